This is an optimization exercise on Yosys and OpenROAD, whose aim is small area, a short achievable clock period and few clock cycles, not a production implementation.
Only simulation tests tie the RTL to the original design; equivalence was not proved.
The runs stand in the order in which they began. Some may have run side by side, so a run need not build on the results above it, and the first need not be the original design.
Not every run is shown, and edits may drop behaviour that the tests do not exercise.

### config.mk
export PLATFORM = sky130hd
export DESIGN_NAME = ConvCalculator
export DESIGN_NICKNAME = ConvCalculator
export VERILOG_FILES = /design/flow/design.v
export SDC_FILE = /design/flow/constraint.sdc
export NUM_CORES = 4
export LEC_CHECK = 0
export CAP_MARGIN = 20
export CORE_MARGIN = 2
export CORE_UTILIZATION = 45
export PLACE_DENSITY = 0.6
export SLEW_MARGIN = 20
### constraint.sdc
create_clock -name core_clock -period 24.0 [get_ports {clk}]
set_input_delay 4.8000 -clock core_clock [delete_from_list [all_inputs] [get_ports {clk}]]
set_output_delay 4.8000 -clock core_clock [all_outputs]
set_load 0.01 [all_outputs]
### design.v
module ConvCalculator(
    input clk,
    input rst,
    input [31:0] data_in,
    input in_valid,
    output in_ready,
    input [7:0] input_size,
    input [7:0] filter_size,
    output reg [31:0] data_out,
    output reg out_valid,
    output reg done,
    output [7:0] output_size
);
function [31:0] fp_add_func;
    input [31:0] a;     
    input [31:0] b;     
    reg sign_a, sign_b;
    reg [7:0] exponent_a, exponent_b;
    reg [23:0] mantissa_a, mantissa_b;
    reg [23:0] aligned_mantissa_a, aligned_mantissa_b;
    reg [7:0] exponent_diff;
    reg [7:0] exponent_result;
    reg sign_result;
    reg [24:0] mantissa_sum;
    reg [23:0] mantissa_final;
    reg [7:0] exponent_adjusted;
    reg [6:0] norm_fac;
    reg a_is_zero, b_is_zero;
    reg a_is_inf, b_is_inf;
    reg a_is_nan, b_is_nan;
    integer i;
    begin
        sign_a = a[31];
        sign_b = b[31];
        exponent_a = a[30:23];
        exponent_b = b[30:23];
        mantissa_a = (exponent_a == 0) ? {1'b0, a[22:0]} : {1'b1, a[22:0]};  
        mantissa_b = (exponent_b == 0) ? {1'b0, b[22:0]} : {1'b1, b[22:0]};  
        a_is_zero = (exponent_a == 8'd0 && a[22:0] == 23'd0);
        b_is_zero = (exponent_b == 8'd0 && b[22:0] == 23'd0);
        a_is_inf = (exponent_a == 8'd255 && a[22:0] == 23'd0);
        b_is_inf = (exponent_b == 8'd255 && b[22:0] == 23'd0);
        a_is_nan = (exponent_a == 8'd255 && a[22:0] != 23'd0);
        b_is_nan = (exponent_b == 8'd255 && b[22:0] != 23'd0);
        exponent_diff = (exponent_a > exponent_b) ? (exponent_a - exponent_b) : (exponent_b - exponent_a);
        aligned_mantissa_a = (exponent_a > exponent_b) ? mantissa_a : (mantissa_a >> exponent_diff);
        aligned_mantissa_b = (exponent_b > exponent_a) ? mantissa_b : (mantissa_b >> exponent_diff);
        exponent_result = (exponent_a > exponent_b) ? exponent_a : exponent_b;
        mantissa_sum = (sign_a == sign_b) ? ({1'b0, aligned_mantissa_a} + {1'b0, aligned_mantissa_b}) :
                                             (aligned_mantissa_a >= aligned_mantissa_b) ? ({1'b0, aligned_mantissa_a} - {1'b0, aligned_mantissa_b}) :
                                                                                             ({1'b0, aligned_mantissa_b} - {1'b0, aligned_mantissa_a});
        sign_result = (aligned_mantissa_a >= aligned_mantissa_b) ? sign_a : sign_b;
        mantissa_final = mantissa_sum[24] ? mantissa_sum[24:1] : mantissa_sum[23:0];
        exponent_adjusted = mantissa_sum[24] ? exponent_result + 1 : exponent_result;
        norm_fac = mantissa_final[23] ? 0 : (mantissa_final[22] ? 1 : (mantissa_final[21] ? 2 : (mantissa_final[20] ? 3 : 
        (mantissa_final[19] ? 4 : (mantissa_final[18] ? 5 : (mantissa_final[17] ? 6 : (mantissa_final[16] ? 7 : 
        (mantissa_final[15] ? 8 : (mantissa_final[14] ? 9 : (mantissa_final[13] ? 10 : (mantissa_final[12] ? 11 : 
        mantissa_final[11] ? 12 : (mantissa_final[10] ? 13 : (mantissa_final[9] ? 14 : (mantissa_final[8] ? 15 : 
        mantissa_final[7] ? 16 : (mantissa_final[6] ? 17 : (mantissa_final[5] ? 18 : (mantissa_final[4] ? 19 : 
        mantissa_final[3] ? 20 : (mantissa_final[2] ? 21 : (mantissa_final[1] ? 22 : (mantissa_final[0] ? 23 : 24))))))))))))))))))));
        mantissa_final = mantissa_final << norm_fac;
        exponent_adjusted = exponent_adjusted - norm_fac;
        fp_add_func = a_is_nan ? a :
                       b_is_nan ? b :
                       (a_is_inf & b_is_inf & (sign_a != sign_b)) ? 32'hFFC00000 :  
                       a_is_inf ? a :
                       b_is_inf ? b :
                       a_is_zero ? b :
                       b_is_zero ? a :
                       {sign_result, exponent_adjusted[7:0], mantissa_final[22:0]};
    end
endfunction
function [31:0] fp_mul_func;
    input [31:0] a;     
    input [31:0] b;     
    reg sign_a;
    reg sign_b;
    reg [7:0] exponent_a;
    reg [7:0] exponent_b;
    reg [23:0] mantissa_a;
    reg [23:0] mantissa_b;
    reg sign_result;
    reg [8:0] exponent_result;
    reg [47:0] mantissa_result;
    reg [22:0] mantissa_final;
    reg [7:0] exponent_final;
    reg overflow;
    reg a_is_zero, b_is_zero;
    reg a_is_inf, b_is_inf;
    reg a_is_nan, b_is_nan;
    begin
        sign_a = a[31];
        sign_b = b[31];
        exponent_a = a[30:23];
        exponent_b = b[30:23];
        mantissa_a = {1'b1, a[22:0]};  
        mantissa_b = {1'b1, b[22:0]};  
        a_is_zero = (exponent_a == 8'd0 && a[22:0] == 23'd0);
        b_is_zero = (exponent_b == 8'd0 && b[22:0] == 23'd0);
        a_is_inf = (exponent_a == 8'd255 && a[22:0] == 23'd0);
        b_is_inf = (exponent_b == 8'd255 && b[22:0] == 23'd0);
        a_is_nan = (exponent_a == 8'd255 && a[22:0] != 23'd0);
        b_is_nan = (exponent_b == 8'd255 && b[22:0] != 23'd0);
        sign_result = sign_a ^ sign_b;
        exponent_result = exponent_a + exponent_b - 8'd127;
        mantissa_result = mantissa_a * mantissa_b;
        mantissa_final = mantissa_result[47] ? mantissa_result[46:24] : mantissa_result[45:23];
        exponent_final = mantissa_result[47] ? exponent_result + 1 : exponent_result;
        overflow = (exponent_final > 8'd254);
        fp_mul_func = a_is_nan ? a :
                       b_is_nan ? b :
                       (a_is_inf & b_is_zero) | (b_is_inf & a_is_zero) ? 32'hFFC00000 :  
                       a_is_inf | b_is_inf ? {sign_result, 8'hFF, 23'd0} :
                       a_is_zero | b_is_zero ? {sign_result, 31'd0} :
                       overflow ? {sign_result, 8'hFF, 23'd0} :  
                       {sign_result, exponent_final[7:0], mantissa_final[22:0]};
    end
endfunction
    reg [31:0] input_matrix [0:63];    
    reg [31:0] filter_matrix [0:15];   
    reg [3:0] in_size;                 
    reg [2:0] f_size;
    reg [2:0] row_count;
    reg [2:0] col_count;
    reg [1:0] filter_row;
    reg [1:0] filter_col;
    reg [31:0] sum;
    reg [1:0] state;
    parameter READ_INPUT = 0,
              READ_FILTER = 1,
              CONVOLVE = 2;
    assign output_size = input_size - filter_size + 1;
    assign in_ready = (state != CONVOLVE);
    wire first_word = (row_count == 0) && (col_count == 0);
    wire [3:0] cur_in_size = first_word ? input_size[3:0] : in_size;
    wire [2:0] cur_f_size = first_word ? filter_size[2:0] : f_size;
    wire [2:0] in_row = row_count + {1'b0, filter_row};
    wire [2:0] in_col = col_count + {1'b0, filter_col};
    wire [31:0] product = fp_mul_func(input_matrix[{in_row, in_col}], filter_matrix[{filter_row, filter_col}]);
    wire [31:0] new_sum = fp_add_func(sum, product);
    wire last_tap = (filter_row == f_size - 1) && (filter_col == f_size - 1);
    wire [2:0] out_last = in_size - f_size;
    always @(posedge clk or posedge rst) begin
        if (rst) begin
            state <= READ_INPUT;
            in_size <= 0;
            f_size <= 0;
            row_count <= 0;
            col_count <= 0;
            filter_row <= 0;
            filter_col <= 0;
            sum <= 0;
            data_out <= 0;
            out_valid <= 0;
            done <= 0;
        end else begin
            out_valid <= 0;
            done <= 0;
            case (state)
                READ_INPUT: begin
                    if (in_valid) begin
                        input_matrix[{row_count, col_count}] <= data_in;
                        if (first_word) begin
                            in_size <= input_size[3:0];
                            f_size <= filter_size[2:0];
                        end
                        if (col_count == cur_in_size - 1) begin
                            col_count <= 0;
                            if (row_count == cur_in_size - 1) begin
                                row_count <= 0;
                                state <= READ_FILTER;
                            end else
                                row_count <= row_count + 1;
                        end else
                            col_count <= col_count + 1;
                    end
                end
                READ_FILTER: begin
                    if (in_valid) begin
                        filter_matrix[{filter_row, filter_col}] <= data_in;
                        if (filter_col == f_size - 1) begin
                            filter_col <= 0;
                            if (filter_row == f_size - 1) begin
                                filter_row <= 0;
                                sum <= 0;
                                state <= CONVOLVE;
                            end else
                                filter_row <= filter_row + 1;
                        end else
                            filter_col <= filter_col + 1;
                    end
                end
                CONVOLVE: begin
                    if (last_tap) begin
                        data_out <= new_sum;
                        out_valid <= 1;
                        sum <= 0;
                        filter_row <= 0;
                        filter_col <= 0;
                        if (col_count == out_last) begin
                            col_count <= 0;
                            if (row_count == out_last) begin
                                row_count <= 0;
                                done <= 1;
                                state <= READ_INPUT;
                            end else
                                row_count <= row_count + 1;
                        end else
                            col_count <= col_count + 1;
                    end else begin
                        sum <= new_sum;
                        if (filter_col == f_size - 1) begin
                            filter_col <= 0;
                            filter_row <= filter_row + 1;
                        end else
                            filter_col <= filter_col + 1;
                    end
                end
                default: state <= READ_INPUT;
            endcase
        end
    end
endmodule
### run.sh
#!/bin/bash
# synth_recipe.tcl (not shown) runs the flow's synth.tcl, then flattens the netlist and writes it again
# the make line also repeats each setting of config.mk as NAME=value (left out here)
make -C /OpenROAD-flow-scripts/flow DESIGN_CONFIG=/design/flow/config.mk WORK_HOME=/design/flow/orfs CLKGATE_MAP_FILE= SYNTH_SCRIPT=/design/flow/synth_recipe.tcl finish
==> summary.md, run 1 <==
| Metric | Value |
|---|---|
| Row count | 200 |
| Worst Path Class, Setup | reg -> reg |
| Number of storage elements in the synthesis netlist | 2645 |
| Clock sink count | 2645 |
| Post-synthesis area per instance | 12.9 um^2 |
| Minimum setup slack among reg-to-reg paths | 910 ps |
| Worst path slowest cell | sky130_fd_sc_hd__fa_4 |
| Count of flip-flops with a built-in enable after synthesis | 2560 |
| DRC | 0 |
| Run status | timing/DRC/antenna clean |
| Global-route wire length before repair | 841 mm |
| Clk pin slew, worst setup/hold paths | 60 ps |
| Vias in the first global route | 100k |
| Effective utilization at floorplan | 0.453 |
| Seq/Total Area, Yosys | 0.588 |
| Final critical-path setup slack | 913 ps |
| Buffer levels on the longest clock path | 4 |
| Drt first-iter violations | 20.7k |
| Placeable core region | 297000 um^2 |
| Arr. time, crit path | 23900 ps |
| Clock tree from TritonCTS | yes |
| Synth-to-layout area growth | 16.6% |
| Number of input and output port buffers inserted | 93 |
| Worst-case headroom to the max-slew limit | 0.0898 |
| Number of max-cap violations | 0 |
| Htree depth | 5 |
| Final worst-path cycle share | 0.962 |
| Warnings from Yosys | 3 |
| Net count after synthesis | 11.3k |
| Post-layout util | 0.528 |
| Post-Layout Inst Area | 157000 um^2 |
| Commonest non-fill, non-tap cell in the layout | sky130_fd_sc_hd__edfxtp_1 |
| Biggest fanout along the worst timing path | 27 |
| Kind of launch point of the worst setup path | register |
| Capturing element type of the critical path | register |
| Number of distinct library cells after synthesis | 118 |
| Data required time at the worst endpoint | 24810 ps |
| Cts bufs inserted | 286 |
| Hold crit path type | reg -> reg |
| Worst setup slack after placement | 122 ps |
| Sum Neg Setup Slack | 0 ps |
| Number of antenna violations at the first check in global routing | 45 |
| Die ar. | 303000 um^2 |
| Most used cells in the layout excluding fill and tap cells | 2560 x sky130_fd_sc_hd__edfxtp_1, 1013 x sky130_fd_sc_hd__buf_4, 949 x sky130_fd_sc_hd__nand2_1 |
| Cell at the root of the clock tree | sky130_fd_sc_hd__clkbuf_16 |
| Pins Over Slew Limit | 0 |
| Endpoints failing hold | 0 |
| Layout cell share with drive strength beyond 1 | 0.175 |
| Fraction of registers with async set or reset after synthesis | 0.0321 |
| ANT nets after route | 0 |
| Overall die height | 551 um |
| Netlist area before placement | 134000 um^2 |
| Remaining Overflow, GRT | 0 |
| Number of endpoints failing setup at the final stage | 0 |
| Maximum number of pins on one net before global-route repair | 81 |
| Time the worst path needs with I/O delays and setup | 23090 ps |
| Ys flop type | sky130_fd_sc_hd__edfxtp_1 |
| Total track usage | 0.404 |
| Via-per-instance ratio | 6.92 |
| Cell count after synthesis | 10.4k |
| Via count | 106k |
| Most common cell type on the critical path | sky130_fd_sc_hd__buf_4 |
| Boundary pin count | 94 |
| Post-detailed-routing wire length | 626 mm |
| Total placed instance area | 146000 um^2 |
| Clock skew | 73.4 ps |
| Pre-Repair DR Iteration Count | 7 |
| Post-DR wirelength/cell | 40.7 um |
| Maximum achievable frequency | 0.0433 GHz |
| Layout net count | 12.0k |
| Overall die width | 551 um |
| Largest incremental delay on the critical path | 1040 ps |
| Worst-Margin Slew | 1370 ps |
| DP HPWL | 397 mm |
| Final weighted congestion of routability-driven global placement | 0.983 |
| Clock network latency to the later pin of the worst-skew pair | 960 ps |
[kinds of logic after synthesis]
kind of cell | Yosys count | synth area share
flops | 2645 | 0.588
xor+xnor | 95 | 0.00658
mux | 482 | 0.0407
fa+ha+maj | 803 | 0.102
buf+inv | 1446 | 0.0458
compound gates | 2339 | 0.126
simple gates | 2590 | 0.0914
[stage by stage]
stage	hold WS [ps]	cells
2_1_floorplan	479	10400
3_3_place_gp	466	14800
3_5_place_dp	469	14800
4_1_cts	482	15300
5_1_grt	514	15400
6_report	479	15400
[registers in the layout (all words and copies together), names as in the netlist]
| register | cells |
|---|---|
| done | 1 |
| out_valid | 1 |
| input_matrix | 2048 |
| filter_row | 2 |
| filter_col | 2 |
| in_size | 4 |
| f_size | 3 |
| state | 2 |
| data_out | 32 |
| row_count | 3 |
| filter_matrix | 512 |
| col_count | 3 |
| sum | 32 |
[cell usage after synthesis, types with 243 or more instances]
master / count / share of area
sky130_fd_sc_hd__clkbuf_1: 341 / 0.0095
sky130_fd_sc_hd__mux2i_1: 324 / 0.024
sky130_fd_sc_hd__inv_1: 746 / 0.021
sky130_fd_sc_hd__a21oi_1: 476 / 0.018
sky130_fd_sc_hd__nand3_1: 331 / 0.012
sky130_fd_sc_hd__o21ai_0: 243 / 0.0090
sky130_fd_sc_hd__nand2_1: 961 / 0.027
sky130_fd_sc_hd__fa_1: 492 / 0.073
sky130_fd_sc_hd__edfxtp_1: 2560 / 0.57
sky130_fd_sc_hd__ha_1: 311 / 0.029
sky130_fd_sc_hd__nor2_1: 520 / 0.015
sky130_fd_sc_hd__a22oi_1: 285 / 0.016
[path summary, 6_finish.rpt]
path	start	end	depth (start not counted)
hold / removal	data_out[5]	data_out[5]	2
setup / recovery	col_count[0]	sum[29]	103
min in group asynchronous	rst	in_size[2]	2
hold reg to reg	data_out[5]	data_out[5]	2
max in group asynchronous	rst	f_size[2]	3
setup reg to reg	col_count[0]	sum[29]	103
[per-layer routing]
layer / up-vias / GRT usage / routed length [um] / part of all wire
met2: 9918 / 0.569 / 254000 / 0.41
li1: 40900 / - / - / -
met5: - / 0.00516 / 572 / 0.00091
met3: 2635 / 0.160 / 100000 / 0.16
met1: 53000 / 0.515 / 218000 / 0.35
met4: 54 / 0.261 / 52600 / 0.084
[worst max-delay path: cells and delay by family (launching register included)]
kind	cells	cell delay, ps
buf+inv	23	3530
simple gates	17	3920
mux	4	810
compound gates	43	7530
xor+xnor	1	120
fa+ha+maj	15	6490
flops	1	440
[cell type report]
| type | count | area [um^2] |
|---|---|---|
| diodes | 27 | 67.6 |
| clock buffers | 346 | 7460 |
| clock inverters | 165 | 1550 |
| fillers | 24900 | 140000 |
| inverters | 760 | 2880 |
| multi-input cells | 6311 | 50800 |
| flip-flops and latches | 2645 | 79000 |
| well taps | 3939 | 4930 |
| repair buffers | 1187 | 10100 |
[timing repair]
item                                    in CTS  in global routing
cloned                                       0                  5
gates resized for setup                      0                 97
buffers inserted                             3                 71
hold buffers                                 0                  0
endpoints found under the setup margin       2                 60
pin swaps                                    1                 22
Testbench counts, summed over its fixed seeds: cycles 16,510.
Power of run 1 is not shown: default switching activity piles up to over one toggle a cycle in this logic, so the estimate is an artifact.
==> run 2, diff against run 1 <==
--- a/design.v
+++ b/design.v
@@ -116,108 +116,267 @@
                        {sign_result, exponent_final[7:0], mantissa_final[22:0]};
     end
 endfunction
+    localparam K = 4;              
     reg [31:0] input_matrix [0:63];    
     reg [31:0] filter_matrix [0:15];   
-    reg [3:0] in_size;                 
-    reg [2:0] f_size;
-    reg [2:0] row_count;
-    reg [2:0] col_count;
-    reg [1:0] filter_row;
-    reg [1:0] filter_col;
-    reg [31:0] sum;
-    reg [1:0] state;
-    parameter READ_INPUT = 0,
-              READ_FILTER = 1,
-              CONVOLVE = 2;
     assign output_size = input_size - filter_size + 1;
-    assign in_ready = (state != CONVOLVE);
-    wire first_word = (row_count == 0) && (col_count == 0);
-    wire [3:0] cur_in_size = first_word ? input_size[3:0] : in_size;
-    wire [2:0] cur_f_size = first_word ? filter_size[2:0] : f_size;
-    wire [2:0] in_row = row_count + {1'b0, filter_row};
-    wire [2:0] in_col = col_count + {1'b0, filter_col};
-    wire [31:0] product = fp_mul_func(input_matrix[{in_row, in_col}], filter_matrix[{filter_row, filter_col}]);
-    wire [31:0] new_sum = fp_add_func(sum, product);
-    wire last_tap = (filter_row == f_size - 1) && (filter_col == f_size - 1);
-    wire [2:0] out_last = in_size - f_size;
+    reg        ld_filt;                
+    reg        handed;                 
+    reg [2:0]  wrow, wcol;
+    reg [3:0]  ld_n;
+    reg [2:0]  ld_f;
+    reg [1:0]  frow, fcol;
+    reg [4:0]  fcnt;                   
+    reg [3:0]  e_n;
+    reg [3:0]  e_w;                    
+    reg [4:0]  e_f2;                   
+    reg        busy0;                  
+    reg [4:0]  tcount;
+    reg [1:0]  tm, tn;
+    reg [2:0]  wr, wc;                 
+    reg        w_end;                  
+    reg [4:0]  dcnt;                   
+    reg [2:0]  r_cur, r_prev;
+    reg [1:0] e_f_m1_r;
+    wire [2:0] e_f_m1 = {1'b0, e_f_m1_r};
+    wire [K-1:0] act, first, last;
+    wire [1:0]   l_tm [0:K-1];
+    wire [1:0]   l_tn [0:K-1];
+    wire [31:0]  l_fw [0:K-1];
+    wire [K-1:0] st = act & first;
+    wire         adv = |st;
+    wire [2:0] w_last = e_w[2:0] - 3'd1;
+    wire walker_last = (wr == w_last) && (wc == w_last);
+    wire lane_quiet;
+    wire st_quiet;
+    wire idle_ok = !busy0 && w_end && st_quiet;
+    wire all_free = !busy0 && w_end && lane_quiet;
+    wire first_word = !ld_filt && (wrow == 0) && (wcol == 0);
+    wire [3:0] cur_n = first_word ? input_size[3:0] : ld_n;
+    wire row_ok = (wrow < r_prev) || ({1'b0, wrow} >= e_n) || all_free;
+    wire take = ld_filt && !handed && idle_ok;
+    assign in_ready = ld_filt ? (handed || idle_ok) : row_ok;
+    wire acc_in = in_valid && !ld_filt && row_ok;
+    wire acc_f = in_valid && ld_filt && (handed || idle_ok);
+    wire start = !busy0 && !w_end && (dcnt < e_f2) && (fcnt != 0);
+    wire tap_ok = busy0 && (tcount < fcnt);
+    wire issue0 = start || tap_ok;
+    wire last0 = start ? (e_f2 == 5'd1) : (tcount == e_f2 - 5'd1);
+    wire bubble = busy0 && !tap_ok;
+    assign act[0] = issue0;
+    assign first[0] = start;
+    assign last[0] = last0;
+    assign l_tm[0] = tm;
+    assign l_tn[0] = tn;
+    assign l_fw[0] = filter_matrix[{tm, tn}];
     always @(posedge clk or posedge rst) begin
         if (rst) begin
-            state <= READ_INPUT;
-            in_size <= 0;
-            f_size <= 0;
-            row_count <= 0;
-            col_count <= 0;
-            filter_row <= 0;
-            filter_col <= 0;
-            sum <= 0;
-            data_out <= 0;
-            out_valid <= 0;
-            done <= 0;
+            ld_filt <= 0;
+            handed <= 0;
+            wrow <= 0;
+            wcol <= 0;
+            ld_n <= 0;
+            ld_f <= 0;
+            frow <= 0;
+            fcol <= 0;
+            fcnt <= 0;
+            e_n <= 0;
+            e_w <= 0;
+            e_f2 <= 0;
+            busy0 <= 0;
+            tcount <= 0;
+            tm <= 0;
+            tn <= 0;
+            wr <= 0;
+            wc <= 0;
+            w_end <= 1;
+            dcnt <= 0;
+            r_cur <= 0;
+            r_prev <= 0;
         end else begin
+            if (acc_in) begin
+                input_matrix[{wrow, wcol}] <= data_in;
+                if (first_word) begin
+                    ld_n <= input_size[3:0];
+                    ld_f <= filter_size[2:0];
+                end
+                if ({1'b0, wcol} == cur_n - 4'd1) begin
+                    wcol <= 0;
+                    if ({1'b0, wrow} == cur_n - 4'd1) begin
+                        wrow <= 0;
+                        ld_filt <= 1;
+                    end else
+                        wrow <= wrow + 1;
+                end else
+                    wcol <= wcol + 1;
+            end
+            if (take) begin
+                handed <= 1;
+                e_n <= ld_n;
+                e_w <= ld_n - {1'b0, ld_f} + 4'd1;
+                e_f2 <= ld_f * ld_f;
+                wr <= 0;
+                wc <= 0;
+                w_end <= 0;
+                r_cur <= 0;
+                r_prev <= 0;
+                fcnt <= acc_f ? 5'd1 : 5'd0;
+            end else if (acc_f)
+                fcnt <= fcnt + 1;
+            if (acc_f) begin
+                filter_matrix[{frow, fcol}] <= data_in;
+                if ({1'b0, fcol} == ld_f - 3'd1) begin
+                    fcol <= 0;
+                    if ({1'b0, frow} == ld_f - 3'd1) begin
+                        frow <= 0;
+                        ld_filt <= 0;
+                        handed <= 0;
+                    end else
+                        frow <= frow + 1;
+                end else
+                    fcol <= fcol + 1;
+            end
+            if (!take) begin
+                if (adv && !w_end) begin
+                    if (wc == w_last) begin
+                        wc <= 0;
+                        if (wr == w_last)
+                            w_end <= 1;
+                        else
+                            wr <= wr + 1;
+                    end else
+                        wc <= wc + 1;
+                end
+                if (start) begin
+                    r_prev <= r_cur;
+                    r_cur <= wr;
+                end
+            end
+            if (start)
+                dcnt <= e_f2 + K - 2;
+            else if (dcnt != 0 && !bubble)
+                dcnt <= dcnt - 1;
+            if (issue0) begin
+                if (last0) begin
+                    busy0 <= 0;
+                    tcount <= 0;
+                    tm <= 0;
+                    tn <= 0;
+                end else begin
+                    busy0 <= 1;
+                    tcount <= tcount + 1;
+                    if ({1'b0, tn} == e_f_m1) begin
+                        tn <= 0;
+                        tm <= tm + 1;
+                    end else
+                        tn <= tn + 1;
+                end
+            end
+        end
+    end
+    always @(posedge clk or posedge rst)
+        if (rst)
+            e_f_m1_r <= 0;
+        else if (take)
+            e_f_m1_r <= ld_f[1:0] - 2'd1;
+    genvar k;
+    generate
+        for (k = 1; k < K; k = k + 1) begin : chain
+            reg a_r, f_r, l_r;
+            reg [1:0] m_r, n_r;
+            reg [31:0] fw_r;
+            always @(posedge clk or posedge rst)
+                if (rst) begin
+                    a_r <= 0;
+                    f_r <= 0;
+                    l_r <= 0;
+                end else begin
+                    a_r <= act[k-1];
+                    f_r <= first[k-1];
+                    l_r <= last[k-1];
+                end
+            always @(posedge clk) begin
+                m_r <= l_tm[k-1];
+                n_r <= l_tn[k-1];
+                fw_r <= l_fw[k-1];
+            end
+            assign act[k] = a_r;
+            assign first[k] = f_r;
+            assign last[k] = l_r;
+            assign l_tm[k] = m_r;
+            assign l_tn[k] = n_r;
+            assign l_fw[k] = fw_r;
+        end
+    endgenerate
+    wire [K-1:0] emit;
+    wire [K-1:0] emit_last;
+    wire [31:0] acc_o [0:K-1];
+    wire [K-1:0] busy_rd;
+    generate
+        for (k = 0; k < K; k = k + 1) begin : lane
+            reg [2:0] br, bc;
+            reg v, jl;
+            reg [31:0] p;
+            reg a1, f1, l1, v1, jl1;
+            reg [31:0] acc;
+            wire [2:0] rb = st[k] ? wr : br;
+            wire [2:0] cb = st[k] ? wc : bc;
+            wire [2:0] rr = rb + {1'b0, l_tm[k]};
+            wire [2:0] cc = cb + {1'b0, l_tn[k]};
+            wire [31:0] x = input_matrix[{rr, cc}];
+            wire [31:0] prod = fp_mul_func(x, l_fw[k]);
+            always @(posedge clk) begin
+                if (st[k]) begin
+                    br <= wr;
+                    bc <= wc;
+                    v <= !w_end;
+                    jl <= walker_last && !w_end;
+                end
+                if (act[k]) begin
+                    p <= prod;
+                    f1 <= first[k];
+                    l1 <= last[k];
+                    v1 <= st[k] ? !w_end : v;
+                    jl1 <= st[k] ? (walker_last && !w_end) : jl;
+                end
+                if (a1)
+                    acc <= f1 ? p : fp_add_func(acc, p);
+            end
+            always @(posedge clk or posedge rst)
+                if (rst)
+                    a1 <= 0;
+                else
+                    a1 <= act[k];
+            assign emit[k] = a1 && l1 && v1;
+            assign emit_last[k] = a1 && l1 && v1 && jl1;
+            assign acc_o[k] = acc;
+        end
+    endgenerate
+    generate
+        if (K > 1) begin : quiet_g
+            assign lane_quiet = !(|act[K-1:1]);
+            assign st_quiet = !(|st[K-1:1]);
+        end else begin : quiet_s
+            assign lane_quiet = 1'b1;
+            assign st_quiet = 1'b1;
+        end
+    endgenerate
+    reg [K-1:0] osel;
+    always @(posedge clk or posedge rst)
+        if (rst) begin
             out_valid <= 0;
             done <= 0;
-            case (state)
-                READ_INPUT: begin
-                    if (in_valid) begin
-                        input_matrix[{row_count, col_count}] <= data_in;
-                        if (first_word) begin
-                            in_size <= input_size[3:0];
-                            f_size <= filter_size[2:0];
-                        end
-                        if (col_count == cur_in_size - 1) begin
-                            col_count <= 0;
-                            if (row_count == cur_in_size - 1) begin
-                                row_count <= 0;
-                                state <= READ_FILTER;
-                            end else
-                                row_count <= row_count + 1;
-                        end else
-                            col_count <= col_count + 1;
-                    end
-                end
-                READ_FILTER: begin
-                    if (in_valid) begin
-                        filter_matrix[{filter_row, filter_col}] <= data_in;
-                        if (filter_col == f_size - 1) begin
-                            filter_col <= 0;
-                            if (filter_row == f_size - 1) begin
-                                filter_row <= 0;
-                                sum <= 0;
-                                state <= CONVOLVE;
-                            end else
-                                filter_row <= filter_row + 1;
-                        end else
-                            filter_col <= filter_col + 1;
-                    end
-                end
-                CONVOLVE: begin
-                    if (last_tap) begin
-                        data_out <= new_sum;
-                        out_valid <= 1;
-                        sum <= 0;
-                        filter_row <= 0;
-                        filter_col <= 0;
-                        if (col_count == out_last) begin
-                            col_count <= 0;
-                            if (row_count == out_last) begin
-                                row_count <= 0;
-                                done <= 1;
-                                state <= READ_INPUT;
-                            end else
-                                row_count <= row_count + 1;
-                        end else
-                            col_count <= col_count + 1;
-                    end else begin
-                        sum <= new_sum;
-                        if (filter_col == f_size - 1) begin
-                            filter_col <= 0;
-                            filter_row <= filter_row + 1;
-                        end else
-                            filter_col <= filter_col + 1;
-                    end
-                end
-                default: state <= READ_INPUT;
-            endcase
+            osel <= 0;
+        end else begin
+            out_valid <= |emit;
+            done <= |emit_last;
+            osel <= emit;
         end
+    integer j;
+    always @(*) begin
+        data_out = 32'd0;
+        for (j = 0; j < K; j = j + 1)
+            if (osel[j])
+                data_out = data_out | acc_o[j];
     end
 endmodule
==> summary.md, run 2 <==
| Metric | Value |
|---|---|
| Count of flip-flops with a built-in enable after synthesis | 2832 |
| Cells taking the most area after synthesis | sky130_fd_sc_hd__edfxtp_1 31%, sky130_fd_sc_hd__fa_1 14%, sky130_fd_sc_hd__a22oi_1 7.1% |
| Post-synth top area share | 0.314 |
| Clock sink count | 3053 |
| DP HPWL | 1590 mm |
| Final weighted congestion of routability-driven global placement | 1.36 |
| Stage where the flow stopped | 5_1_grt |
| Run status | aborted with a tool error |
| Number of storage elements in the synthesis netlist | 3053 |
| Ys flop type | sky130_fd_sc_hd__edfxtp_1 |
| Post-CTS setup buffers | 0 |
| PostCTS Resize Cnt | 0 |
| Cts bufs inserted | 358 |
| Boundary pin count | 94 |
| Post-synthesis area per instance | 9.61 um^2 |
| Most common cell in the netlist | sky130_fd_sc_hd__nand2_1 |
| Number of input and output port buffers inserted | 93 |
| Cts hold-fix bufs | 0 |
| First Err | [ERROR GRT-0116] Global routing finished with congestion. Check the congestion regions in the DRC Viewer. |
| Overall die height | 780 um |
| Effective utilization at floorplan | 0.452 |
| Netlist area before placement | 271000 um^2 |
| Placed Cells | 35.9k |
| Cell taking the most area after synthesis | sky130_fd_sc_hd__edfxtp_1 |
| Warnings from Yosys | 3 |
| Row count | 284 |
| Top cells by count, synth | 3324 x sky130_fd_sc_hd__nand2_1, 2932 x sky130_fd_sc_hd__inv_1, 2832 x sky130_fd_sc_hd__edfxtp_1 |
| Cell count after synthesis | 28.2k |
| Fraction of registers with async set or reset after synthesis | 0.0265 |
| Net count after synthesis | 31.4k |
| Remaining Overflow, GRT | 2403 |
| Seq/Total Area, Yosys | 0.332 |
| Htree depth | 5 |
| Total track usage | 0.846 |
| Cell at the root of the clock tree | sky130_fd_sc_hd__clkbuf_16 |
| Vias in the first global route | 331k |
| Number of distinct library cells after synthesis | 144 |
| Buffer levels on the longest clock path | 4 |
| Maximum number of pins on one net before global-route repair | 81 |
| Global-route wire length before repair | 3540 mm |
| Overall die width | 780 um |
## run 2: changes by cell type after synthesis, moves of 363 or more
cell                       delta
sky130_fd_sc_hd__a21oi_1    +468
sky130_fd_sc_hd__a22o_1     +364
sky130_fd_sc_hd__a22oi_1   +2259
sky130_fd_sc_hd__and3_1     +363
sky130_fd_sc_hd__clkbuf_1  +1091
sky130_fd_sc_hd__fa_1      +1469
sky130_fd_sc_hd__ha_1       +871
sky130_fd_sc_hd__inv_1     +2186
sky130_fd_sc_hd__nand2_1   +2363
sky130_fd_sc_hd__nand3_1    +481
sky130_fd_sc_hd__nand4_1    +638
sky130_fd_sc_hd__nor2_1     +660
sky130_fd_sc_hd__nor3_1     +501
sky130_fd_sc_hd__o21ai_0    +434
## run 2: how the worst max path moves through the flow
stage                    endpoint  slack (ps)
global placement    lane[0].p[21]        5890
detailed placement  lane[0].p[21]        6170
CTS                 lane[0].p[21]        6090
floorplan           lane[0].p[20]       10330
## run 2: logic make-up after synthesis
| logic type | after synthesis | synth area share |
|---|---|---|
| flops | 3053 | 0.332 |
| mux | 766 | 0.0322 |
| xor+xnor | 335 | 0.0109 |
| compound gates | 7467 | 0.203 |
| fa+ha+maj | 3143 | 0.200 |
| buf+inv | 4871 | 0.0696 |
| simple gates | 8549 | 0.152 |
## run 2: stage by stage
stage / worst slack (ps) / utilization / area (um^2) / hold slack, ps
after floorplan: 10330 / - / 271000 / 329
after global placement: 5890 / 0.485 / 291000 / 341
after detailed placement: 6170 / 0.486 / 291000 / 342
after CTS: 6090 / 0.507 / 303000 / 343
## run 2: per-layer routing
metal,track usage,overflow
met1,0.860,353
met2,0.936,846
met3,0.776,421
met4,0.785,733
met5,0.618,50
Testbench counts for the RTL of run 2, summed over its fixed seeds: cycles 6,133.
==> run 3, diff against run 2 <==
--- a/design.v
+++ b/design.v
@@ -116,7 +116,7 @@
                        {sign_result, exponent_final[7:0], mantissa_final[22:0]};
     end
 endfunction
-    localparam K = 4;              
+    localparam K = 4;
     reg [31:0] input_matrix [0:63];    
     reg [31:0] filter_matrix [0:15];   
     assign output_size = input_size - filter_size + 1;
@@ -127,48 +127,67 @@
     reg [2:0]  ld_f;
     reg [1:0]  frow, fcol;
     reg [4:0]  fcnt;                   
+    reg [2:0]  ld_base;                
     reg [3:0]  e_n;
     reg [3:0]  e_w;                    
     reg [4:0]  e_f2;                   
+    reg [1:0]  e_fm1;                  
+    reg [2:0]  e_base;                 
     reg        busy0;                  
     reg [4:0]  tcount;
     reg [1:0]  tm, tn;
     reg [2:0]  wr, wc;                 
     reg        w_end;                  
     reg [4:0]  dcnt;                   
-    reg [2:0]  r_cur, r_prev;
-    reg [1:0] e_f_m1_r;
-    wire [2:0] e_f_m1 = {1'b0, e_f_m1_r};
-    wire [K-1:0] act, first, last;
-    wire [1:0]   l_tm [0:K-1];
-    wire [1:0]   l_tn [0:K-1];
-    wire [31:0]  l_fw [0:K-1];
-    wire [K-1:0] st = act & first;
-    wire         adv = |st;
-    wire [2:0] w_last = e_w[2:0] - 3'd1;
-    wire walker_last = (wr == w_last) && (wc == w_last);
-    wire lane_quiet;
-    wire st_quiet;
-    wire idle_ok = !busy0 && w_end && st_quiet;
-    wire all_free = !busy0 && w_end && lane_quiet;
+    reg        linger;
+    reg [2:0]  r_min_r;
+    reg        all_free_r;
+    reg [2:0]   g_r0;
+    reg [2:0]   g_c [0:K-1];
+    reg [K-1:0] g_hi;                  
+    reg [K-1:0] g_v;                   
+    reg [K-1:0] g_jl;                  
+    wire idle_ok = !busy0 && w_end;
+    wire all_free = idle_ok;
+    wire [2:0] r_min = busy0 ? g_r0 : wr;
     wire first_word = !ld_filt && (wrow == 0) && (wcol == 0);
     wire [3:0] cur_n = first_word ? input_size[3:0] : ld_n;
-    wire row_ok = (wrow < r_prev) || ({1'b0, wrow} >= e_n) || all_free;
+    wire row_ok = (({1'b0, wrow} + e_n < {1'b1, r_min_r}) || all_free_r) && !linger;
     wire take = ld_filt && !handed && idle_ok;
     assign in_ready = ld_filt ? (handed || idle_ok) : row_ok;
     wire acc_in = in_valid && !ld_filt && row_ok;
     wire acc_f = in_valid && ld_filt && (handed || idle_ok);
+    wire [2:0] ld_prow = ld_base + wrow;
+    wire [2:0] w_last = e_w[2:0] - 3'd1;
+    wire [2:0] pr [0:K];
+    wire [2:0] pc [0:K];
+    wire [K:0] pe;
+    assign pr[0] = wr;
+    assign pc[0] = wc;
+    assign pe[0] = w_end;
+    genvar k;
+    generate
+        for (k = 0; k < K; k = k + 1) begin : pos
+            wire lc = (pc[k] == w_last);
+            wire lr = (pr[k] == w_last);
+            assign pc[k+1] = lc ? 3'd0 : pc[k] + 3'd1;
+            assign pr[k+1] = lc ? pr[k] + 3'd1 : pr[k];
+            assign pe[k+1] = pe[k] || (lc && lr);
+        end
+    endgenerate
+    wire [K-1:0] n_hi, n_v, n_jl;
+    generate
+        for (k = 0; k < K; k = k + 1) begin : nxt
+            assign n_hi[k] = (pr[k] != wr);
+            assign n_v[k] = !pe[k];
+            assign n_jl[k] = !pe[k] && (pr[k] == w_last) && (pc[k] == w_last);
+        end
+    endgenerate
     wire start = !busy0 && !w_end && (dcnt < e_f2) && (fcnt != 0);
     wire tap_ok = busy0 && (tcount < fcnt);
-    wire issue0 = start || tap_ok;
-    wire last0 = start ? (e_f2 == 5'd1) : (tcount == e_f2 - 5'd1);
+    wire issue = start || tap_ok;
+    wire last = start ? (e_f2 == 5'd1) : (tcount == e_f2 - 5'd1);
     wire bubble = busy0 && !tap_ok;
-    assign act[0] = issue0;
-    assign first[0] = start;
-    assign last[0] = last0;
-    assign l_tm[0] = tm;
-    assign l_tn[0] = tn;
-    assign l_fw[0] = filter_matrix[{tm, tn}];
     always @(posedge clk or posedge rst) begin
         if (rst) begin
             ld_filt <= 0;
@@ -180,9 +199,12 @@
             frow <= 0;
             fcol <= 0;
             fcnt <= 0;
+            ld_base <= 0;
             e_n <= 0;
             e_w <= 0;
             e_f2 <= 0;
+            e_fm1 <= 0;
+            e_base <= 0;
             busy0 <= 0;
             tcount <= 0;
             tm <= 0;
@@ -191,11 +213,15 @@
             wc <= 0;
             w_end <= 1;
             dcnt <= 0;
-            r_cur <= 0;
-            r_prev <= 0;
+            linger <= 0;
+            r_min_r <= 0;
+            all_free_r <= 1;
         end else begin
+            r_min_r <= r_min;
+            all_free_r <= all_free;
+            linger <= take;
             if (acc_in) begin
-                input_matrix[{wrow, wcol}] <= data_in;
+                input_matrix[{ld_prow, wcol}] <= data_in;
                 if (first_word) begin
                     ld_n <= input_size[3:0];
                     ld_f <= filter_size[2:0];
@@ -215,11 +241,8 @@
                 e_n <= ld_n;
                 e_w <= ld_n - {1'b0, ld_f} + 4'd1;
                 e_f2 <= ld_f * ld_f;
-                wr <= 0;
-                wc <= 0;
-                w_end <= 0;
-                r_cur <= 0;
-                r_prev <= 0;
+                e_fm1 <= ld_f[1:0] - 2'd1;
+                e_base <= ld_base;
                 fcnt <= acc_f ? 5'd1 : 5'd0;
             end else if (acc_f)
                 fcnt <= fcnt + 1;
@@ -231,33 +254,27 @@
                         frow <= 0;
                         ld_filt <= 0;
                         handed <= 0;
+                        ld_base <= ld_base + ld_n[2:0];
                     end else
                         frow <= frow + 1;
                 end else
                     fcol <= fcol + 1;
             end
-            if (!take) begin
-                if (adv && !w_end) begin
-                    if (wc == w_last) begin
-                        wc <= 0;
-                        if (wr == w_last)
-                            w_end <= 1;
-                        else
-                            wr <= wr + 1;
-                    end else
-                        wc <= wc + 1;
-                end
-                if (start) begin
-                    r_prev <= r_cur;
-                    r_cur <= wr;
-                end
+            if (take) begin
+                wr <= 0;
+                wc <= 0;
+                w_end <= 0;
+            end else if (start) begin
+                wr <= pr[K];
+                wc <= pc[K];
+                w_end <= pe[K];
             end
             if (start)
                 dcnt <= e_f2 + K - 2;
             else if (dcnt != 0 && !bubble)
                 dcnt <= dcnt - 1;
-            if (issue0) begin
-                if (last0) begin
+            if (issue) begin
+                if (last) begin
                     busy0 <= 0;
                     tcount <= 0;
                     tm <= 0;
@@ -265,7 +282,7 @@
                 end else begin
                     busy0 <= 1;
                     tcount <= tcount + 1;
-                    if ({1'b0, tn} == e_f_m1) begin
+                    if (tn == e_fm1) begin
                         tn <= 0;
                         tm <= tm + 1;
                     end else
@@ -274,109 +291,1247 @@
             end
         end
     end
-    always @(posedge clk or posedge rst)
-        if (rst)
-            e_f_m1_r <= 0;
-        else if (take)
-            e_f_m1_r <= ld_f[1:0] - 2'd1;
-    genvar k;
+    wire [2:0] row0 = busy0 ? g_r0 : wr;
+    wire [2:0] prow0 = e_base + row0 + {1'b0, tm};
+    wire [2:0] prow1 = prow0 + 3'd1;
+    wire [31:0] port0 [0:7];
+    wire [31:0] port1 [0:7];
     generate
-        for (k = 1; k < K; k = k + 1) begin : chain
-            reg a_r, f_r, l_r;
-            reg [1:0] m_r, n_r;
-            reg [31:0] fw_r;
-            always @(posedge clk or posedge rst)
-                if (rst) begin
-                    a_r <= 0;
-                    f_r <= 0;
-                    l_r <= 0;
-                end else begin
-                    a_r <= act[k-1];
-                    f_r <= first[k-1];
-                    l_r <= last[k-1];
-                end
-            always @(posedge clk) begin
-                m_r <= l_tm[k-1];
-                n_r <= l_tn[k-1];
-                fw_r <= l_fw[k-1];
-            end
-            assign act[k] = a_r;
-            assign first[k] = f_r;
-            assign last[k] = l_r;
-            assign l_tm[k] = m_r;
-            assign l_tn[k] = n_r;
-            assign l_fw[k] = fw_r;
+        for (k = 0; k < 8; k = k + 1) begin : ports
+            assign port0[k] = input_matrix[{prow0, k[2:0]}];
+            assign port1[k] = input_matrix[{prow1, k[2:0]}];
         end
     endgenerate
-    wire [K-1:0] emit;
-    wire [K-1:0] emit_last;
-    wire [31:0] acc_o [0:K-1];
-    wire [K-1:0] busy_rd;
+    reg [31:0] fw;                     
+    reg a1, l1, f1, a2, l2, f2;
+    reg [K-1:0] v1, jl1, v2, jl2;
+    always @(posedge clk) begin
+        if (start) begin
+            g_r0 <= wr;
+            g_hi <= n_hi;
+            g_v <= n_v;
+            g_jl <= n_jl;
+        end
+        fw <= filter_matrix[{tm, tn}];
+        f1 <= start;
+        l1 <= last;
+        v1 <= busy0 ? g_v : n_v;
+        jl1 <= busy0 ? g_jl : n_jl;
+        f2 <= f1;
+        l2 <= l1;
+        v2 <= v1;
+        jl2 <= jl1;
+    end
+    always @(posedge clk or posedge rst)
+        if (rst) begin
+            a1 <= 0;
+            a2 <= 0;
+        end else begin
+            a1 <= issue;
+            a2 <= a1;
+        end
+    wire [31:0] res_o [0:K-1];
     generate
         for (k = 0; k < K; k = k + 1) begin : lane
-            reg [2:0] br, bc;
-            reg v, jl;
-            reg [31:0] p;
-            reg a1, f1, l1, v1, jl1;
-            reg [31:0] acc;
-            wire [2:0] rb = st[k] ? wr : br;
-            wire [2:0] cb = st[k] ? wc : bc;
-            wire [2:0] rr = rb + {1'b0, l_tm[k]};
-            wire [2:0] cc = cb + {1'b0, l_tn[k]};
-            wire [31:0] x = input_matrix[{rr, cc}];
-            wire [31:0] prod = fp_mul_func(x, l_fw[k]);
+            reg [31:0] x, p, acc, res;
+            wire [2:0] cb = busy0 ? g_c[k] : pc[k];
+            wire hi = busy0 ? g_hi[k] : n_hi[k];
+            wire [2:0] col = cb + {1'b0, tn};
+            wire [31:0] prod, sum;
+            cc_fmul u_mul(.a(x), .b(fw), .y(prod));
+            cc_fadd u_add(.a(acc), .b(p), .y(sum));
+            wire [31:0] nacc = f2 ? p : sum;
             always @(posedge clk) begin
-                if (st[k]) begin
-                    br <= wr;
-                    bc <= wc;
-                    v <= !w_end;
-                    jl <= walker_last && !w_end;
-                end
-                if (act[k]) begin
-                    p <= prod;
-                    f1 <= first[k];
-                    l1 <= last[k];
-                    v1 <= st[k] ? !w_end : v;
-                    jl1 <= st[k] ? (walker_last && !w_end) : jl;
+                if (start)
+                    g_c[k] <= pc[k];
+                x <= hi ? port1[col] : port0[col];
+                p <= prod;
+                if (a2) begin
+                    if (l2)
+                        res <= nacc;
+                    else
+                        acc <= nacc;
                 end
-                if (a1)
-                    acc <= f1 ? p : fp_add_func(acc, p);
             end
-            always @(posedge clk or posedge rst)
-                if (rst)
-                    a1 <= 0;
-                else
-                    a1 <= act[k];
-            assign emit[k] = a1 && l1 && v1;
-            assign emit_last[k] = a1 && l1 && v1 && jl1;
-            assign acc_o[k] = acc;
-        end
-    endgenerate
-    generate
-        if (K > 1) begin : quiet_g
-            assign lane_quiet = !(|act[K-1:1]);
-            assign st_quiet = !(|st[K-1:1]);
-        end else begin : quiet_s
-            assign lane_quiet = 1'b1;
-            assign st_quiet = 1'b1;
+            assign res_o[k] = res;
         end
     endgenerate
+    reg [K-1:0] pend, pjl;
     reg [K-1:0] osel;
+    wire [K-1:0] src_v = (a2 && l2) ? v2 : pend;
+    wire [K-1:0] src_jl = (a2 && l2) ? jl2 : pjl;
+    wire [K-1:0] pick = src_v & (~src_v + 1'b1);
     always @(posedge clk or posedge rst)
         if (rst) begin
             out_valid <= 0;
             done <= 0;
             osel <= 0;
+            pend <= 0;
+            pjl <= 0;
         end else begin
-            out_valid <= |emit;
-            done <= |emit_last;
-            osel <= emit;
+            out_valid <= |src_v;
+            done <= |(pick & src_jl);
+            osel <= pick;
+            pend <= src_v & ~pick;
+            pjl <= src_jl;
         end
     integer j;
     always @(*) begin
         data_out = 32'd0;
         for (j = 0; j < K; j = j + 1)
             if (osel[j])
-                data_out = data_out | acc_o[j];
+                data_out = data_out | res_o[j];
     end
 endmodule
+module cc_fmul(input [31:0] a, input [31:0] b, output [31:0] y);
+    wire [7:0] ea = a[30:23];
+    wire [7:0] eb = b[30:23];
+    wire a_fz = (a[22:0] == 23'd0);
+    wire b_fz = (b[22:0] == 23'd0);
+    wire a_zero = (ea == 8'd0) && a_fz;
+    wire b_zero = (eb == 8'd0) && b_fz;
+    wire a_e1 = (ea == 8'd255);
+    wire b_e1 = (eb == 8'd255);
+    wire a_inf = a_e1 && a_fz;
+    wire b_inf = b_e1 && b_fz;
+    wire a_nan = a_e1 && !a_fz;
+    wire b_nan = b_e1 && !b_fz;
+    wire sr = a[31] ^ b[31];
+    wire [47:0] m;
+    cc_mul24 u_mul(.a({1'b1, a[22:0]}), .b({1'b1, b[22:0]}), .p(m));
+    wire [7:0] e0 = ea + eb + 8'd129;         
+    wire [7:0] e1 = ea + eb + 8'd130;         
+    wire [7:0] ef = m[47] ? e1 : e0;
+    wire [22:0] mf = m[47] ? m[46:24] : m[45:23];
+    wire ovf = m[47] ? (e1 == 8'd255) : (e0 == 8'd255);
+    assign y = a_nan ? a :
+               b_nan ? b :
+               ((a_inf & b_zero) | (b_inf & a_zero)) ? 32'hFFC00000 :
+               (a_inf | b_inf) ? {sr, 8'hFF, 23'd0} :
+               (a_zero | b_zero) ? {sr, 31'd0} :
+               ovf ? {sr, 8'hFF, 23'd0} :
+               {sr, ef, mf};
+endmodule
+module cc_fadd(input [31:0] a, input [31:0] b, output [31:0] y);
+    wire [7:0] ea = a[30:23];
+    wire [7:0] eb = b[30:23];
+    wire a_fz = (a[22:0] == 23'd0);
+    wire b_fz = (b[22:0] == 23'd0);
+    wire a_ez = (ea == 8'd0);
+    wire b_ez = (eb == 8'd0);
+    wire a_zero = a_ez && a_fz;
+    wire b_zero = b_ez && b_fz;
+    wire a_e1 = (ea == 8'd255);
+    wire b_e1 = (eb == 8'd255);
+    wire a_inf = a_e1 && a_fz;
+    wire b_inf = b_e1 && b_fz;
+    wire a_nan = a_e1 && !a_fz;
+    wire b_nan = b_e1 && !b_fz;
+    wire [23:0] ma = {!a_ez, a[22:0]};
+    wire [23:0] mb = {!b_ez, b[22:0]};
+    wire [7:0] dab, dba;
+    wire a_ge_e;                            
+    wire unused_c0;
+    cc_ks #(8) u_dab(.a(ea), .b(~eb), .ci(1'b1), .s(dab), .co(a_ge_e));
+    cc_ks #(8) u_dba(.a(eb), .b(~ea), .ci(1'b1), .s(dba), .co(unused_c0));
+    wire [7:0] sh = a_ge_e ? dab : dba;
+    wire [23:0] mu = a_ge_e ? ma : mb;      
+    wire [23:0] ms = a_ge_e ? mb : ma;      
+    wire [7:0] eu = a_ge_e ? ea : eb;
+    wire [23:0] al = (sh[7:5] != 3'd0) ? 24'd0 : (ms >> sh[4:0]);
+    wire [24:0] s_add;
+    wire [23:0] s_d1, s_d2;
+    wire d1_nb, unused_c1;
+    cc_ks #(24) u_add(.a(mu), .b(al), .ci(1'b0), .s(s_add[23:0]), .co(s_add[24]));
+    cc_ks #(24) u_d1(.a(mu), .b(~al), .ci(1'b1), .s(s_d1), .co(d1_nb));
+    cc_ks #(24) u_d2(.a(al), .b(~mu), .ci(1'b1), .s(s_d2), .co(unused_c1));
+    wire d1_neg = !d1_nb;
+    wire a_big = a_ge_e && !d1_neg;
+    wire sr = a_big ? a[31] : b[31];
+    wire same = (a[31] == b[31]);
+    wire [24:0] sum = same ? s_add : {1'b0, d1_neg ? s_d2 : s_d1};
+    wire [23:0] mf = sum[24] ? sum[24:1] : sum[23:0];
+    wire [4:0] nf;
+    cc_lzc24 u_lzc(.x(mf), .n(nf));
+    wire [23:0] mn = mf << nf;
+    wire [4:0] lo;
+    wire lo_nb, unused_c2;
+    cc_ks #(5) u_lo(.a(eu[4:0]), .b(~nf), .ci(1'b1), .s(lo), .co(lo_nb));
+    wire [2:0] hi = lo_nb ? eu[7:5] : eu[7:5] - 3'd1;
+    wire [7:0] eu1;
+    cc_ks #(8) u_eu1(.a(eu), .b(8'd0), .ci(1'b1), .s(eu1), .co(unused_c2));
+    wire [7:0] en = sum[24] ? eu1 : {hi, lo};
+    assign y = a_nan ? a :
+               b_nan ? b :
+               (a_inf & b_inf & (a[31] != b[31])) ? 32'hFFC00000 :
+               a_inf ? a :
+               b_inf ? b :
+               a_zero ? b :
+               b_zero ? a :
+               {sr, en, mn[22:0]};
+endmodule
+module cc_lzc24(input [23:0] x, output [4:0] n);
+    wire [3:0] g [0:5];
+    wire [5:0] nz;
+    wire [1:0] c [0:5];
+    genvar i;
+    generate
+        for (i = 0; i < 6; i = i + 1) begin : grp
+            assign g[i] = x[23 - 4 * i -: 4];
+            assign nz[i] = |g[i];
+            assign c[i] = g[i][3] ? 2'd0 : g[i][2] ? 2'd1 : g[i][1] ? 2'd2 : 2'd3;
+        end
+    endgenerate
+    assign n = nz[0] ? {3'd0, c[0]} :
+               nz[1] ? {3'd1, c[1]} :
+               nz[2] ? {3'd2, c[2]} :
+               nz[3] ? {3'd3, c[3]} :
+               nz[4] ? {3'd4, c[4]} :
+               nz[5] ? {3'd5, c[5]} : 5'd24;
+endmodule
+module cc_ks #(parameter W = 8) (input [W-1:0] a, input [W-1:0] b, input ci, output [W-1:0] s, output co);
+    localparam L = (W + 1 > 32) ? 6 : (W + 1 > 16) ? 5 : (W + 1 > 8) ? 4 : (W + 1 > 4) ? 3 : (W + 1 > 2) ? 2 : 1;
+    wire [W:0] g [0:L];
+    wire [W:0] p [0:L];
+    assign g[0] = {a & b, ci};
+    assign p[0] = {a ^ b, 1'b0};
+    genvar i, j;
+    generate
+        for (i = 0; i < L; i = i + 1) begin : lvl
+            for (j = 0; j <= W; j = j + 1) begin : bitj
+                if (j >= (1 << i)) begin : m
+                    assign g[i+1][j] = g[i][j] | (p[i][j] & g[i][j - (1 << i)]);
+                    assign p[i+1][j] = p[i][j] & p[i][j - (1 << i)];
+                end else begin : c
+                    assign g[i+1][j] = g[i][j];
+                    assign p[i+1][j] = p[i][j];
+                end
+            end
+        end
+    endgenerate
+    assign s = p[0][W:1] ^ g[L][W-1:0];
+    assign co = g[L][W];
+endmodule
+module cc_mul24(input [23:0] a, input [23:0] b, output [47:0] p);
+    wire [23:0] pp [0:23];
+    genvar gi;
+    generate for (gi = 0; gi < 24; gi = gi + 1) begin : g_pp
+        assign pp[gi] = a & {24{b[gi]}};
+    end endgenerate
+    wire t1 = pp[0][19] ^ pp[1][18];
+    wire t2 = pp[0][19] & pp[1][18];
+    wire t3 = pp[0][20] ^ pp[1][19] ^ pp[2][18];
+    wire t4 = (pp[0][20] & pp[1][19]) | (pp[0][20] & pp[2][18]) | (pp[1][19] & pp[2][18]);
+    wire t5 = pp[3][17] ^ pp[4][16];
+    wire t6 = pp[3][17] & pp[4][16];
+    wire t7 = pp[0][21] ^ pp[1][20] ^ pp[2][19];
+    wire t8 = (pp[0][21] & pp[1][20]) | (pp[0][21] & pp[2][19]) | (pp[1][20] & pp[2][19]);
+    wire t9 = pp[3][18] ^ pp[4][17] ^ pp[5][16];
+    wire t10 = (pp[3][18] & pp[4][17]) | (pp[3][18] & pp[5][16]) | (pp[4][17] & pp[5][16]);
+    wire t11 = pp[6][15] ^ pp[7][14];
+    wire t12 = pp[6][15] & pp[7][14];
+    wire t13 = pp[0][22] ^ pp[1][21] ^ pp[2][20];
+    wire t14 = (pp[0][22] & pp[1][21]) | (pp[0][22] & pp[2][20]) | (pp[1][21] & pp[2][20]);
+    wire t15 = pp[3][19] ^ pp[4][18] ^ pp[5][17];
+    wire t16 = (pp[3][19] & pp[4][18]) | (pp[3][19] & pp[5][17]) | (pp[4][18] & pp[5][17]);
+    wire t17 = pp[6][16] ^ pp[7][15] ^ pp[8][14];
+    wire t18 = (pp[6][16] & pp[7][15]) | (pp[6][16] & pp[8][14]) | (pp[7][15] & pp[8][14]);
+    wire t19 = pp[9][13] ^ pp[10][12];
+    wire t20 = pp[9][13] & pp[10][12];
+    wire t21 = pp[0][23] ^ pp[1][22] ^ pp[2][21];
+    wire t22 = (pp[0][23] & pp[1][22]) | (pp[0][23] & pp[2][21]) | (pp[1][22] & pp[2][21]);
+    wire t23 = pp[3][20] ^ pp[4][19] ^ pp[5][18];
+    wire t24 = (pp[3][20] & pp[4][19]) | (pp[3][20] & pp[5][18]) | (pp[4][19] & pp[5][18]);
+    wire t25 = pp[6][17] ^ pp[7][16] ^ pp[8][15];
+    wire t26 = (pp[6][17] & pp[7][16]) | (pp[6][17] & pp[8][15]) | (pp[7][16] & pp[8][15]);
+    wire t27 = pp[9][14] ^ pp[10][13] ^ pp[11][12];
+    wire t28 = (pp[9][14] & pp[10][13]) | (pp[9][14] & pp[11][12]) | (pp[10][13] & pp[11][12]);
+    wire t29 = pp[12][11] ^ pp[13][10];
+    wire t30 = pp[12][11] & pp[13][10];
+    wire t31 = pp[1][23] ^ pp[2][22] ^ pp[3][21];
+    wire t32 = (pp[1][23] & pp[2][22]) | (pp[1][23] & pp[3][21]) | (pp[2][22] & pp[3][21]);
+    wire t33 = pp[4][20] ^ pp[5][19] ^ pp[6][18];
+    wire t34 = (pp[4][20] & pp[5][19]) | (pp[4][20] & pp[6][18]) | (pp[5][19] & pp[6][18]);
+    wire t35 = pp[7][17] ^ pp[8][16] ^ pp[9][15];
+    wire t36 = (pp[7][17] & pp[8][16]) | (pp[7][17] & pp[9][15]) | (pp[8][16] & pp[9][15]);
+    wire t37 = pp[10][14] ^ pp[11][13] ^ pp[12][12];
+    wire t38 = (pp[10][14] & pp[11][13]) | (pp[10][14] & pp[12][12]) | (pp[11][13] & pp[12][12]);
+    wire t39 = pp[13][11] ^ pp[14][10];
+    wire t40 = pp[13][11] & pp[14][10];
+    wire t41 = pp[2][23] ^ pp[3][22] ^ pp[4][21];
+    wire t42 = (pp[2][23] & pp[3][22]) | (pp[2][23] & pp[4][21]) | (pp[3][22] & pp[4][21]);
+    wire t43 = pp[5][20] ^ pp[6][19] ^ pp[7][18];
+    wire t44 = (pp[5][20] & pp[6][19]) | (pp[5][20] & pp[7][18]) | (pp[6][19] & pp[7][18]);
+    wire t45 = pp[8][17] ^ pp[9][16] ^ pp[10][15];
+    wire t46 = (pp[8][17] & pp[9][16]) | (pp[8][17] & pp[10][15]) | (pp[9][16] & pp[10][15]);
+    wire t47 = pp[11][14] ^ pp[12][13] ^ pp[13][12];
+    wire t48 = (pp[11][14] & pp[12][13]) | (pp[11][14] & pp[13][12]) | (pp[12][13] & pp[13][12]);
+    wire t49 = pp[3][23] ^ pp[4][22] ^ pp[5][21];
+    wire t50 = (pp[3][23] & pp[4][22]) | (pp[3][23] & pp[5][21]) | (pp[4][22] & pp[5][21]);
+    wire t51 = pp[6][20] ^ pp[7][19] ^ pp[8][18];
+    wire t52 = (pp[6][20] & pp[7][19]) | (pp[6][20] & pp[8][18]) | (pp[7][19] & pp[8][18]);
+    wire t53 = pp[9][17] ^ pp[10][16] ^ pp[11][15];
+    wire t54 = (pp[9][17] & pp[10][16]) | (pp[9][17] & pp[11][15]) | (pp[10][16] & pp[11][15]);
+    wire t55 = pp[4][23] ^ pp[5][22] ^ pp[6][21];
+    wire t56 = (pp[4][23] & pp[5][22]) | (pp[4][23] & pp[6][21]) | (pp[5][22] & pp[6][21]);
+    wire t57 = pp[7][20] ^ pp[8][19] ^ pp[9][18];
+    wire t58 = (pp[7][20] & pp[8][19]) | (pp[7][20] & pp[9][18]) | (pp[8][19] & pp[9][18]);
+    wire t59 = pp[5][23] ^ pp[6][22] ^ pp[7][21];
+    wire t60 = (pp[5][23] & pp[6][22]) | (pp[5][23] & pp[7][21]) | (pp[6][22] & pp[7][21]);
+    wire t61 = pp[0][13] ^ pp[1][12];
+    wire t62 = pp[0][13] & pp[1][12];
+    wire t63 = pp[0][14] ^ pp[1][13] ^ pp[2][12];
+    wire t64 = (pp[0][14] & pp[1][13]) | (pp[0][14] & pp[2][12]) | (pp[1][13] & pp[2][12]);
+    wire t65 = pp[3][11] ^ pp[4][10];
+    wire t66 = pp[3][11] & pp[4][10];
+    wire t67 = pp[0][15] ^ pp[1][14] ^ pp[2][13];
+    wire t68 = (pp[0][15] & pp[1][14]) | (pp[0][15] & pp[2][13]) | (pp[1][14] & pp[2][13]);
+    wire t69 = pp[3][12] ^ pp[4][11] ^ pp[5][10];
+    wire t70 = (pp[3][12] & pp[4][11]) | (pp[3][12] & pp[5][10]) | (pp[4][11] & pp[5][10]);
+    wire t71 = pp[6][9] ^ pp[7][8];
+    wire t72 = pp[6][9] & pp[7][8];
+    wire t73 = pp[0][16] ^ pp[1][15] ^ pp[2][14];
+    wire t74 = (pp[0][16] & pp[1][15]) | (pp[0][16] & pp[2][14]) | (pp[1][15] & pp[2][14]);
+    wire t75 = pp[3][13] ^ pp[4][12] ^ pp[5][11];
+    wire t76 = (pp[3][13] & pp[4][12]) | (pp[3][13] & pp[5][11]) | (pp[4][12] & pp[5][11]);
+    wire t77 = pp[6][10] ^ pp[7][9] ^ pp[8][8];
+    wire t78 = (pp[6][10] & pp[7][9]) | (pp[6][10] & pp[8][8]) | (pp[7][9] & pp[8][8]);
+    wire t79 = pp[9][7] ^ pp[10][6];
+    wire t80 = pp[9][7] & pp[10][6];
+    wire t81 = pp[0][17] ^ pp[1][16] ^ pp[2][15];
+    wire t82 = (pp[0][17] & pp[1][16]) | (pp[0][17] & pp[2][15]) | (pp[1][16] & pp[2][15]);
+    wire t83 = pp[3][14] ^ pp[4][13] ^ pp[5][12];
+    wire t84 = (pp[3][14] & pp[4][13]) | (pp[3][14] & pp[5][12]) | (pp[4][13] & pp[5][12]);
+    wire t85 = pp[6][11] ^ pp[7][10] ^ pp[8][9];
+    wire t86 = (pp[6][11] & pp[7][10]) | (pp[6][11] & pp[8][9]) | (pp[7][10] & pp[8][9]);
+    wire t87 = pp[9][8] ^ pp[10][7] ^ pp[11][6];
+    wire t88 = (pp[9][8] & pp[10][7]) | (pp[9][8] & pp[11][6]) | (pp[10][7] & pp[11][6]);
+    wire t89 = pp[12][5] ^ pp[13][4];
+    wire t90 = pp[12][5] & pp[13][4];
+    wire t91 = pp[0][18] ^ pp[1][17] ^ pp[2][16];
+    wire t92 = (pp[0][18] & pp[1][17]) | (pp[0][18] & pp[2][16]) | (pp[1][17] & pp[2][16]);
+    wire t93 = pp[3][15] ^ pp[4][14] ^ pp[5][13];
+    wire t94 = (pp[3][15] & pp[4][14]) | (pp[3][15] & pp[5][13]) | (pp[4][14] & pp[5][13]);
+    wire t95 = pp[6][12] ^ pp[7][11] ^ pp[8][10];
+    wire t96 = (pp[6][12] & pp[7][11]) | (pp[6][12] & pp[8][10]) | (pp[7][11] & pp[8][10]);
+    wire t97 = pp[9][9] ^ pp[10][8] ^ pp[11][7];
+    wire t98 = (pp[9][9] & pp[10][8]) | (pp[9][9] & pp[11][7]) | (pp[10][8] & pp[11][7]);
+    wire t99 = pp[12][6] ^ pp[13][5] ^ pp[14][4];
+    wire t100 = (pp[12][6] & pp[13][5]) | (pp[12][6] & pp[14][4]) | (pp[13][5] & pp[14][4]);
+    wire t101 = pp[15][3] ^ pp[16][2];
+    wire t102 = pp[15][3] & pp[16][2];
+    wire t103 = pp[2][17] ^ pp[3][16] ^ pp[4][15];
+    wire t104 = (pp[2][17] & pp[3][16]) | (pp[2][17] & pp[4][15]) | (pp[3][16] & pp[4][15]);
+    wire t105 = pp[5][14] ^ pp[6][13] ^ pp[7][12];
+    wire t106 = (pp[5][14] & pp[6][13]) | (pp[5][14] & pp[7][12]) | (pp[6][13] & pp[7][12]);
+    wire t107 = pp[8][11] ^ pp[9][10] ^ pp[10][9];
+    wire t108 = (pp[8][11] & pp[9][10]) | (pp[8][11] & pp[10][9]) | (pp[9][10] & pp[10][9]);
+    wire t109 = pp[11][8] ^ pp[12][7] ^ pp[13][6];
+    wire t110 = (pp[11][8] & pp[12][7]) | (pp[11][8] & pp[13][6]) | (pp[12][7] & pp[13][6]);
+    wire t111 = pp[14][5] ^ pp[15][4] ^ pp[16][3];
+    wire t112 = (pp[14][5] & pp[15][4]) | (pp[14][5] & pp[16][3]) | (pp[15][4] & pp[16][3]);
+    wire t113 = pp[17][2] ^ pp[18][1] ^ pp[19][0];
+    wire t114 = (pp[17][2] & pp[18][1]) | (pp[17][2] & pp[19][0]) | (pp[18][1] & pp[19][0]);
+    wire t115 = pp[5][15] ^ pp[6][14] ^ pp[7][13];
+    wire t116 = (pp[5][15] & pp[6][14]) | (pp[5][15] & pp[7][13]) | (pp[6][14] & pp[7][13]);
+    wire t117 = pp[8][12] ^ pp[9][11] ^ pp[10][10];
+    wire t118 = (pp[8][12] & pp[9][11]) | (pp[8][12] & pp[10][10]) | (pp[9][11] & pp[10][10]);
+    wire t119 = pp[11][9] ^ pp[12][8] ^ pp[13][7];
+    wire t120 = (pp[11][9] & pp[12][8]) | (pp[11][9] & pp[13][7]) | (pp[12][8] & pp[13][7]);
+    wire t121 = pp[14][6] ^ pp[15][5] ^ pp[16][4];
+    wire t122 = (pp[14][6] & pp[15][5]) | (pp[14][6] & pp[16][4]) | (pp[15][5] & pp[16][4]);
+    wire t123 = pp[17][3] ^ pp[18][2] ^ pp[19][1];
+    wire t124 = (pp[17][3] & pp[18][2]) | (pp[17][3] & pp[19][1]) | (pp[18][2] & pp[19][1]);
+    wire t125 = pp[20][0] ^ t2 ^ t3;
+    wire t126 = (pp[20][0] & t2) | (pp[20][0] & t3) | (t2 & t3);
+    wire t127 = pp[8][13] ^ pp[9][12] ^ pp[10][11];
+    wire t128 = (pp[8][13] & pp[9][12]) | (pp[8][13] & pp[10][11]) | (pp[9][12] & pp[10][11]);
+    wire t129 = pp[11][10] ^ pp[12][9] ^ pp[13][8];
+    wire t130 = (pp[11][10] & pp[12][9]) | (pp[11][10] & pp[13][8]) | (pp[12][9] & pp[13][8]);
+    wire t131 = pp[14][7] ^ pp[15][6] ^ pp[16][5];
+    wire t132 = (pp[14][7] & pp[15][6]) | (pp[14][7] & pp[16][5]) | (pp[15][6] & pp[16][5]);
+    wire t133 = pp[17][4] ^ pp[18][3] ^ pp[19][2];
+    wire t134 = (pp[17][4] & pp[18][3]) | (pp[17][4] & pp[19][2]) | (pp[18][3] & pp[19][2]);
+    wire t135 = pp[20][1] ^ pp[21][0] ^ t4;
+    wire t136 = (pp[20][1] & pp[21][0]) | (pp[20][1] & t4) | (pp[21][0] & t4);
+    wire t137 = t6 ^ t7 ^ t9;
+    wire t138 = (t6 & t7) | (t6 & t9) | (t7 & t9);
+    wire t139 = pp[11][11] ^ pp[12][10] ^ pp[13][9];
+    wire t140 = (pp[11][11] & pp[12][10]) | (pp[11][11] & pp[13][9]) | (pp[12][10] & pp[13][9]);
+    wire t141 = pp[14][8] ^ pp[15][7] ^ pp[16][6];
+    wire t142 = (pp[14][8] & pp[15][7]) | (pp[14][8] & pp[16][6]) | (pp[15][7] & pp[16][6]);
+    wire t143 = pp[17][5] ^ pp[18][4] ^ pp[19][3];
+    wire t144 = (pp[17][5] & pp[18][4]) | (pp[17][5] & pp[19][3]) | (pp[18][4] & pp[19][3]);
+    wire t145 = pp[20][2] ^ pp[21][1] ^ pp[22][0];
+    wire t146 = (pp[20][2] & pp[21][1]) | (pp[20][2] & pp[22][0]) | (pp[21][1] & pp[22][0]);
+    wire t147 = t8 ^ t10 ^ t12;
+    wire t148 = (t8 & t10) | (t8 & t12) | (t10 & t12);
+    wire t149 = t13 ^ t15 ^ t17;
+    wire t150 = (t13 & t15) | (t13 & t17) | (t15 & t17);
+    wire t151 = pp[14][9] ^ pp[15][8] ^ pp[16][7];
+    wire t152 = (pp[14][9] & pp[15][8]) | (pp[14][9] & pp[16][7]) | (pp[15][8] & pp[16][7]);
+    wire t153 = pp[17][6] ^ pp[18][5] ^ pp[19][4];
+    wire t154 = (pp[17][6] & pp[18][5]) | (pp[17][6] & pp[19][4]) | (pp[18][5] & pp[19][4]);
+    wire t155 = pp[20][3] ^ pp[21][2] ^ pp[22][1];
+    wire t156 = (pp[20][3] & pp[21][2]) | (pp[20][3] & pp[22][1]) | (pp[21][2] & pp[22][1]);
+    wire t157 = pp[23][0] ^ t14 ^ t16;
+    wire t158 = (pp[23][0] & t14) | (pp[23][0] & t16) | (t14 & t16);
+    wire t159 = t18 ^ t20 ^ t21;
+    wire t160 = (t18 & t20) | (t18 & t21) | (t20 & t21);
+    wire t161 = t23 ^ t25 ^ t27;
+    wire t162 = (t23 & t25) | (t23 & t27) | (t25 & t27);
+    wire t163 = pp[15][9] ^ pp[16][8] ^ pp[17][7];
+    wire t164 = (pp[15][9] & pp[16][8]) | (pp[15][9] & pp[17][7]) | (pp[16][8] & pp[17][7]);
+    wire t165 = pp[18][6] ^ pp[19][5] ^ pp[20][4];
+    wire t166 = (pp[18][6] & pp[19][5]) | (pp[18][6] & pp[20][4]) | (pp[19][5] & pp[20][4]);
+    wire t167 = pp[21][3] ^ pp[22][2] ^ pp[23][1];
+    wire t168 = (pp[21][3] & pp[22][2]) | (pp[21][3] & pp[23][1]) | (pp[22][2] & pp[23][1]);
+    wire t169 = t22 ^ t24 ^ t26;
+    wire t170 = (t22 & t24) | (t22 & t26) | (t24 & t26);
+    wire t171 = t28 ^ t30 ^ t31;
+    wire t172 = (t28 & t30) | (t28 & t31) | (t30 & t31);
+    wire t173 = t33 ^ t35 ^ t37;
+    wire t174 = (t33 & t35) | (t33 & t37) | (t35 & t37);
+    wire t175 = pp[14][11] ^ pp[15][10] ^ pp[16][9];
+    wire t176 = (pp[14][11] & pp[15][10]) | (pp[14][11] & pp[16][9]) | (pp[15][10] & pp[16][9]);
+    wire t177 = pp[17][8] ^ pp[18][7] ^ pp[19][6];
+    wire t178 = (pp[17][8] & pp[18][7]) | (pp[17][8] & pp[19][6]) | (pp[18][7] & pp[19][6]);
+    wire t179 = pp[20][5] ^ pp[21][4] ^ pp[22][3];
+    wire t180 = (pp[20][5] & pp[21][4]) | (pp[20][5] & pp[22][3]) | (pp[21][4] & pp[22][3]);
+    wire t181 = pp[23][2] ^ t32 ^ t34;
+    wire t182 = (pp[23][2] & t32) | (pp[23][2] & t34) | (t32 & t34);
+    wire t183 = t36 ^ t38 ^ t40;
+    wire t184 = (t36 & t38) | (t36 & t40) | (t38 & t40);
+    wire t185 = t41 ^ t43 ^ t45;
+    wire t186 = (t41 & t43) | (t41 & t45) | (t43 & t45);
+    wire t187 = pp[12][14] ^ pp[13][13] ^ pp[14][12];
+    wire t188 = (pp[12][14] & pp[13][13]) | (pp[12][14] & pp[14][12]) | (pp[13][13] & pp[14][12]);
+    wire t189 = pp[15][11] ^ pp[16][10] ^ pp[17][9];
+    wire t190 = (pp[15][11] & pp[16][10]) | (pp[15][11] & pp[17][9]) | (pp[16][10] & pp[17][9]);
+    wire t191 = pp[18][8] ^ pp[19][7] ^ pp[20][6];
+    wire t192 = (pp[18][8] & pp[19][7]) | (pp[18][8] & pp[20][6]) | (pp[19][7] & pp[20][6]);
+    wire t193 = pp[21][5] ^ pp[22][4] ^ pp[23][3];
+    wire t194 = (pp[21][5] & pp[22][4]) | (pp[21][5] & pp[23][3]) | (pp[22][4] & pp[23][3]);
+    wire t195 = t42 ^ t44 ^ t46;
+    wire t196 = (t42 & t44) | (t42 & t46) | (t44 & t46);
+    wire t197 = t48 ^ t49 ^ t51;
+    wire t198 = (t48 & t49) | (t48 & t51) | (t49 & t51);
+    wire t199 = pp[10][17] ^ pp[11][16] ^ pp[12][15];
+    wire t200 = (pp[10][17] & pp[11][16]) | (pp[10][17] & pp[12][15]) | (pp[11][16] & pp[12][15]);
+    wire t201 = pp[13][14] ^ pp[14][13] ^ pp[15][12];
+    wire t202 = (pp[13][14] & pp[14][13]) | (pp[13][14] & pp[15][12]) | (pp[14][13] & pp[15][12]);
+    wire t203 = pp[16][11] ^ pp[17][10] ^ pp[18][9];
+    wire t204 = (pp[16][11] & pp[17][10]) | (pp[16][11] & pp[18][9]) | (pp[17][10] & pp[18][9]);
+    wire t205 = pp[19][8] ^ pp[20][7] ^ pp[21][6];
+    wire t206 = (pp[19][8] & pp[20][7]) | (pp[19][8] & pp[21][6]) | (pp[20][7] & pp[21][6]);
+    wire t207 = pp[22][5] ^ pp[23][4] ^ t50;
+    wire t208 = (pp[22][5] & pp[23][4]) | (pp[22][5] & t50) | (pp[23][4] & t50);
+    wire t209 = t52 ^ t54 ^ t55;
+    wire t210 = (t52 & t54) | (t52 & t55) | (t54 & t55);
+    wire t211 = pp[8][20] ^ pp[9][19] ^ pp[10][18];
+    wire t212 = (pp[8][20] & pp[9][19]) | (pp[8][20] & pp[10][18]) | (pp[9][19] & pp[10][18]);
+    wire t213 = pp[11][17] ^ pp[12][16] ^ pp[13][15];
+    wire t214 = (pp[11][17] & pp[12][16]) | (pp[11][17] & pp[13][15]) | (pp[12][16] & pp[13][15]);
+    wire t215 = pp[14][14] ^ pp[15][13] ^ pp[16][12];
+    wire t216 = (pp[14][14] & pp[15][13]) | (pp[14][14] & pp[16][12]) | (pp[15][13] & pp[16][12]);
+    wire t217 = pp[17][11] ^ pp[18][10] ^ pp[19][9];
+    wire t218 = (pp[17][11] & pp[18][10]) | (pp[17][11] & pp[19][9]) | (pp[18][10] & pp[19][9]);
+    wire t219 = pp[20][8] ^ pp[21][7] ^ pp[22][6];
+    wire t220 = (pp[20][8] & pp[21][7]) | (pp[20][8] & pp[22][6]) | (pp[21][7] & pp[22][6]);
+    wire t221 = pp[23][5] ^ t56 ^ t58;
+    wire t222 = (pp[23][5] & t56) | (pp[23][5] & t58) | (t56 & t58);
+    wire t223 = pp[6][23] ^ pp[7][22] ^ pp[8][21];
+    wire t224 = (pp[6][23] & pp[7][22]) | (pp[6][23] & pp[8][21]) | (pp[7][22] & pp[8][21]);
+    wire t225 = pp[9][20] ^ pp[10][19] ^ pp[11][18];
+    wire t226 = (pp[9][20] & pp[10][19]) | (pp[9][20] & pp[11][18]) | (pp[10][19] & pp[11][18]);
+    wire t227 = pp[12][17] ^ pp[13][16] ^ pp[14][15];
+    wire t228 = (pp[12][17] & pp[13][16]) | (pp[12][17] & pp[14][15]) | (pp[13][16] & pp[14][15]);
+    wire t229 = pp[15][14] ^ pp[16][13] ^ pp[17][12];
+    wire t230 = (pp[15][14] & pp[16][13]) | (pp[15][14] & pp[17][12]) | (pp[16][13] & pp[17][12]);
+    wire t231 = pp[18][11] ^ pp[19][10] ^ pp[20][9];
+    wire t232 = (pp[18][11] & pp[19][10]) | (pp[18][11] & pp[20][9]) | (pp[19][10] & pp[20][9]);
+    wire t233 = pp[21][8] ^ pp[22][7] ^ pp[23][6];
+    wire t234 = (pp[21][8] & pp[22][7]) | (pp[21][8] & pp[23][6]) | (pp[22][7] & pp[23][6]);
+    wire t235 = pp[7][23] ^ pp[8][22] ^ pp[9][21];
+    wire t236 = (pp[7][23] & pp[8][22]) | (pp[7][23] & pp[9][21]) | (pp[8][22] & pp[9][21]);
+    wire t237 = pp[10][20] ^ pp[11][19] ^ pp[12][18];
+    wire t238 = (pp[10][20] & pp[11][19]) | (pp[10][20] & pp[12][18]) | (pp[11][19] & pp[12][18]);
+    wire t239 = pp[13][17] ^ pp[14][16] ^ pp[15][15];
+    wire t240 = (pp[13][17] & pp[14][16]) | (pp[13][17] & pp[15][15]) | (pp[14][16] & pp[15][15]);
+    wire t241 = pp[16][14] ^ pp[17][13] ^ pp[18][12];
+    wire t242 = (pp[16][14] & pp[17][13]) | (pp[16][14] & pp[18][12]) | (pp[17][13] & pp[18][12]);
+    wire t243 = pp[19][11] ^ pp[20][10] ^ pp[21][9];
+    wire t244 = (pp[19][11] & pp[20][10]) | (pp[19][11] & pp[21][9]) | (pp[20][10] & pp[21][9]);
+    wire t245 = pp[8][23] ^ pp[9][22] ^ pp[10][21];
+    wire t246 = (pp[8][23] & pp[9][22]) | (pp[8][23] & pp[10][21]) | (pp[9][22] & pp[10][21]);
+    wire t247 = pp[11][20] ^ pp[12][19] ^ pp[13][18];
+    wire t248 = (pp[11][20] & pp[12][19]) | (pp[11][20] & pp[13][18]) | (pp[12][19] & pp[13][18]);
+    wire t249 = pp[14][17] ^ pp[15][16] ^ pp[16][15];
+    wire t250 = (pp[14][17] & pp[15][16]) | (pp[14][17] & pp[16][15]) | (pp[15][16] & pp[16][15]);
+    wire t251 = pp[17][14] ^ pp[18][13] ^ pp[19][12];
+    wire t252 = (pp[17][14] & pp[18][13]) | (pp[17][14] & pp[19][12]) | (pp[18][13] & pp[19][12]);
+    wire t253 = pp[9][23] ^ pp[10][22] ^ pp[11][21];
+    wire t254 = (pp[9][23] & pp[10][22]) | (pp[9][23] & pp[11][21]) | (pp[10][22] & pp[11][21]);
+    wire t255 = pp[12][20] ^ pp[13][19] ^ pp[14][18];
+    wire t256 = (pp[12][20] & pp[13][19]) | (pp[12][20] & pp[14][18]) | (pp[13][19] & pp[14][18]);
+    wire t257 = pp[15][17] ^ pp[16][16] ^ pp[17][15];
+    wire t258 = (pp[15][17] & pp[16][16]) | (pp[15][17] & pp[17][15]) | (pp[16][16] & pp[17][15]);
+    wire t259 = pp[10][23] ^ pp[11][22] ^ pp[12][21];
+    wire t260 = (pp[10][23] & pp[11][22]) | (pp[10][23] & pp[12][21]) | (pp[11][22] & pp[12][21]);
+    wire t261 = pp[13][20] ^ pp[14][19] ^ pp[15][18];
+    wire t262 = (pp[13][20] & pp[14][19]) | (pp[13][20] & pp[15][18]) | (pp[14][19] & pp[15][18]);
+    wire t263 = pp[11][23] ^ pp[12][22] ^ pp[13][21];
+    wire t264 = (pp[11][23] & pp[12][22]) | (pp[11][23] & pp[13][21]) | (pp[12][22] & pp[13][21]);
+    wire t265 = pp[0][9] ^ pp[1][8];
+    wire t266 = pp[0][9] & pp[1][8];
+    wire t267 = pp[0][10] ^ pp[1][9] ^ pp[2][8];
+    wire t268 = (pp[0][10] & pp[1][9]) | (pp[0][10] & pp[2][8]) | (pp[1][9] & pp[2][8]);
+    wire t269 = pp[3][7] ^ pp[4][6];
+    wire t270 = pp[3][7] & pp[4][6];
+    wire t271 = pp[0][11] ^ pp[1][10] ^ pp[2][9];
+    wire t272 = (pp[0][11] & pp[1][10]) | (pp[0][11] & pp[2][9]) | (pp[1][10] & pp[2][9]);
+    wire t273 = pp[3][8] ^ pp[4][7] ^ pp[5][6];
+    wire t274 = (pp[3][8] & pp[4][7]) | (pp[3][8] & pp[5][6]) | (pp[4][7] & pp[5][6]);
+    wire t275 = pp[6][5] ^ pp[7][4];
+    wire t276 = pp[6][5] & pp[7][4];
+    wire t277 = pp[0][12] ^ pp[1][11] ^ pp[2][10];
+    wire t278 = (pp[0][12] & pp[1][11]) | (pp[0][12] & pp[2][10]) | (pp[1][11] & pp[2][10]);
+    wire t279 = pp[3][9] ^ pp[4][8] ^ pp[5][7];
+    wire t280 = (pp[3][9] & pp[4][8]) | (pp[3][9] & pp[5][7]) | (pp[4][8] & pp[5][7]);
+    wire t281 = pp[6][6] ^ pp[7][5] ^ pp[8][4];
+    wire t282 = (pp[6][6] & pp[7][5]) | (pp[6][6] & pp[8][4]) | (pp[7][5] & pp[8][4]);
+    wire t283 = pp[9][3] ^ pp[10][2];
+    wire t284 = pp[9][3] & pp[10][2];
+    wire t285 = pp[2][11] ^ pp[3][10] ^ pp[4][9];
+    wire t286 = (pp[2][11] & pp[3][10]) | (pp[2][11] & pp[4][9]) | (pp[3][10] & pp[4][9]);
+    wire t287 = pp[5][8] ^ pp[6][7] ^ pp[7][6];
+    wire t288 = (pp[5][8] & pp[6][7]) | (pp[5][8] & pp[7][6]) | (pp[6][7] & pp[7][6]);
+    wire t289 = pp[8][5] ^ pp[9][4] ^ pp[10][3];
+    wire t290 = (pp[8][5] & pp[9][4]) | (pp[8][5] & pp[10][3]) | (pp[9][4] & pp[10][3]);
+    wire t291 = pp[11][2] ^ pp[12][1] ^ pp[13][0];
+    wire t292 = (pp[11][2] & pp[12][1]) | (pp[11][2] & pp[13][0]) | (pp[12][1] & pp[13][0]);
+    wire t293 = pp[5][9] ^ pp[6][8] ^ pp[7][7];
+    wire t294 = (pp[5][9] & pp[6][8]) | (pp[5][9] & pp[7][7]) | (pp[6][8] & pp[7][7]);
+    wire t295 = pp[8][6] ^ pp[9][5] ^ pp[10][4];
+    wire t296 = (pp[8][6] & pp[9][5]) | (pp[8][6] & pp[10][4]) | (pp[9][5] & pp[10][4]);
+    wire t297 = pp[11][3] ^ pp[12][2] ^ pp[13][1];
+    wire t298 = (pp[11][3] & pp[12][2]) | (pp[11][3] & pp[13][1]) | (pp[12][2] & pp[13][1]);
+    wire t299 = pp[14][0] ^ t62 ^ t63;
+    wire t300 = (pp[14][0] & t62) | (pp[14][0] & t63) | (t62 & t63);
+    wire t301 = pp[8][7] ^ pp[9][6] ^ pp[10][5];
+    wire t302 = (pp[8][7] & pp[9][6]) | (pp[8][7] & pp[10][5]) | (pp[9][6] & pp[10][5]);
+    wire t303 = pp[11][4] ^ pp[12][3] ^ pp[13][2];
+    wire t304 = (pp[11][4] & pp[12][3]) | (pp[11][4] & pp[13][2]) | (pp[12][3] & pp[13][2]);
+    wire t305 = pp[14][1] ^ pp[15][0] ^ t64;
+    wire t306 = (pp[14][1] & pp[15][0]) | (pp[14][1] & t64) | (pp[15][0] & t64);
+    wire t307 = t66 ^ t67 ^ t69;
+    wire t308 = (t66 & t67) | (t66 & t69) | (t67 & t69);
+    wire t309 = pp[11][5] ^ pp[12][4] ^ pp[13][3];
+    wire t310 = (pp[11][5] & pp[12][4]) | (pp[11][5] & pp[13][3]) | (pp[12][4] & pp[13][3]);
+    wire t311 = pp[14][2] ^ pp[15][1] ^ pp[16][0];
+    wire t312 = (pp[14][2] & pp[15][1]) | (pp[14][2] & pp[16][0]) | (pp[15][1] & pp[16][0]);
+    wire t313 = t68 ^ t70 ^ t72;
+    wire t314 = (t68 & t70) | (t68 & t72) | (t70 & t72);
+    wire t315 = t73 ^ t75 ^ t77;
+    wire t316 = (t73 & t75) | (t73 & t77) | (t75 & t77);
+    wire t317 = pp[14][3] ^ pp[15][2] ^ pp[16][1];
+    wire t318 = (pp[14][3] & pp[15][2]) | (pp[14][3] & pp[16][1]) | (pp[15][2] & pp[16][1]);
+    wire t319 = pp[17][0] ^ t74 ^ t76;
+    wire t320 = (pp[17][0] & t74) | (pp[17][0] & t76) | (t74 & t76);
+    wire t321 = t78 ^ t80 ^ t81;
+    wire t322 = (t78 & t80) | (t78 & t81) | (t80 & t81);
+    wire t323 = t83 ^ t85 ^ t87;
+    wire t324 = (t83 & t85) | (t83 & t87) | (t85 & t87);
+    wire t325 = pp[17][1] ^ pp[18][0] ^ t82;
+    wire t326 = (pp[17][1] & pp[18][0]) | (pp[17][1] & t82) | (pp[18][0] & t82);
+    wire t327 = t84 ^ t86 ^ t88;
+    wire t328 = (t84 & t86) | (t84 & t88) | (t86 & t88);
+    wire t329 = t90 ^ t91 ^ t93;
+    wire t330 = (t90 & t91) | (t90 & t93) | (t91 & t93);
+    wire t331 = t95 ^ t97 ^ t99;
+    wire t332 = (t95 & t97) | (t95 & t99) | (t97 & t99);
+    wire t333 = t1 ^ t92 ^ t94;
+    wire t334 = (t1 & t92) | (t1 & t94) | (t92 & t94);
+    wire t335 = t96 ^ t98 ^ t100;
+    wire t336 = (t96 & t98) | (t96 & t100) | (t98 & t100);
+    wire t337 = t102 ^ t103 ^ t105;
+    wire t338 = (t102 & t103) | (t102 & t105) | (t103 & t105);
+    wire t339 = t107 ^ t109 ^ t111;
+    wire t340 = (t107 & t109) | (t107 & t111) | (t109 & t111);
+    wire t341 = t5 ^ t104 ^ t106;
+    wire t342 = (t5 & t104) | (t5 & t106) | (t104 & t106);
+    wire t343 = t108 ^ t110 ^ t112;
+    wire t344 = (t108 & t110) | (t108 & t112) | (t110 & t112);
+    wire t345 = t114 ^ t115 ^ t117;
+    wire t346 = (t114 & t115) | (t114 & t117) | (t115 & t117);
+    wire t347 = t119 ^ t121 ^ t123;
+    wire t348 = (t119 & t121) | (t119 & t123) | (t121 & t123);
+    wire t349 = t11 ^ t116 ^ t118;
+    wire t350 = (t11 & t116) | (t11 & t118) | (t116 & t118);
+    wire t351 = t120 ^ t122 ^ t124;
+    wire t352 = (t120 & t122) | (t120 & t124) | (t122 & t124);
+    wire t353 = t126 ^ t127 ^ t129;
+    wire t354 = (t126 & t127) | (t126 & t129) | (t127 & t129);
+    wire t355 = t131 ^ t133 ^ t135;
+    wire t356 = (t131 & t133) | (t131 & t135) | (t133 & t135);
+    wire t357 = t19 ^ t128 ^ t130;
+    wire t358 = (t19 & t128) | (t19 & t130) | (t128 & t130);
+    wire t359 = t132 ^ t134 ^ t136;
+    wire t360 = (t132 & t134) | (t132 & t136) | (t134 & t136);
+    wire t361 = t138 ^ t139 ^ t141;
+    wire t362 = (t138 & t139) | (t138 & t141) | (t139 & t141);
+    wire t363 = t143 ^ t145 ^ t147;
+    wire t364 = (t143 & t145) | (t143 & t147) | (t145 & t147);
+    wire t365 = t29 ^ t140 ^ t142;
+    wire t366 = (t29 & t140) | (t29 & t142) | (t140 & t142);
+    wire t367 = t144 ^ t146 ^ t148;
+    wire t368 = (t144 & t146) | (t144 & t148) | (t146 & t148);
+    wire t369 = t150 ^ t151 ^ t153;
+    wire t370 = (t150 & t151) | (t150 & t153) | (t151 & t153);
+    wire t371 = t155 ^ t157 ^ t159;
+    wire t372 = (t155 & t157) | (t155 & t159) | (t157 & t159);
+    wire t373 = t39 ^ t152 ^ t154;
+    wire t374 = (t39 & t152) | (t39 & t154) | (t152 & t154);
+    wire t375 = t156 ^ t158 ^ t160;
+    wire t376 = (t156 & t158) | (t156 & t160) | (t158 & t160);
+    wire t377 = t162 ^ t163 ^ t165;
+    wire t378 = (t162 & t163) | (t162 & t165) | (t163 & t165);
+    wire t379 = t167 ^ t169 ^ t171;
+    wire t380 = (t167 & t169) | (t167 & t171) | (t169 & t171);
+    wire t381 = t47 ^ t164 ^ t166;
+    wire t382 = (t47 & t164) | (t47 & t166) | (t164 & t166);
+    wire t383 = t168 ^ t170 ^ t172;
+    wire t384 = (t168 & t170) | (t168 & t172) | (t170 & t172);
+    wire t385 = t174 ^ t175 ^ t177;
+    wire t386 = (t174 & t175) | (t174 & t177) | (t175 & t177);
+    wire t387 = t179 ^ t181 ^ t183;
+    wire t388 = (t179 & t181) | (t179 & t183) | (t181 & t183);
+    wire t389 = t53 ^ t176 ^ t178;
+    wire t390 = (t53 & t176) | (t53 & t178) | (t176 & t178);
+    wire t391 = t180 ^ t182 ^ t184;
+    wire t392 = (t180 & t182) | (t180 & t184) | (t182 & t184);
+    wire t393 = t186 ^ t187 ^ t189;
+    wire t394 = (t186 & t187) | (t186 & t189) | (t187 & t189);
+    wire t395 = t191 ^ t193 ^ t195;
+    wire t396 = (t191 & t193) | (t191 & t195) | (t193 & t195);
+    wire t397 = t57 ^ t188 ^ t190;
+    wire t398 = (t57 & t188) | (t57 & t190) | (t188 & t190);
+    wire t399 = t192 ^ t194 ^ t196;
+    wire t400 = (t192 & t194) | (t192 & t196) | (t194 & t196);
+    wire t401 = t198 ^ t199 ^ t201;
+    wire t402 = (t198 & t199) | (t198 & t201) | (t199 & t201);
+    wire t403 = t203 ^ t205 ^ t207;
+    wire t404 = (t203 & t205) | (t203 & t207) | (t205 & t207);
+    wire t405 = t59 ^ t200 ^ t202;
+    wire t406 = (t59 & t200) | (t59 & t202) | (t200 & t202);
+    wire t407 = t204 ^ t206 ^ t208;
+    wire t408 = (t204 & t206) | (t204 & t208) | (t206 & t208);
+    wire t409 = t210 ^ t211 ^ t213;
+    wire t410 = (t210 & t211) | (t210 & t213) | (t211 & t213);
+    wire t411 = t215 ^ t217 ^ t219;
+    wire t412 = (t215 & t217) | (t215 & t219) | (t217 & t219);
+    wire t413 = t60 ^ t212 ^ t214;
+    wire t414 = (t60 & t212) | (t60 & t214) | (t212 & t214);
+    wire t415 = t216 ^ t218 ^ t220;
+    wire t416 = (t216 & t218) | (t216 & t220) | (t218 & t220);
+    wire t417 = t222 ^ t223 ^ t225;
+    wire t418 = (t222 & t223) | (t222 & t225) | (t223 & t225);
+    wire t419 = t227 ^ t229 ^ t231;
+    wire t420 = (t227 & t229) | (t227 & t231) | (t229 & t231);
+    wire t421 = pp[22][8] ^ pp[23][7] ^ t224;
+    wire t422 = (pp[22][8] & pp[23][7]) | (pp[22][8] & t224) | (pp[23][7] & t224);
+    wire t423 = t226 ^ t228 ^ t230;
+    wire t424 = (t226 & t228) | (t226 & t230) | (t228 & t230);
+    wire t425 = t232 ^ t234 ^ t235;
+    wire t426 = (t232 & t234) | (t232 & t235) | (t234 & t235);
+    wire t427 = t237 ^ t239 ^ t241;
+    wire t428 = (t237 & t239) | (t237 & t241) | (t239 & t241);
+    wire t429 = pp[20][11] ^ pp[21][10] ^ pp[22][9];
+    wire t430 = (pp[20][11] & pp[21][10]) | (pp[20][11] & pp[22][9]) | (pp[21][10] & pp[22][9]);
+    wire t431 = pp[23][8] ^ t236 ^ t238;
+    wire t432 = (pp[23][8] & t236) | (pp[23][8] & t238) | (t236 & t238);
+    wire t433 = t240 ^ t242 ^ t244;
+    wire t434 = (t240 & t242) | (t240 & t244) | (t242 & t244);
+    wire t435 = t245 ^ t247 ^ t249;
+    wire t436 = (t245 & t247) | (t245 & t249) | (t247 & t249);
+    wire t437 = pp[18][14] ^ pp[19][13] ^ pp[20][12];
+    wire t438 = (pp[18][14] & pp[19][13]) | (pp[18][14] & pp[20][12]) | (pp[19][13] & pp[20][12]);
+    wire t439 = pp[21][11] ^ pp[22][10] ^ pp[23][9];
+    wire t440 = (pp[21][11] & pp[22][10]) | (pp[21][11] & pp[23][9]) | (pp[22][10] & pp[23][9]);
+    wire t441 = t246 ^ t248 ^ t250;
+    wire t442 = (t246 & t248) | (t246 & t250) | (t248 & t250);
+    wire t443 = t252 ^ t253 ^ t255;
+    wire t444 = (t252 & t253) | (t252 & t255) | (t253 & t255);
+    wire t445 = pp[16][17] ^ pp[17][16] ^ pp[18][15];
+    wire t446 = (pp[16][17] & pp[17][16]) | (pp[16][17] & pp[18][15]) | (pp[17][16] & pp[18][15]);
+    wire t447 = pp[19][14] ^ pp[20][13] ^ pp[21][12];
+    wire t448 = (pp[19][14] & pp[20][13]) | (pp[19][14] & pp[21][12]) | (pp[20][13] & pp[21][12]);
+    wire t449 = pp[22][11] ^ pp[23][10] ^ t254;
+    wire t450 = (pp[22][11] & pp[23][10]) | (pp[22][11] & t254) | (pp[23][10] & t254);
+    wire t451 = t256 ^ t258 ^ t259;
+    wire t452 = (t256 & t258) | (t256 & t259) | (t258 & t259);
+    wire t453 = pp[14][20] ^ pp[15][19] ^ pp[16][18];
+    wire t454 = (pp[14][20] & pp[15][19]) | (pp[14][20] & pp[16][18]) | (pp[15][19] & pp[16][18]);
+    wire t455 = pp[17][17] ^ pp[18][16] ^ pp[19][15];
+    wire t456 = (pp[17][17] & pp[18][16]) | (pp[17][17] & pp[19][15]) | (pp[18][16] & pp[19][15]);
+    wire t457 = pp[20][14] ^ pp[21][13] ^ pp[22][12];
+    wire t458 = (pp[20][14] & pp[21][13]) | (pp[20][14] & pp[22][12]) | (pp[21][13] & pp[22][12]);
+    wire t459 = pp[23][11] ^ t260 ^ t262;
+    wire t460 = (pp[23][11] & t260) | (pp[23][11] & t262) | (t260 & t262);
+    wire t461 = pp[12][23] ^ pp[13][22] ^ pp[14][21];
+    wire t462 = (pp[12][23] & pp[13][22]) | (pp[12][23] & pp[14][21]) | (pp[13][22] & pp[14][21]);
+    wire t463 = pp[15][20] ^ pp[16][19] ^ pp[17][18];
+    wire t464 = (pp[15][20] & pp[16][19]) | (pp[15][20] & pp[17][18]) | (pp[16][19] & pp[17][18]);
+    wire t465 = pp[18][17] ^ pp[19][16] ^ pp[20][15];
+    wire t466 = (pp[18][17] & pp[19][16]) | (pp[18][17] & pp[20][15]) | (pp[19][16] & pp[20][15]);
+    wire t467 = pp[21][14] ^ pp[22][13] ^ pp[23][12];
+    wire t468 = (pp[21][14] & pp[22][13]) | (pp[21][14] & pp[23][12]) | (pp[22][13] & pp[23][12]);
+    wire t469 = pp[13][23] ^ pp[14][22] ^ pp[15][21];
+    wire t470 = (pp[13][23] & pp[14][22]) | (pp[13][23] & pp[15][21]) | (pp[14][22] & pp[15][21]);
+    wire t471 = pp[16][20] ^ pp[17][19] ^ pp[18][18];
+    wire t472 = (pp[16][20] & pp[17][19]) | (pp[16][20] & pp[18][18]) | (pp[17][19] & pp[18][18]);
+    wire t473 = pp[19][17] ^ pp[20][16] ^ pp[21][15];
+    wire t474 = (pp[19][17] & pp[20][16]) | (pp[19][17] & pp[21][15]) | (pp[20][16] & pp[21][15]);
+    wire t475 = pp[14][23] ^ pp[15][22] ^ pp[16][21];
+    wire t476 = (pp[14][23] & pp[15][22]) | (pp[14][23] & pp[16][21]) | (pp[15][22] & pp[16][21]);
+    wire t477 = pp[17][20] ^ pp[18][19] ^ pp[19][18];
+    wire t478 = (pp[17][20] & pp[18][19]) | (pp[17][20] & pp[19][18]) | (pp[18][19] & pp[19][18]);
+    wire t479 = pp[15][23] ^ pp[16][22] ^ pp[17][21];
+    wire t480 = (pp[15][23] & pp[16][22]) | (pp[15][23] & pp[17][21]) | (pp[16][22] & pp[17][21]);
+    wire t481 = pp[0][6] ^ pp[1][5];
+    wire t482 = pp[0][6] & pp[1][5];
+    wire t483 = pp[0][7] ^ pp[1][6] ^ pp[2][5];
+    wire t484 = (pp[0][7] & pp[1][6]) | (pp[0][7] & pp[2][5]) | (pp[1][6] & pp[2][5]);
+    wire t485 = pp[3][4] ^ pp[4][3];
+    wire t486 = pp[3][4] & pp[4][3];
+    wire t487 = pp[0][8] ^ pp[1][7] ^ pp[2][6];
+    wire t488 = (pp[0][8] & pp[1][7]) | (pp[0][8] & pp[2][6]) | (pp[1][7] & pp[2][6]);
+    wire t489 = pp[3][5] ^ pp[4][4] ^ pp[5][3];
+    wire t490 = (pp[3][5] & pp[4][4]) | (pp[3][5] & pp[5][3]) | (pp[4][4] & pp[5][3]);
+    wire t491 = pp[6][2] ^ pp[7][1];
+    wire t492 = pp[6][2] & pp[7][1];
+    wire t493 = pp[2][7] ^ pp[3][6] ^ pp[4][5];
+    wire t494 = (pp[2][7] & pp[3][6]) | (pp[2][7] & pp[4][5]) | (pp[3][6] & pp[4][5]);
+    wire t495 = pp[5][4] ^ pp[6][3] ^ pp[7][2];
+    wire t496 = (pp[5][4] & pp[6][3]) | (pp[5][4] & pp[7][2]) | (pp[6][3] & pp[7][2]);
+    wire t497 = pp[8][1] ^ pp[9][0] ^ t265;
+    wire t498 = (pp[8][1] & pp[9][0]) | (pp[8][1] & t265) | (pp[9][0] & t265);
+    wire t499 = pp[5][5] ^ pp[6][4] ^ pp[7][3];
+    wire t500 = (pp[5][5] & pp[6][4]) | (pp[5][5] & pp[7][3]) | (pp[6][4] & pp[7][3]);
+    wire t501 = pp[8][2] ^ pp[9][1] ^ pp[10][0];
+    wire t502 = (pp[8][2] & pp[9][1]) | (pp[8][2] & pp[10][0]) | (pp[9][1] & pp[10][0]);
+    wire t503 = t266 ^ t267 ^ t269;
+    wire t504 = (t266 & t267) | (t266 & t269) | (t267 & t269);
+    wire t505 = pp[8][3] ^ pp[9][2] ^ pp[10][1];
+    wire t506 = (pp[8][3] & pp[9][2]) | (pp[8][3] & pp[10][1]) | (pp[9][2] & pp[10][1]);
+    wire t507 = pp[11][0] ^ t268 ^ t270;
+    wire t508 = (pp[11][0] & t268) | (pp[11][0] & t270) | (t268 & t270);
+    wire t509 = t271 ^ t273 ^ t275;
+    wire t510 = (t271 & t273) | (t271 & t275) | (t273 & t275);
+    wire t511 = pp[11][1] ^ pp[12][0] ^ t272;
+    wire t512 = (pp[11][1] & pp[12][0]) | (pp[11][1] & t272) | (pp[12][0] & t272);
+    wire t513 = t274 ^ t276 ^ t277;
+    wire t514 = (t274 & t276) | (t274 & t277) | (t276 & t277);
+    wire t515 = t279 ^ t281 ^ t283;
+    wire t516 = (t279 & t281) | (t279 & t283) | (t281 & t283);
+    wire t517 = t61 ^ t278 ^ t280;
+    wire t518 = (t61 & t278) | (t61 & t280) | (t278 & t280);
+    wire t519 = t282 ^ t284 ^ t285;
+    wire t520 = (t282 & t284) | (t282 & t285) | (t284 & t285);
+    wire t521 = t287 ^ t289 ^ t291;
+    wire t522 = (t287 & t289) | (t287 & t291) | (t289 & t291);
+    wire t523 = t65 ^ t286 ^ t288;
+    wire t524 = (t65 & t286) | (t65 & t288) | (t286 & t288);
+    wire t525 = t290 ^ t292 ^ t293;
+    wire t526 = (t290 & t292) | (t290 & t293) | (t292 & t293);
+    wire t527 = t295 ^ t297 ^ t299;
+    wire t528 = (t295 & t297) | (t295 & t299) | (t297 & t299);
+    wire t529 = t71 ^ t294 ^ t296;
+    wire t530 = (t71 & t294) | (t71 & t296) | (t294 & t296);
+    wire t531 = t298 ^ t300 ^ t301;
+    wire t532 = (t298 & t300) | (t298 & t301) | (t300 & t301);
+    wire t533 = t303 ^ t305 ^ t307;
+    wire t534 = (t303 & t305) | (t303 & t307) | (t305 & t307);
+    wire t535 = t79 ^ t302 ^ t304;
+    wire t536 = (t79 & t302) | (t79 & t304) | (t302 & t304);
+    wire t537 = t306 ^ t308 ^ t309;
+    wire t538 = (t306 & t308) | (t306 & t309) | (t308 & t309);
+    wire t539 = t311 ^ t313 ^ t315;
+    wire t540 = (t311 & t313) | (t311 & t315) | (t313 & t315);
+    wire t541 = t89 ^ t310 ^ t312;
+    wire t542 = (t89 & t310) | (t89 & t312) | (t310 & t312);
+    wire t543 = t314 ^ t316 ^ t317;
+    wire t544 = (t314 & t316) | (t314 & t317) | (t316 & t317);
+    wire t545 = t319 ^ t321 ^ t323;
+    wire t546 = (t319 & t321) | (t319 & t323) | (t321 & t323);
+    wire t547 = t101 ^ t318 ^ t320;
+    wire t548 = (t101 & t318) | (t101 & t320) | (t318 & t320);
+    wire t549 = t322 ^ t324 ^ t325;
+    wire t550 = (t322 & t324) | (t322 & t325) | (t324 & t325);
+    wire t551 = t327 ^ t329 ^ t331;
+    wire t552 = (t327 & t329) | (t327 & t331) | (t329 & t331);
+    wire t553 = t113 ^ t326 ^ t328;
+    wire t554 = (t113 & t326) | (t113 & t328) | (t326 & t328);
+    wire t555 = t330 ^ t332 ^ t333;
+    wire t556 = (t330 & t332) | (t330 & t333) | (t332 & t333);
+    wire t557 = t335 ^ t337 ^ t339;
+    wire t558 = (t335 & t337) | (t335 & t339) | (t337 & t339);
+    wire t559 = t125 ^ t334 ^ t336;
+    wire t560 = (t125 & t334) | (t125 & t336) | (t334 & t336);
+    wire t561 = t338 ^ t340 ^ t341;
+    wire t562 = (t338 & t340) | (t338 & t341) | (t340 & t341);
+    wire t563 = t343 ^ t345 ^ t347;
+    wire t564 = (t343 & t345) | (t343 & t347) | (t345 & t347);
+    wire t565 = t137 ^ t342 ^ t344;
+    wire t566 = (t137 & t342) | (t137 & t344) | (t342 & t344);
+    wire t567 = t346 ^ t348 ^ t349;
+    wire t568 = (t346 & t348) | (t346 & t349) | (t348 & t349);
+    wire t569 = t351 ^ t353 ^ t355;
+    wire t570 = (t351 & t353) | (t351 & t355) | (t353 & t355);
+    wire t571 = t149 ^ t350 ^ t352;
+    wire t572 = (t149 & t350) | (t149 & t352) | (t350 & t352);
+    wire t573 = t354 ^ t356 ^ t357;
+    wire t574 = (t354 & t356) | (t354 & t357) | (t356 & t357);
+    wire t575 = t359 ^ t361 ^ t363;
+    wire t576 = (t359 & t361) | (t359 & t363) | (t361 & t363);
+    wire t577 = t161 ^ t358 ^ t360;
+    wire t578 = (t161 & t358) | (t161 & t360) | (t358 & t360);
+    wire t579 = t362 ^ t364 ^ t365;
+    wire t580 = (t362 & t364) | (t362 & t365) | (t364 & t365);
+    wire t581 = t367 ^ t369 ^ t371;
+    wire t582 = (t367 & t369) | (t367 & t371) | (t369 & t371);
+    wire t583 = t173 ^ t366 ^ t368;
+    wire t584 = (t173 & t366) | (t173 & t368) | (t366 & t368);
+    wire t585 = t370 ^ t372 ^ t373;
+    wire t586 = (t370 & t372) | (t370 & t373) | (t372 & t373);
+    wire t587 = t375 ^ t377 ^ t379;
+    wire t588 = (t375 & t377) | (t375 & t379) | (t377 & t379);
+    wire t589 = t185 ^ t374 ^ t376;
+    wire t590 = (t185 & t374) | (t185 & t376) | (t374 & t376);
+    wire t591 = t378 ^ t380 ^ t381;
+    wire t592 = (t378 & t380) | (t378 & t381) | (t380 & t381);
+    wire t593 = t383 ^ t385 ^ t387;
+    wire t594 = (t383 & t385) | (t383 & t387) | (t385 & t387);
+    wire t595 = t197 ^ t382 ^ t384;
+    wire t596 = (t197 & t382) | (t197 & t384) | (t382 & t384);
+    wire t597 = t386 ^ t388 ^ t389;
+    wire t598 = (t386 & t388) | (t386 & t389) | (t388 & t389);
+    wire t599 = t391 ^ t393 ^ t395;
+    wire t600 = (t391 & t393) | (t391 & t395) | (t393 & t395);
+    wire t601 = t209 ^ t390 ^ t392;
+    wire t602 = (t209 & t390) | (t209 & t392) | (t390 & t392);
+    wire t603 = t394 ^ t396 ^ t397;
+    wire t604 = (t394 & t396) | (t394 & t397) | (t396 & t397);
+    wire t605 = t399 ^ t401 ^ t403;
+    wire t606 = (t399 & t401) | (t399 & t403) | (t401 & t403);
+    wire t607 = t221 ^ t398 ^ t400;
+    wire t608 = (t221 & t398) | (t221 & t400) | (t398 & t400);
+    wire t609 = t402 ^ t404 ^ t405;
+    wire t610 = (t402 & t404) | (t402 & t405) | (t404 & t405);
+    wire t611 = t407 ^ t409 ^ t411;
+    wire t612 = (t407 & t409) | (t407 & t411) | (t409 & t411);
+    wire t613 = t233 ^ t406 ^ t408;
+    wire t614 = (t233 & t406) | (t233 & t408) | (t406 & t408);
+    wire t615 = t410 ^ t412 ^ t413;
+    wire t616 = (t410 & t412) | (t410 & t413) | (t412 & t413);
+    wire t617 = t415 ^ t417 ^ t419;
+    wire t618 = (t415 & t417) | (t415 & t419) | (t417 & t419);
+    wire t619 = t243 ^ t414 ^ t416;
+    wire t620 = (t243 & t414) | (t243 & t416) | (t414 & t416);
+    wire t621 = t418 ^ t420 ^ t421;
+    wire t622 = (t418 & t420) | (t418 & t421) | (t420 & t421);
+    wire t623 = t423 ^ t425 ^ t427;
+    wire t624 = (t423 & t425) | (t423 & t427) | (t425 & t427);
+    wire t625 = t251 ^ t422 ^ t424;
+    wire t626 = (t251 & t422) | (t251 & t424) | (t422 & t424);
+    wire t627 = t426 ^ t428 ^ t429;
+    wire t628 = (t426 & t428) | (t426 & t429) | (t428 & t429);
+    wire t629 = t431 ^ t433 ^ t435;
+    wire t630 = (t431 & t433) | (t431 & t435) | (t433 & t435);
+    wire t631 = t257 ^ t430 ^ t432;
+    wire t632 = (t257 & t430) | (t257 & t432) | (t430 & t432);
+    wire t633 = t434 ^ t436 ^ t437;
+    wire t634 = (t434 & t436) | (t434 & t437) | (t436 & t437);
+    wire t635 = t439 ^ t441 ^ t443;
+    wire t636 = (t439 & t441) | (t439 & t443) | (t441 & t443);
+    wire t637 = t261 ^ t438 ^ t440;
+    wire t638 = (t261 & t438) | (t261 & t440) | (t438 & t440);
+    wire t639 = t442 ^ t444 ^ t445;
+    wire t640 = (t442 & t444) | (t442 & t445) | (t444 & t445);
+    wire t641 = t447 ^ t449 ^ t451;
+    wire t642 = (t447 & t449) | (t447 & t451) | (t449 & t451);
+    wire t643 = t263 ^ t446 ^ t448;
+    wire t644 = (t263 & t446) | (t263 & t448) | (t446 & t448);
+    wire t645 = t450 ^ t452 ^ t453;
+    wire t646 = (t450 & t452) | (t450 & t453) | (t452 & t453);
+    wire t647 = t455 ^ t457 ^ t459;
+    wire t648 = (t455 & t457) | (t455 & t459) | (t457 & t459);
+    wire t649 = t264 ^ t454 ^ t456;
+    wire t650 = (t264 & t454) | (t264 & t456) | (t454 & t456);
+    wire t651 = t458 ^ t460 ^ t461;
+    wire t652 = (t458 & t460) | (t458 & t461) | (t460 & t461);
+    wire t653 = t463 ^ t465 ^ t467;
+    wire t654 = (t463 & t465) | (t463 & t467) | (t465 & t467);
+    wire t655 = pp[22][14] ^ pp[23][13] ^ t462;
+    wire t656 = (pp[22][14] & pp[23][13]) | (pp[22][14] & t462) | (pp[23][13] & t462);
+    wire t657 = t464 ^ t466 ^ t468;
+    wire t658 = (t464 & t466) | (t464 & t468) | (t466 & t468);
+    wire t659 = t469 ^ t471 ^ t473;
+    wire t660 = (t469 & t471) | (t469 & t473) | (t471 & t473);
+    wire t661 = pp[20][17] ^ pp[21][16] ^ pp[22][15];
+    wire t662 = (pp[20][17] & pp[21][16]) | (pp[20][17] & pp[22][15]) | (pp[21][16] & pp[22][15]);
+    wire t663 = pp[23][14] ^ t470 ^ t472;
+    wire t664 = (pp[23][14] & t470) | (pp[23][14] & t472) | (t470 & t472);
+    wire t665 = t474 ^ t475 ^ t477;
+    wire t666 = (t474 & t475) | (t474 & t477) | (t475 & t477);
+    wire t667 = pp[18][20] ^ pp[19][19] ^ pp[20][18];
+    wire t668 = (pp[18][20] & pp[19][19]) | (pp[18][20] & pp[20][18]) | (pp[19][19] & pp[20][18]);
+    wire t669 = pp[21][17] ^ pp[22][16] ^ pp[23][15];
+    wire t670 = (pp[21][17] & pp[22][16]) | (pp[21][17] & pp[23][15]) | (pp[22][16] & pp[23][15]);
+    wire t671 = t476 ^ t478 ^ t479;
+    wire t672 = (t476 & t478) | (t476 & t479) | (t478 & t479);
+    wire t673 = pp[16][23] ^ pp[17][22] ^ pp[18][21];
+    wire t674 = (pp[16][23] & pp[17][22]) | (pp[16][23] & pp[18][21]) | (pp[17][22] & pp[18][21]);
+    wire t675 = pp[19][20] ^ pp[20][19] ^ pp[21][18];
+    wire t676 = (pp[19][20] & pp[20][19]) | (pp[19][20] & pp[21][18]) | (pp[20][19] & pp[21][18]);
+    wire t677 = pp[22][17] ^ pp[23][16] ^ t480;
+    wire t678 = (pp[22][17] & pp[23][16]) | (pp[22][17] & t480) | (pp[23][16] & t480);
+    wire t679 = pp[17][23] ^ pp[18][22] ^ pp[19][21];
+    wire t680 = (pp[17][23] & pp[18][22]) | (pp[17][23] & pp[19][21]) | (pp[18][22] & pp[19][21]);
+    wire t681 = pp[20][20] ^ pp[21][19] ^ pp[22][18];
+    wire t682 = (pp[20][20] & pp[21][19]) | (pp[20][20] & pp[22][18]) | (pp[21][19] & pp[22][18]);
+    wire t683 = pp[18][23] ^ pp[19][22] ^ pp[20][21];
+    wire t684 = (pp[18][23] & pp[19][22]) | (pp[18][23] & pp[20][21]) | (pp[19][22] & pp[20][21]);
+    wire t685 = pp[0][4] ^ pp[1][3];
+    wire t686 = pp[0][4] & pp[1][3];
+    wire t687 = pp[0][5] ^ pp[1][4] ^ pp[2][3];
+    wire t688 = (pp[0][5] & pp[1][4]) | (pp[0][5] & pp[2][3]) | (pp[1][4] & pp[2][3]);
+    wire t689 = pp[3][2] ^ pp[4][1];
+    wire t690 = pp[3][2] & pp[4][1];
+    wire t691 = pp[2][4] ^ pp[3][3] ^ pp[4][2];
+    wire t692 = (pp[2][4] & pp[3][3]) | (pp[2][4] & pp[4][2]) | (pp[3][3] & pp[4][2]);
+    wire t693 = pp[5][1] ^ pp[6][0] ^ t481;
+    wire t694 = (pp[5][1] & pp[6][0]) | (pp[5][1] & t481) | (pp[6][0] & t481);
+    wire t695 = pp[5][2] ^ pp[6][1] ^ pp[7][0];
+    wire t696 = (pp[5][2] & pp[6][1]) | (pp[5][2] & pp[7][0]) | (pp[6][1] & pp[7][0]);
+    wire t697 = t482 ^ t483 ^ t485;
+    wire t698 = (t482 & t483) | (t482 & t485) | (t483 & t485);
+    wire t699 = pp[8][0] ^ t484 ^ t486;
+    wire t700 = (pp[8][0] & t484) | (pp[8][0] & t486) | (t484 & t486);
+    wire t701 = t487 ^ t489 ^ t491;
+    wire t702 = (t487 & t489) | (t487 & t491) | (t489 & t491);
+    wire t703 = t488 ^ t490 ^ t492;
+    wire t704 = (t488 & t490) | (t488 & t492) | (t490 & t492);
+    wire t705 = t493 ^ t495 ^ t497;
+    wire t706 = (t493 & t495) | (t493 & t497) | (t495 & t497);
+    wire t707 = t494 ^ t496 ^ t498;
+    wire t708 = (t494 & t496) | (t494 & t498) | (t496 & t498);
+    wire t709 = t499 ^ t501 ^ t503;
+    wire t710 = (t499 & t501) | (t499 & t503) | (t501 & t503);
+    wire t711 = t500 ^ t502 ^ t504;
+    wire t712 = (t500 & t502) | (t500 & t504) | (t502 & t504);
+    wire t713 = t505 ^ t507 ^ t509;
+    wire t714 = (t505 & t507) | (t505 & t509) | (t507 & t509);
+    wire t715 = t506 ^ t508 ^ t510;
+    wire t716 = (t506 & t508) | (t506 & t510) | (t508 & t510);
+    wire t717 = t511 ^ t513 ^ t515;
+    wire t718 = (t511 & t513) | (t511 & t515) | (t513 & t515);
+    wire t719 = t512 ^ t514 ^ t516;
+    wire t720 = (t512 & t514) | (t512 & t516) | (t514 & t516);
+    wire t721 = t517 ^ t519 ^ t521;
+    wire t722 = (t517 & t519) | (t517 & t521) | (t519 & t521);
+    wire t723 = t518 ^ t520 ^ t522;
+    wire t724 = (t518 & t520) | (t518 & t522) | (t520 & t522);
+    wire t725 = t523 ^ t525 ^ t527;
+    wire t726 = (t523 & t525) | (t523 & t527) | (t525 & t527);
+    wire t727 = t524 ^ t526 ^ t528;
+    wire t728 = (t524 & t526) | (t524 & t528) | (t526 & t528);
+    wire t729 = t529 ^ t531 ^ t533;
+    wire t730 = (t529 & t531) | (t529 & t533) | (t531 & t533);
+    wire t731 = t530 ^ t532 ^ t534;
+    wire t732 = (t530 & t532) | (t530 & t534) | (t532 & t534);
+    wire t733 = t535 ^ t537 ^ t539;
+    wire t734 = (t535 & t537) | (t535 & t539) | (t537 & t539);
+    wire t735 = t536 ^ t538 ^ t540;
+    wire t736 = (t536 & t538) | (t536 & t540) | (t538 & t540);
+    wire t737 = t541 ^ t543 ^ t545;
+    wire t738 = (t541 & t543) | (t541 & t545) | (t543 & t545);
+    wire t739 = t542 ^ t544 ^ t546;
+    wire t740 = (t542 & t544) | (t542 & t546) | (t544 & t546);
+    wire t741 = t547 ^ t549 ^ t551;
+    wire t742 = (t547 & t549) | (t547 & t551) | (t549 & t551);
+    wire t743 = t548 ^ t550 ^ t552;
+    wire t744 = (t548 & t550) | (t548 & t552) | (t550 & t552);
+    wire t745 = t553 ^ t555 ^ t557;
+    wire t746 = (t553 & t555) | (t553 & t557) | (t555 & t557);
+    wire t747 = t554 ^ t556 ^ t558;
+    wire t748 = (t554 & t556) | (t554 & t558) | (t556 & t558);
+    wire t749 = t559 ^ t561 ^ t563;
+    wire t750 = (t559 & t561) | (t559 & t563) | (t561 & t563);
+    wire t751 = t560 ^ t562 ^ t564;
+    wire t752 = (t560 & t562) | (t560 & t564) | (t562 & t564);
+    wire t753 = t565 ^ t567 ^ t569;
+    wire t754 = (t565 & t567) | (t565 & t569) | (t567 & t569);
+    wire t755 = t566 ^ t568 ^ t570;
+    wire t756 = (t566 & t568) | (t566 & t570) | (t568 & t570);
+    wire t757 = t571 ^ t573 ^ t575;
+    wire t758 = (t571 & t573) | (t571 & t575) | (t573 & t575);
+    wire t759 = t572 ^ t574 ^ t576;
+    wire t760 = (t572 & t574) | (t572 & t576) | (t574 & t576);
+    wire t761 = t577 ^ t579 ^ t581;
+    wire t762 = (t577 & t579) | (t577 & t581) | (t579 & t581);
+    wire t763 = t578 ^ t580 ^ t582;
+    wire t764 = (t578 & t580) | (t578 & t582) | (t580 & t582);
+    wire t765 = t583 ^ t585 ^ t587;
+    wire t766 = (t583 & t585) | (t583 & t587) | (t585 & t587);
+    wire t767 = t584 ^ t586 ^ t588;
+    wire t768 = (t584 & t586) | (t584 & t588) | (t586 & t588);
+    wire t769 = t589 ^ t591 ^ t593;
+    wire t770 = (t589 & t591) | (t589 & t593) | (t591 & t593);
+    wire t771 = t590 ^ t592 ^ t594;
+    wire t772 = (t590 & t592) | (t590 & t594) | (t592 & t594);
+    wire t773 = t595 ^ t597 ^ t599;
+    wire t774 = (t595 & t597) | (t595 & t599) | (t597 & t599);
+    wire t775 = t596 ^ t598 ^ t600;
+    wire t776 = (t596 & t598) | (t596 & t600) | (t598 & t600);
+    wire t777 = t601 ^ t603 ^ t605;
+    wire t778 = (t601 & t603) | (t601 & t605) | (t603 & t605);
+    wire t779 = t602 ^ t604 ^ t606;
+    wire t780 = (t602 & t604) | (t602 & t606) | (t604 & t606);
+    wire t781 = t607 ^ t609 ^ t611;
+    wire t782 = (t607 & t609) | (t607 & t611) | (t609 & t611);
+    wire t783 = t608 ^ t610 ^ t612;
+    wire t784 = (t608 & t610) | (t608 & t612) | (t610 & t612);
+    wire t785 = t613 ^ t615 ^ t617;
+    wire t786 = (t613 & t615) | (t613 & t617) | (t615 & t617);
+    wire t787 = t614 ^ t616 ^ t618;
+    wire t788 = (t614 & t616) | (t614 & t618) | (t616 & t618);
+    wire t789 = t619 ^ t621 ^ t623;
+    wire t790 = (t619 & t621) | (t619 & t623) | (t621 & t623);
+    wire t791 = t620 ^ t622 ^ t624;
+    wire t792 = (t620 & t622) | (t620 & t624) | (t622 & t624);
+    wire t793 = t625 ^ t627 ^ t629;
+    wire t794 = (t625 & t627) | (t625 & t629) | (t627 & t629);
+    wire t795 = t626 ^ t628 ^ t630;
+    wire t796 = (t626 & t628) | (t626 & t630) | (t628 & t630);
+    wire t797 = t631 ^ t633 ^ t635;
+    wire t798 = (t631 & t633) | (t631 & t635) | (t633 & t635);
+    wire t799 = t632 ^ t634 ^ t636;
+    wire t800 = (t632 & t634) | (t632 & t636) | (t634 & t636);
+    wire t801 = t637 ^ t639 ^ t641;
+    wire t802 = (t637 & t639) | (t637 & t641) | (t639 & t641);
+    wire t803 = t638 ^ t640 ^ t642;
+    wire t804 = (t638 & t640) | (t638 & t642) | (t640 & t642);
+    wire t805 = t643 ^ t645 ^ t647;
+    wire t806 = (t643 & t645) | (t643 & t647) | (t645 & t647);
+    wire t807 = t644 ^ t646 ^ t648;
+    wire t808 = (t644 & t646) | (t644 & t648) | (t646 & t648);
+    wire t809 = t649 ^ t651 ^ t653;
+    wire t810 = (t649 & t651) | (t649 & t653) | (t651 & t653);
+    wire t811 = t650 ^ t652 ^ t654;
+    wire t812 = (t650 & t652) | (t650 & t654) | (t652 & t654);
+    wire t813 = t655 ^ t657 ^ t659;
+    wire t814 = (t655 & t657) | (t655 & t659) | (t657 & t659);
+    wire t815 = t656 ^ t658 ^ t660;
+    wire t816 = (t656 & t658) | (t656 & t660) | (t658 & t660);
+    wire t817 = t661 ^ t663 ^ t665;
+    wire t818 = (t661 & t663) | (t661 & t665) | (t663 & t665);
+    wire t819 = t662 ^ t664 ^ t666;
+    wire t820 = (t662 & t664) | (t662 & t666) | (t664 & t666);
+    wire t821 = t667 ^ t669 ^ t671;
+    wire t822 = (t667 & t669) | (t667 & t671) | (t669 & t671);
+    wire t823 = t668 ^ t670 ^ t672;
+    wire t824 = (t668 & t670) | (t668 & t672) | (t670 & t672);
+    wire t825 = t673 ^ t675 ^ t677;
+    wire t826 = (t673 & t675) | (t673 & t677) | (t675 & t677);
+    wire t827 = pp[23][17] ^ t674 ^ t676;
+    wire t828 = (pp[23][17] & t674) | (pp[23][17] & t676) | (t674 & t676);
+    wire t829 = t678 ^ t679 ^ t681;
+    wire t830 = (t678 & t679) | (t678 & t681) | (t679 & t681);
+    wire t831 = pp[21][20] ^ pp[22][19] ^ pp[23][18];
+    wire t832 = (pp[21][20] & pp[22][19]) | (pp[21][20] & pp[23][18]) | (pp[22][19] & pp[23][18]);
+    wire t833 = t680 ^ t682 ^ t683;
+    wire t834 = (t680 & t682) | (t680 & t683) | (t682 & t683);
+    wire t835 = pp[19][23] ^ pp[20][22] ^ pp[21][21];
+    wire t836 = (pp[19][23] & pp[20][22]) | (pp[19][23] & pp[21][21]) | (pp[20][22] & pp[21][21]);
+    wire t837 = pp[22][20] ^ pp[23][19] ^ t684;
+    wire t838 = (pp[22][20] & pp[23][19]) | (pp[22][20] & t684) | (pp[23][19] & t684);
+    wire t839 = pp[20][23] ^ pp[21][22] ^ pp[22][21];
+    wire t840 = (pp[20][23] & pp[21][22]) | (pp[20][23] & pp[22][21]) | (pp[21][22] & pp[22][21]);
+    wire t841 = pp[0][3] ^ pp[1][2];
+    wire t842 = pp[0][3] & pp[1][2];
+    wire t843 = pp[2][2] ^ pp[3][1] ^ pp[4][0];
+    wire t844 = (pp[2][2] & pp[3][1]) | (pp[2][2] & pp[4][0]) | (pp[3][1] & pp[4][0]);
+    wire t845 = pp[5][0] ^ t686 ^ t687;
+    wire t846 = (pp[5][0] & t686) | (pp[5][0] & t687) | (t686 & t687);
+    wire t847 = t688 ^ t690 ^ t691;
+    wire t848 = (t688 & t690) | (t688 & t691) | (t690 & t691);
+    wire t849 = t692 ^ t694 ^ t695;
+    wire t850 = (t692 & t694) | (t692 & t695) | (t694 & t695);
+    wire t851 = t696 ^ t698 ^ t699;
+    wire t852 = (t696 & t698) | (t696 & t699) | (t698 & t699);
+    wire t853 = t700 ^ t702 ^ t703;
+    wire t854 = (t700 & t702) | (t700 & t703) | (t702 & t703);
+    wire t855 = t704 ^ t706 ^ t707;
+    wire t856 = (t704 & t706) | (t704 & t707) | (t706 & t707);
+    wire t857 = t708 ^ t710 ^ t711;
+    wire t858 = (t708 & t710) | (t708 & t711) | (t710 & t711);
+    wire t859 = t712 ^ t714 ^ t715;
+    wire t860 = (t712 & t714) | (t712 & t715) | (t714 & t715);
+    wire t861 = t716 ^ t718 ^ t719;
+    wire t862 = (t716 & t718) | (t716 & t719) | (t718 & t719);
+    wire t863 = t720 ^ t722 ^ t723;
+    wire t864 = (t720 & t722) | (t720 & t723) | (t722 & t723);
+    wire t865 = t724 ^ t726 ^ t727;
+    wire t866 = (t724 & t726) | (t724 & t727) | (t726 & t727);
+    wire t867 = t728 ^ t730 ^ t731;
+    wire t868 = (t728 & t730) | (t728 & t731) | (t730 & t731);
+    wire t869 = t732 ^ t734 ^ t735;
+    wire t870 = (t732 & t734) | (t732 & t735) | (t734 & t735);
+    wire t871 = t736 ^ t738 ^ t739;
+    wire t872 = (t736 & t738) | (t736 & t739) | (t738 & t739);
+    wire t873 = t740 ^ t742 ^ t743;
+    wire t874 = (t740 & t742) | (t740 & t743) | (t742 & t743);
+    wire t875 = t744 ^ t746 ^ t747;
+    wire t876 = (t744 & t746) | (t744 & t747) | (t746 & t747);
+    wire t877 = t748 ^ t750 ^ t751;
+    wire t878 = (t748 & t750) | (t748 & t751) | (t750 & t751);
+    wire t879 = t752 ^ t754 ^ t755;
+    wire t880 = (t752 & t754) | (t752 & t755) | (t754 & t755);
+    wire t881 = t756 ^ t758 ^ t759;
+    wire t882 = (t756 & t758) | (t756 & t759) | (t758 & t759);
+    wire t883 = t760 ^ t762 ^ t763;
+    wire t884 = (t760 & t762) | (t760 & t763) | (t762 & t763);
+    wire t885 = t764 ^ t766 ^ t767;
+    wire t886 = (t764 & t766) | (t764 & t767) | (t766 & t767);
+    wire t887 = t768 ^ t770 ^ t771;
+    wire t888 = (t768 & t770) | (t768 & t771) | (t770 & t771);
+    wire t889 = t772 ^ t774 ^ t775;
+    wire t890 = (t772 & t774) | (t772 & t775) | (t774 & t775);
+    wire t891 = t776 ^ t778 ^ t779;
+    wire t892 = (t776 & t778) | (t776 & t779) | (t778 & t779);
+    wire t893 = t780 ^ t782 ^ t783;
+    wire t894 = (t780 & t782) | (t780 & t783) | (t782 & t783);
+    wire t895 = t784 ^ t786 ^ t787;
+    wire t896 = (t784 & t786) | (t784 & t787) | (t786 & t787);
+    wire t897 = t788 ^ t790 ^ t791;
+    wire t898 = (t788 & t790) | (t788 & t791) | (t790 & t791);
+    wire t899 = t792 ^ t794 ^ t795;
+    wire t900 = (t792 & t794) | (t792 & t795) | (t794 & t795);
+    wire t901 = t796 ^ t798 ^ t799;
+    wire t902 = (t796 & t798) | (t796 & t799) | (t798 & t799);
+    wire t903 = t800 ^ t802 ^ t803;
+    wire t904 = (t800 & t802) | (t800 & t803) | (t802 & t803);
+    wire t905 = t804 ^ t806 ^ t807;
+    wire t906 = (t804 & t806) | (t804 & t807) | (t806 & t807);
+    wire t907 = t808 ^ t810 ^ t811;
+    wire t908 = (t808 & t810) | (t808 & t811) | (t810 & t811);
+    wire t909 = t812 ^ t814 ^ t815;
+    wire t910 = (t812 & t814) | (t812 & t815) | (t814 & t815);
+    wire t911 = t816 ^ t818 ^ t819;
+    wire t912 = (t816 & t818) | (t816 & t819) | (t818 & t819);
+    wire t913 = t820 ^ t822 ^ t823;
+    wire t914 = (t820 & t822) | (t820 & t823) | (t822 & t823);
+    wire t915 = t824 ^ t826 ^ t827;
+    wire t916 = (t824 & t826) | (t824 & t827) | (t826 & t827);
+    wire t917 = t828 ^ t830 ^ t831;
+    wire t918 = (t828 & t830) | (t828 & t831) | (t830 & t831);
+    wire t919 = t832 ^ t834 ^ t835;
+    wire t920 = (t832 & t834) | (t832 & t835) | (t834 & t835);
+    wire t921 = pp[23][20] ^ t836 ^ t838;
+    wire t922 = (pp[23][20] & t836) | (pp[23][20] & t838) | (t836 & t838);
+    wire t923 = pp[21][23] ^ pp[22][22] ^ pp[23][21];
+    wire t924 = (pp[21][23] & pp[22][22]) | (pp[21][23] & pp[23][21]) | (pp[22][22] & pp[23][21]);
+    wire t925 = pp[0][2] ^ pp[1][1];
+    wire t926 = pp[0][2] & pp[1][1];
+    wire t927 = pp[2][1] ^ pp[3][0] ^ t841;
+    wire t928 = (pp[2][1] & pp[3][0]) | (pp[2][1] & t841) | (pp[3][0] & t841);
+    wire t929 = t685 ^ t842 ^ t843;
+    wire t930 = (t685 & t842) | (t685 & t843) | (t842 & t843);
+    wire t931 = t689 ^ t844 ^ t845;
+    wire t932 = (t689 & t844) | (t689 & t845) | (t844 & t845);
+    wire t933 = t693 ^ t846 ^ t847;
+    wire t934 = (t693 & t846) | (t693 & t847) | (t846 & t847);
+    wire t935 = t697 ^ t848 ^ t849;
+    wire t936 = (t697 & t848) | (t697 & t849) | (t848 & t849);
+    wire t937 = t701 ^ t850 ^ t851;
+    wire t938 = (t701 & t850) | (t701 & t851) | (t850 & t851);
+    wire t939 = t705 ^ t852 ^ t853;
+    wire t940 = (t705 & t852) | (t705 & t853) | (t852 & t853);
+    wire t941 = t709 ^ t854 ^ t855;
+    wire t942 = (t709 & t854) | (t709 & t855) | (t854 & t855);
+    wire t943 = t713 ^ t856 ^ t857;
+    wire t944 = (t713 & t856) | (t713 & t857) | (t856 & t857);
+    wire t945 = t717 ^ t858 ^ t859;
+    wire t946 = (t717 & t858) | (t717 & t859) | (t858 & t859);
+    wire t947 = t721 ^ t860 ^ t861;
+    wire t948 = (t721 & t860) | (t721 & t861) | (t860 & t861);
+    wire t949 = t725 ^ t862 ^ t863;
+    wire t950 = (t725 & t862) | (t725 & t863) | (t862 & t863);
+    wire t951 = t729 ^ t864 ^ t865;
+    wire t952 = (t729 & t864) | (t729 & t865) | (t864 & t865);
+    wire t953 = t733 ^ t866 ^ t867;
+    wire t954 = (t733 & t866) | (t733 & t867) | (t866 & t867);
+    wire t955 = t737 ^ t868 ^ t869;
+    wire t956 = (t737 & t868) | (t737 & t869) | (t868 & t869);
+    wire t957 = t741 ^ t870 ^ t871;
+    wire t958 = (t741 & t870) | (t741 & t871) | (t870 & t871);
+    wire t959 = t745 ^ t872 ^ t873;
+    wire t960 = (t745 & t872) | (t745 & t873) | (t872 & t873);
+    wire t961 = t749 ^ t874 ^ t875;
+    wire t962 = (t749 & t874) | (t749 & t875) | (t874 & t875);
+    wire t963 = t753 ^ t876 ^ t877;
+    wire t964 = (t753 & t876) | (t753 & t877) | (t876 & t877);
+    wire t965 = t757 ^ t878 ^ t879;
+    wire t966 = (t757 & t878) | (t757 & t879) | (t878 & t879);
+    wire t967 = t761 ^ t880 ^ t881;
+    wire t968 = (t761 & t880) | (t761 & t881) | (t880 & t881);
+    wire t969 = t765 ^ t882 ^ t883;
+    wire t970 = (t765 & t882) | (t765 & t883) | (t882 & t883);
+    wire t971 = t769 ^ t884 ^ t885;
+    wire t972 = (t769 & t884) | (t769 & t885) | (t884 & t885);
+    wire t973 = t773 ^ t886 ^ t887;
+    wire t974 = (t773 & t886) | (t773 & t887) | (t886 & t887);
+    wire t975 = t777 ^ t888 ^ t889;
+    wire t976 = (t777 & t888) | (t777 & t889) | (t888 & t889);
+    wire t977 = t781 ^ t890 ^ t891;
+    wire t978 = (t781 & t890) | (t781 & t891) | (t890 & t891);
+    wire t979 = t785 ^ t892 ^ t893;
+    wire t980 = (t785 & t892) | (t785 & t893) | (t892 & t893);
+    wire t981 = t789 ^ t894 ^ t895;
+    wire t982 = (t789 & t894) | (t789 & t895) | (t894 & t895);
+    wire t983 = t793 ^ t896 ^ t897;
+    wire t984 = (t793 & t896) | (t793 & t897) | (t896 & t897);
+    wire t985 = t797 ^ t898 ^ t899;
+    wire t986 = (t797 & t898) | (t797 & t899) | (t898 & t899);
+    wire t987 = t801 ^ t900 ^ t901;
+    wire t988 = (t801 & t900) | (t801 & t901) | (t900 & t901);
+    wire t989 = t805 ^ t902 ^ t903;
+    wire t990 = (t805 & t902) | (t805 & t903) | (t902 & t903);
+    wire t991 = t809 ^ t904 ^ t905;
+    wire t992 = (t809 & t904) | (t809 & t905) | (t904 & t905);
+    wire t993 = t813 ^ t906 ^ t907;
+    wire t994 = (t813 & t906) | (t813 & t907) | (t906 & t907);
+    wire t995 = t817 ^ t908 ^ t909;
+    wire t996 = (t817 & t908) | (t817 & t909) | (t908 & t909);
+    wire t997 = t821 ^ t910 ^ t911;
+    wire t998 = (t821 & t910) | (t821 & t911) | (t910 & t911);
+    wire t999 = t825 ^ t912 ^ t913;
+    wire t1000 = (t825 & t912) | (t825 & t913) | (t912 & t913);
+    wire t1001 = t829 ^ t914 ^ t915;
+    wire t1002 = (t829 & t914) | (t829 & t915) | (t914 & t915);
+    wire t1003 = t833 ^ t916 ^ t917;
+    wire t1004 = (t833 & t916) | (t833 & t917) | (t916 & t917);
+    wire t1005 = t837 ^ t918 ^ t919;
+    wire t1006 = (t837 & t918) | (t837 & t919) | (t918 & t919);
+    wire t1007 = t839 ^ t920 ^ t921;
+    wire t1008 = (t839 & t920) | (t839 & t921) | (t920 & t921);
+    wire t1009 = t840 ^ t922 ^ t923;
+    wire t1010 = (t840 & t922) | (t840 & t923) | (t922 & t923);
+    wire t1011 = pp[22][23] ^ pp[23][22] ^ t924;
+    wire t1012 = (pp[22][23] & pp[23][22]) | (pp[22][23] & t924) | (pp[23][22] & t924);
+    wire [47:0] r0 = {1'b0, pp[23][23], t1010, t1008, t1006, t1004, t1002, t1000, t998, t996, t994, t992, t990, t988, t986, t984, t982, t980, t978, t976, t974, t972, t970, t968, t966, t964, t962, t960, t958, t956, t954, t952, t950, t948, t946, t944, t942, t940, t938, t936, t934, t932, t930, t928, t926, pp[2][0], pp[0][1], pp[0][0]};
+    wire [47:0] r1 = {1'b0, t1012, t1011, t1009, t1007, t1005, t1003, t1001, t999, t997, t995, t993, t991, t989, t987, t985, t983, t981, t979, t977, t975, t973, t971, t969, t967, t965, t963, t961, t959, t957, t955, t953, t951, t949, t947, t945, t943, t941, t939, t937, t935, t933, t931, t929, t927, t925, pp[1][0], 1'b0};
+    wire unused_co;
+    cc_ks #(48) u_fin(.a(r0), .b(r1), .ci(1'b0), .s(p), .co(unused_co));
+endmodule
==> summary.md, run 3 <==
| Metric | Value |
|---|---|
| Sum Neg Setup Slack | 0 ps |
| Layout cell share with drive strength beyond 1 | 0.0809 |
| PostCTS Resize Cnt | 0 |
| Data required time at the worst endpoint | 24720 ps |
| Number of max-cap violations | 0 |
| Buffer levels on the longest clock path | 4 |
| Total track usage | 0.395 |
| Layout net count | 28.2k |
| Number of cells on the worst hold path | 0 |
| Arr. time, crit path | 13980 ps |
| Largest delay share family, worst path | compound AO/OA/AOI/OAI gates |
| Warnings from Yosys | 10 |
| Post-detailed-routing wire length | 1180 mm |
| Post-DR wirelength/cell | 35.3 um |
| Most used cells in the layout excluding fill and tap cells | 2860 x sky130_fd_sc_hd__nand2_1, 2842 x sky130_fd_sc_hd__edfxtp_1, 2286 x sky130_fd_sc_hd__inv_1 |
| Source of the worst register-to-register timing path | lane[2].p[23] |
| Final worst-path cycle share | 0.552 |
| Clock tree from TritonCTS | yes |
| Area fraction in and, or, nand and nor cells after synthesis | 0.142 |
| Boundary pin count | 94 |
| Maximum achievable frequency | 0.0754 GHz |
| Most common cell type on the critical path | sky130_fd_sc_hd__a21oi_1 |
| Synthesized-area fraction occupied by xor and xnor cells | 0.0123 |
| Adder-cell share of the synthesized area | 0.190 |
| Worst-case headroom to the max-slew limit | 0.0584 |
| Drt first-iter violations | 34.2k |
| Maximum number of pins on one net before global-route repair | 124 |
| M2 GR Usage | 0.595 |
| Cts bufs inserted | 356 |
| Most common cell in the netlist | sky130_fd_sc_hd__nand2_1 |
| Cells taking the most area after synthesis | sky130_fd_sc_hd__edfxtp_1 33%, sky130_fd_sc_hd__fa_1 15%, sky130_fd_sc_hd__mux2i_1 4.7% |
| Via-per-instance ratio | 6.69 |
| Fraction of registers with async set or reset after synthesis | 0.0260 |
| Hold path startpoint | l1 |
| Capturing element type of the critical path | register |
| Post-CTS setup buffers | 0 |
| Biggest fanout along the worst timing path | 39 |
| Cell at the root of the clock tree | sky130_fd_sc_hd__clkbuf_16 |
| Clock network latency to the later pin of the worst-skew pair | 1080 ps |
| ANT nets after route | 0 |
| Pre-Repair DR Iteration Count | 11 |
| Largest incremental delay on the critical path | 690 ps |
| Overall die height | 760 um |
| Remaining Overflow, GRT | 0 |
| Worst flop-to-flop path endpoint | lane[2].res[30] |
| Clock sink count | 3234 |
| Pins Over Slew Limit | 0 |
| Effective utilization at floorplan | 0.452 |
| Cell taking the most area after synthesis | sky130_fd_sc_hd__edfxtp_1 |
| Met1 Resource Use GR | 0.505 |
| Htree depth | 5 |
| Gr busiest metal | met2 |
| Number of storage elements in the synthesis netlist | 3234 |
| Flip-flop count of the largest register, all copies and words added | 2048 |
| Placed Cells | 32.6k |
| Clk pin slew, worst setup/hold paths | 60 ps |
| Number of distinct library cells after synthesis | 132 |
| Final weighted congestion of routability-driven global placement | 1.05 |
| Post-synth top area share | 0.332 |
| Synthesized-area fraction occupied by ao, oa, aoi and oai cells | 0.167 |
| Met3 track utilization from global routing | 0.100 |
| Net count after synthesis | 28.9k |
| Clock skew | 152 ps |
| Worst-Margin Slew | 1400 ps |
| Number of endpoints failing setup at the final stage | 0 |
| Cts hold-fix bufs | 0 |
| Seq/Total Area, Yosys | 0.364 |
| Share of synthesized area spent on multiplexers | 0.0638 |
| Cell count after synthesis | 26.1k |
| Vias in the first global route | 215k |
| Time the worst path needs with I/O delays and setup | 13260 ps |
| Run status | timing/DRC/antenna clean |
| Die ar. | 578000 um^2 |
| Row count | 277 |
| Placeable core region | 569000 um^2 |
| DP HPWL | 807 mm |
| Post-synthesis area per instance | 9.87 um^2 |
| Commonest non-fill, non-tap cell in the layout | sky130_fd_sc_hd__nand2_1 |
| Overall die width | 760 um |
| DRC | 0 |
| Endpoints failing hold | 0 |
| Setup repair after global routing missed its margin | false |
| Count of flip-flops with a built-in enable after synthesis | 2842 |
| Dominant combinational cell family by area after synthesis | adder cells |
| Number of input and output port buffers inserted | 93 |
| Largest Register | input_matrix |
| Number of buffer and inverter stages on the critical path | 6 |
| Number of antenna violations at the first check in global routing | 111 |
| Worst path slowest cell | sky130_fd_sc_hd__and2_1 |
| End point of the most critical hold path | l2 |
| Via count | 223k |
| Ys flop type | sky130_fd_sc_hd__edfxtp_1 |
| Global-route wire length before repair | 1650 mm |
| Netlist area before placement | 257000 um^2 |
| Top Registers | input_matrix (2048), filter_matrix (512) |
| Minimum setup slack among reg-to-reg paths | 10740 ps |
| Worst Path Class, Setup | reg -> reg |
| Top cells by count, synth | 2865 x sky130_fd_sc_hd__nand2_1, 2842 x sky130_fd_sc_hd__edfxtp_1, 2294 x sky130_fd_sc_hd__inv_1 |
| Worst reg2reg path depth | 48 |
| Kind of launch point of the worst setup path | register |
| Final non-filler cell total | 33.4k |
| Hold crit path type | reg -> reg |
| Synth-to-layout area growth | 8.70% |
run 3: per-layer routing:
layer  up-vias  wire (um)
met5         -        223
met4        38      97400
met3      3840     144000
met2     16500     504000
met1    111000     433000
li1      91800          -
run 3: how the worst max path moves through the flow:
stage                      endpoint  slack, ps  cells after the start           from
floorplan            output_size[7]      12730                     12  input_size[1]
global placement    lane[2].acc[30]      11220                     47  lane[2].p[23]
CTS                 lane[2].res[30]      11070                     47  lane[2].p[23]
finish              lane[2].res[30]      10740                     48  lane[2].p[23]
detailed placement  lane[2].res[30]      11100                     47  lane[2].p[23]
global route        lane[2].res[30]       9950                     44  lane[2].p[23]
run 3: cell families after synthesis:
kind of cell,Yosys count
AND/OR/NAND/NOR,7839
AO/OA/AOI/OAI,6223
multiplexers,1520
buffers and inverters,4153
flip-flops,3234
adder cells (fa/ha/maj),2737
XOR/XNOR,356
run 3: stage by stage:
step / area, um^2 / setup slack (ps) / hold WS (ps) / util
finish: 280000 / 10740 / 323 / 0.491
global route: 280000 / 9950 / 340 / 0.491
CTS: 279000 / 11070 / 325 / 0.491
detailed placement: 268000 / 11100 / 313 / 0.470
global placement: 268000 / 11220 / 313 / 0.470
floorplan: 257000 / 12730 / 310 / -
run 3: layout make-up:
class / instances / area, um^2
fillers: 52000 / 290000
multi-input cells: 18700 / 149000
flip-flops and latches: 3234 / 93700
clock buffers: 449 / 9470
well taps: 7533 / 9430
inverters: 2345 / 8820
repair buffers: 846 / 6790
clock inverters: 208 / 2140
diodes: 67 / 168
run 3: worst reg2reg max path, delay by kind of cell (launching register included):
kind	cells	cell delay, ps
buf+inv	6	1620
mux	1	250
xor+xnor	1	180
fa+ha+maj	3	950
simple gates	13	3750
flops	1	450
compound gates	24	5840
Testbench counts for the RTL of run 3, summed over its fixed seeds: cycles 5,553.
Power of run 3 is not shown: the default activity estimate is doubtful for this run.

## afterwards: timing with drivers on the ports
In the flow no input, the clock included, has a driving cell. The finished layouts below were timed again as built, in two steps. Step 1 (the two cells are an assumption about what drives the block):
set clk [get_ports {clk}]
set_driving_cell -lib_cell sky130_fd_sc_hd__clkbuf_16 $clk
set_driving_cell -lib_cell sky130_fd_sc_hd__buf_2 [delete_from_list [all_inputs] $clk]
Step 2, shift: input delay + t, output delay - t, t = (earliest + latest rising clock arrival at the registers) / 2. This alone moves slack from input paths to output paths. Three values: ideal, step 1, step 2; two values: the first two.
| run | t, ns | slack for setup (ns) | hold slack, ns | worst slew at a driven data input, ns |
|---|---|---|---|---|
| run 1 | 1.026 | 0.913 / 0.913 / 0.913 | 0.479 / 0.479 / 0.479 | 0.20 |
| run 3 | 1.138 | 10.740 / 10.740 / 10.740 | 0.323 / 0.323 / 0.323 | 0.18 |
After both steps setup and hold are still met in every run listed.
